Background: an optimization exercise with open tools, aiming at small area. Do not read the settings as production practice. The RTL was checked by simulation tests, not by an equivalence proof against the original design. Order is by start time. A run may have started before the one above it ended, and the first run may already hold edits. The series may have gaps, and a smaller design here may also do less where the tests do not look.

==> design/flow/run.sh <==
#!/bin/bash
# synth_recipe.tcl (not shown) runs the flow's synth.tcl, then flattens the netlist and writes it again
# the make line also repeats each setting of config.mk as NAME=value (left out here)
make -C /OpenROAD-flow-scripts/flow DESIGN_CONFIG=/design/flow/config.mk WORK_HOME=/design/flow/orfs CLKGATE_MAP_FILE= SYNTH_SCRIPT=/design/flow/synth_recipe.tcl finish
==> design/flow/config.mk <==
export PLATFORM = sky130hd
export DESIGN_NAME = top_ip_i2c
export DESIGN_NICKNAME = top_ip_i2c
export VERILOG_FILES = /design/flow/design.v
export SDC_FILE = /design/flow/constraint.sdc
export NUM_CORES = 4
export LEC_CHECK = 0
export CAP_MARGIN = 20
export CORE_MARGIN = 2
export CORE_UTILIZATION = 40
export PLACE_DENSITY = 0.5
export SLEW_MARGIN = 20
==> design/flow/constraint.sdc <==
create_clock -name core_clock -period 10.0 [get_ports {PCLK}]
set_input_delay 2.0000 -clock core_clock [delete_from_list [all_inputs] [get_ports {PCLK}]]
set_output_delay 2.0000 -clock core_clock [all_outputs]
set_load 0.01 [all_outputs]
==> design/flow/design.v <==
module delay_signal
(
    input   wire          clk           ,   
    input   wire          rst           ,  
    input   wire          signal_in     ,
    output  wire          signal_out  
);
reg [7:0] reg_delay  ;
always_ff @(posedge clk or negedge rst)
begin
    if(~rst)
        begin
            reg_delay <= 8'b0 ;
        end
    else
        begin
            reg_delay  <= {reg_delay[6:0] ,signal_in} ;
        end
end
assign signal_out = reg_delay[7] ;
endmodule
module div_clk 
(   
    input   wire                clk, rst        ,
    input   wire    [10:0]      div_cnt         ,
    input   wire                stretch         ,
    output  reg                 sclk ,clk_en
);
reg [10:0] counter;
reg [10:0] counter_clk;
always_ff @( posedge clk or negedge rst)
    begin
        if(~rst)
            begin
            counter <= 16'b0      ;
            sclk    <= 1'b0  ;
            end
                else if (counter >= div_cnt)
                    begin
                    counter <= 16'b0  ;
                    sclk <= 1'b1 ;
                    end
                else if(~stretch)
                    begin
                    counter <= counter +1'b1;
                    sclk <= 1'b0;
                    end
    end
always_ff @(posedge clk or negedge rst)
    begin
        if(~rst)
            begin
                counter_clk <= 16'b0;
                clk_en <= 1'b0;
            end
        else if (counter_clk >= div_cnt/2)
            begin
                clk_en <= ~ clk_en;
                counter_clk <= 0;
            end
        else if(~stretch)
            begin
                clk_en <= 1'b0;
                counter_clk <= counter_clk +1;
            end
    end
endmodule
module i2c_master(
    input       wire            clk             ,
    input       wire            rst             ,
    input       wire            i2c_ready       ,
    input       wire    [6:0]   addr            ,
    input       wire    [1:0]   rw              ,
    input       wire    [7:0]   data_in         ,
    output      reg     [7:0]   data_out        ,
    input       wire    [7:0]   data_cnt        ,        
    input       wire            sda_i           ,
    input       wire            scl_i           ,
    output      reg             sda_o           ,
    output      wire            scl_o           ,
    output      wire    [7:0]   status          ,
    input       wire    [10:0]  div_cnt         ,        
    input       wire    [1 :0]  mode_i2c
);
reg   [3:0]     Q,Q_next                  ;
reg   [7:0]     counter, counter_byte     ;
reg   [7:0]     data_addr_rw              ;
reg             repeat_sta                ;
wire            sclk,clk_en               ;
reg             sta_sto                   ;
reg   [15:0]    cnt_clk                   ;
wire            scl_falling               ;
wire            scl_rising                ;
reg             reg_scl_i                 ;
wire            stretch                   ;
wire            tx_da_ack                 ;
wire            rx_da_ack                 ;
wire            i2c_done                  ;
localparam  [3:0]   
                    IDLE            = 4'd1 ,
                    START           = 4'd2 ,
                    ADDR            = 4'd3 ,      
                    ADDR_ACK        = 4'd4 ,      
                    WRITE_DATA      = 4'd5 ,      
                    READ_ACK_DATA   = 4'd6 ,      
                    READ_DATA       = 4'd7 ,      
                    WRITE_ACK_DATA  = 4'd8 ,      
                    SR              = 4'd9 ,      
                    STOP            = 4'd10;
div_clk  div_clk(
    .clk        (clk        ),
    .rst        (rst        ),
    .div_cnt    (div_cnt    ),
    .stretch    (stretch    ),
    .clk_en     (clk_en     ),
    .sclk       (sclk       )
);
always_ff @(posedge clk or negedge rst)
begin
    if(~rst)
        cnt_clk <= 16'b0;
    else 
    begin
        if(scl_falling || scl_rising || Q == IDLE || Q==START || Q==ADDR || Q==STOP || Q==SR)
            cnt_clk <= 16'b0 ;
        else if (i2c_ready)
            cnt_clk <= cnt_clk + 1 ;
    end
end
always_ff @(posedge clk or negedge rst)
begin
    if(~rst)
        reg_scl_i <= 1'b0 ;
    else
        reg_scl_i <= scl_i ;
end
always_ff @(posedge clk or negedge rst)
begin
        if(~rst)
            begin
                Q <= IDLE ;              
            end
        else if(sclk)
            begin
                Q <= Q_next ;               
            end
end
always_comb
begin
    Q_next = Q ;
    case(Q)
            IDLE:  
                    begin
                        if(i2c_ready && (mode_i2c == 2'b10))
                            begin 
                                Q_next = START ;
                            end
                        else
                            begin
                                Q_next = IDLE ;
                            end
                    end
            START:      
                    begin   
                        Q_next = ADDR ;
                    end
            ADDR :    
                    begin 
                        if(counter == 0)  
                            begin                            
                                Q_next = ADDR_ACK;
                            end
                    end
            ADDR_ACK:     
                    begin
                        if((data_addr_rw[0] == 1'b0) && (sda_i == 1'b0)) 
                            begin
                                Q_next = WRITE_DATA; 
                            end
                        else if ((data_addr_rw[0] == 1'b1) && (sda_i == 1'b0)) 
                            begin
                                Q_next = READ_DATA;
                            end
                        else 
                            begin
                                Q_next = STOP;
                            end
                    end            
            WRITE_DATA :        
                        begin 
                            if(counter == 8'd0)
                                begin
                                    Q_next = READ_ACK_DATA;
                                end                                
                        end
            READ_ACK_DATA :      
                        begin 
                            if((counter_byte > 0) && ( sda_i == 0 ))
                            begin
                                if (rw == 2'b10)
                                    begin
                                        Q_next = SR ;
                                    end
                                else
                                    begin    
                                        Q_next = WRITE_DATA;                                   
                                    end
                            end 
                            else
                                begin
                                    Q_next = STOP ;
                                end 
                        end   
            READ_DATA :       
                        begin 
                            if(counter == 0)
                                begin
                                    Q_next = WRITE_ACK_DATA;
                                end
                        end
            WRITE_ACK_DATA :      
                        begin 
                            if(counter_byte > 0) 
                                begin  
                                    Q_next = READ_DATA;  
                                end
                            else 
                                begin
                                    Q_next = STOP ;
                                end
                        end
            SR :
                        begin
                            Q_next = START ;
                        end
            STOP :       
                        begin 
                            Q_next = IDLE;
                        end
        endcase
end
always_ff @(posedge clk )
begin
    if(~rst)
    begin
        sda_o               <= 1'b1     ;
        counter             <= 8'b0     ;
        counter_byte        <= 8'b0     ;
        repeat_sta          <= 1'b0     ;
        data_addr_rw        <= 8'b0     ;
        data_out            <= 8'b0     ;
    end
    else
        case(Q)
                    IDLE: begin
                            sda_o           <= 1'b1     ;
                            counter_byte    <= 8'b0     ;
                            counter         <= 8'd7     ;
                          end
                    START :                     
                        begin 
                            counter         <= 8'd7     ;
                            counter_byte    <= data_cnt ;
                            sda_o           <= 1'b0     ;
                            if(repeat_sta)
                                data_addr_rw  <= {addr , rw[1]} ;
                            else
                                data_addr_rw  <= {addr , rw[0]} ;
                        end
                    ADDR : begin
                        if(sclk) 
                        begin 
                            counter <= counter - 1      ;                            
                        end                     
                        sda_o <= data_addr_rw[counter[2:0]]  ;
                        repeat_sta <= 1'b0 ;
                        end
                    ADDR_ACK:begin
                        if(sclk)
                        begin
                            counter      <= 8'd7        ;
                            counter_byte <= data_cnt    ;                            
                        end
                        sda_o <= 1'b1 ;
                        end 
                    WRITE_DATA :
                    begin
                       if(sclk)  
                        begin 
                            counter <= counter -1    ;
                        end
                        sda_o <= data_in[counter[2:0]];
                        end
                    READ_DATA:begin
                       if(sclk)  
                        begin 
                            counter <= counter - 1    ;
                        end
                        sda_o <= 1'b1;
                        data_out[counter[2:0]] <= sda_i    ;
                        end
                    WRITE_ACK_DATA :begin
                        if(sclk)  
                            begin 
                                counter <= 8'd7 ;
                                if((counter_byte > data_cnt) || (counter < 0)) begin
                                    counter_byte <= data_cnt         ;                                   
                                    end
                                else begin
                                    counter_byte <= counter_byte - 1 ;                                   
                                    end
                            end
                        if(counter_byte > 0)
                            sda_o  <= 1'b0 ;
                            else
                            sda_o  <= 1'b1 ;
                        end
                    READ_ACK_DATA :
                    begin
                        if(sclk)  
                        begin
                            counter <= 8'd7 ;
                            if((counter_byte > data_cnt) || (counter < 0))
                                counter_byte <= data_cnt        ;
                            else
                                counter_byte <= counter_byte -1 ;
                        end
                        sda_o <= 1'b1 ;
                        end
                    SR:
                    begin
                        sda_o       <= 1'b1 ;
                        repeat_sta  <= 1'b1 ;
                    end
                    STOP :  
                        begin
                            counter_byte    <= data_cnt     ;
                            sda_o           <= 1'b0         ;
                        end
        endcase                  
end                  
always_ff @(posedge clk or negedge rst)
begin
    if(~rst)
        begin
            sta_sto <= 1'b0 ;
        end
    else if( Q == IDLE)
        begin
            sta_sto <= 1'b0 ;
        end
    else if(clk_en)
        begin
            sta_sto <= ~ sta_sto ;
        end
end
    assign  scl_o           = (Q == IDLE ) ? 1'b1 : ( Q == START ? ~sta_sto : sta_sto )      ;
    assign  i2c_done        =  Q == STOP                                                                ;
    assign  rx_da_ack       = (Q == WRITE_ACK_DATA  )                                                   ;
    assign  tx_da_ack       = (Q == READ_ACK_DATA  || Q == ADDR_ACK) && Q_next != STOP                  ;
    assign  status          = { 4'b0  , rx_da_ack , tx_da_ack  , i2c_done ,1'b0}                        ;
    assign  scl_falling =  ~scl_i &&  reg_scl_i      ;     
    assign  scl_rising  =   scl_i && ~reg_scl_i      ;
    assign  stretch     = (cnt_clk > div_cnt/2 +1 )  ;     
endmodule            
module i2c_slave
(
    input       wire            scl_i          ,
    output      wire            scl_o          ,
    output      reg             sda_o          ,
    input       wire            sda_i          ,
    input       wire            clk            ,
    input       wire            rst            ,
    input       wire    [7:0]   data_in        ,    
    input       wire    [1:0]   mode_i2c       ,    
    input       wire    [6:0]   addr_device    ,   
    input       wire            tx_data_en     ,
    input       wire    [19:0]  time_out       ,
    output      wire    [7:0]   status         ,
    output      reg     [7:0]   data_out           
);
localparam [4:0] 
                IDLE        = 4'd0 ,
                READ_ADDR   = 4'd1 ,
                ACK_ADDR    = 4'd2 ,
                READ_DATA   = 4'd3 ,
                ACK_READ    = 4'd4 ,
                WRITE_DATA  = 4'd5 ,
                ACK_WRITE   = 4'd6 ;
reg     [4:0]   Q , Q_next          ;    
reg     [7:0]   sr                  ;    
reg     [3:0]   cnt_bit             ;    
wire            byte_done           ;    
wire            acc_addr            ;    
reg             reg_addr            ;    
reg             ready               ;    
wire            d_scl_i             ;    
wire            d_sda_falling       ;    
wire            d_sda_rising        ;    
reg             d_sta , d_sto       ;   
reg     [7:0]   cnt_st              ;
reg             reg_sda             ;
reg             reg_scl             ;
reg             scl_falling         ;  
reg             scl_rising          ; 
reg             sda_rising          ;
reg             sda_falling         ;
wire            tx_da_ack           ;     
wire            rx_da_ack           ;     
reg             sta , sto           ;     
reg             rw                  ;     
reg             reg_tx_da_ack       ;
wire            tx_da_ack_rising    ;
wire            stretch             ;    
reg             stc                 ;    
reg             reg_stretch         ;    
reg  [19:0]     cnt_stretch         ;
delay_signal   delay_sda_falling(
    .clk        (clk            ),
    .rst        (rst            ),
    .signal_in  (sda_falling    ),
    .signal_out (d_sda_falling  )
);
delay_signal   delay_sda_rising(
    .clk        (clk            ),
    .rst        (rst            ),
    .signal_in  (sda_rising     ),
    .signal_out (d_sda_rising   )
);
delay_signal   delay_scl(
    .clk        (clk            ),
    .rst        (rst            ),
    .signal_in  (scl_i          ),
    .signal_out (d_scl_i        )
); 
always_ff @(posedge clk or negedge rst)
begin
    if(~rst)
        begin
            reg_scl         <= 1'b1 ;
            reg_sda         <= 1'b1 ;
            reg_tx_da_ack   <= 1'b0 ;
            reg_stretch     <= 1'b0 ;
        end
    else
        begin
            reg_scl         <= scl_i     ;
            reg_sda         <= sda_i     ;
            reg_tx_da_ack   <= tx_da_ack ;
            reg_stretch     <= stretch   ;
        end
end
always_comb
begin
    scl_falling = 1'b0 ;
    scl_rising  = 1'b0 ;
    sda_falling = 1'b0 ;
    sda_rising  = 1'b0 ;
        if(reg_scl && ~scl_i)
            begin
                scl_falling = 1'b1 ;
            end
        else if (~reg_scl && scl_i)
            begin
                scl_rising = 1'b1 ;
            end
        else if (~reg_sda && sda_i)
            begin
                sda_rising = 1'b1 ;
            end
        else if(reg_sda && ~sda_i)
            begin
                sda_falling = 1'b1 ;
            end
        else 
            begin   
                scl_falling = 1'b0 ; 
                scl_rising  = 1'b0 ;
                sda_rising  = 1'b0 ;
                sda_falling = 1'b0 ;
            end
end
always_ff @(posedge clk or negedge rst)
begin
    if(~rst)
        cnt_st <= 8'b0 ;
    else if((sda_falling && d_scl_i) || (sda_rising && d_scl_i))
        cnt_st <= 8'b0 ;
    else   
        cnt_st <= cnt_st + 8'b1 ;
end
always_ff @(posedge clk or negedge rst)
begin
    if(~rst)
        begin
            sta   <= 1'b0 ;
            sto   <= 1'b0 ; 
            d_sta <= 1'b0 ;
            d_sto <= 1'b0 ;         
        end
    else if ( sda_falling && d_scl_i )
        d_sta <= 1'b1 ;                
    else if (( d_sda_falling && scl_i ) && d_sta) 
        sta <= 1'b1 ;
    else if (sda_rising && d_scl_i)
        d_sto <= 1'b1 ;
    else if (( d_sda_rising && scl_i ) && d_sto)
        sto <= 1'b1 ;
    else if(cnt_st > 8'd10)   
        begin
            d_sto <= 1'b0 ;
            d_sta <= 1'b0 ;
        end    
    else
        begin
            sta <= 1'b0 ;
            sto <= 1'b0 ;
        end
end
always_ff @(posedge clk or negedge rst)
begin
    if(~rst)
        ready <= 1'b0;
    else if (sta)
        ready <= 1'b1 ;
    else if (sto)
        ready <= 1'b0 ;
end
always_ff @(posedge clk or negedge rst)
begin
    if(~rst)
        begin
            sr  <= 8'd0 ;           
        end
    else if(scl_rising)   
        begin
            sr <= {sr[6:0],sda_i} ;
        end
end
always_ff @(posedge clk or negedge rst)
    begin
        if(~rst)
            begin
                Q <= IDLE ;         
                reg_addr <= 1'b0 ;      
            end
        else if( scl_falling)
            begin
                Q <= Q_next ;
                reg_addr <= acc_addr ;
            end 
        else if( sto || sta ||(cnt_stretch >= time_out ))
                Q <= IDLE ;
    end
always_comb
begin
    Q_next = Q ;
    case(Q)
    IDLE :      
        begin
            if(ready && (mode_i2c == 2'b01))
                Q_next = READ_ADDR ;
        end
    READ_ADDR :if( scl_falling)     
        begin
            if(cnt_bit == 0 )
                Q_next = ACK_ADDR ;
        end
    ACK_ADDR :if( scl_falling)     
        begin
            if(reg_addr && rw)
                Q_next = WRITE_DATA ;
            else if(reg_addr && ~rw)
                Q_next = READ_DATA ;
            else 
                Q_next = IDLE ; 
        end
    READ_DATA :if( scl_falling)    
        begin
            if(cnt_bit == 0)
                Q_next = ACK_READ ;
        end
    ACK_READ :if( scl_falling)     
        begin
                Q_next = READ_DATA ;
        end
    WRITE_DATA :if( scl_falling)    
        begin
            if(cnt_bit == 0)
                Q_next = ACK_WRITE ;
        end
    ACK_WRITE :if( scl_falling)     
        begin
            if(sr[0] )         
                Q_next = IDLE ;
            else
                Q_next = WRITE_DATA ;
        end
    endcase
end
always_ff @(posedge clk or negedge rst)
begin
    if(~rst)
        begin
            sda_o    <= 1'b1 ;
            cnt_bit  <= 4'd7 ;
            data_out <= 8'b0 ;
            rw       <= 1'b0 ;
        end
    else 
    begin
            case(Q)
            IDLE :      
                begin
                    sda_o    <= 1'd1 ;
                    cnt_bit  <= 4'd8 ;
                end
            READ_ADDR :   
                begin
                    sda_o   <= 1'b1  ;
                    if(scl_rising  )
                        cnt_bit <= cnt_bit - 4'd1 ;          
                    else if ( cnt_bit == 0 )
                        rw      <= sr[0] ;             
                end
            ACK_ADDR :    
                begin 
                    if(rw)
                    cnt_bit <= 4'd7  ;         
                    else
                    cnt_bit <= 4'd8  ;           
                    if(reg_addr)
                        sda_o   <= 1'b0 ;
                    else 
                        sda_o   <= 1'b1 ;
                end
            READ_DATA :     
                begin
                    sda_o    <= 1'b1 ;
                    if(scl_rising  )
                        cnt_bit <= cnt_bit - 4'd1 ;
                    else if (cnt_bit == 0)
                        data_out <= sr   ;
                end
            ACK_READ :      
                begin
                    cnt_bit  <= 4'd8 ;
                    sda_o    <= 1'b0 ;                                      
                end
            WRITE_DATA :     
                begin
                    sda_o   <= data_in[cnt_bit[2:0]] ; 
                    if(scl_falling  )
                        cnt_bit <= cnt_bit - 4'd1 ;
                end
            ACK_WRITE :      
                begin
                    sda_o   <= 1'b1 ;
                    cnt_bit <= 4'd7 ;
                end
            endcase 
        end
end
always_ff @(posedge clk or negedge rst)
begin
    if(~rst)
        begin
            stc <= 1'b0  ;           
        end
     else
        begin
             if (tx_da_ack_rising) 
                begin
                    stc <= 1'b1 ;
                end
            else if ( tx_data_en || (cnt_stretch > time_out)) 
                begin
                    stc <= 1'b0 ;
                end
        end
end
always_ff @(posedge clk or negedge rst)
begin
    if(~rst)
        cnt_stretch <= 20'd0 ;
    else if (stretch)
        cnt_stretch <= cnt_stretch + 20'b1 ;
    else if((stretch && ~reg_stretch) || (~stretch && reg_stretch) || (Q ==  ACK_ADDR || Q == ACK_WRITE))
        cnt_stretch <= 20'd0 ;  
end
assign acc_addr             =   ( sr[7:1] == addr_device )                               ;
assign byte_done            =   ( cnt_bit == 4'd0 )                                      ;
assign stretch              =   (stc & ~tx_da_ack)                                       ;  
assign scl_o                =   (Q ==  WRITE_DATA && rw && stretch) ? 1'b0 : 1'b1        ;  
assign tx_da_ack_rising     =   tx_da_ack && ~reg_tx_da_ack                              ;
assign rx_da_ack            =   ( Q == ACK_READ)                                                        ; 
assign tx_da_ack            =   (((Q == ACK_ADDR || Q == ACK_WRITE ) && Q_next != IDLE ) && rw )        ;
assign status               =   {2'b0 ,rw, rx_da_ack , tx_da_ack  , sto , sta }                         ;   
endmodule
module core_i2c(
    input   wire                clk                 ,
    input   wire                rst                 ,
    input   wire                i2c_ready           ,
    output  reg     [7:0]       status              ,
    input   wire    [8:0]       tx_apb_addr         ,   
    input   wire    [7:0]       tx_apb_data_cnt     ,
    input   wire    [15:0]      tx_ctrl             ,   
    input   wire    [7:0]       tx_apb_data         , 
    input   wire                tx_data_en          ,
    input   wire    [19:0]      time_out            ,
    output  reg     [7:0]       rx_apb_data         ,   
    input   wire                scl_i               ,
    output  reg                 scl_o               ,
    output  reg                 sda_o               ,
    input   wire                sda_i          
    );
reg  [6:0]   addr_device     ;
reg  [7:0]   data_cnt        ;
reg  [8:0]   data_addr_rw    ;
wire [7:0]   data_out_si     ;
reg  [7:0]   data_in_si      ;
wire [7:0]   data_out_mi     ;
reg  [7:0]   data_in_mi      ;
wire [7:0]   m_status        ;
wire [7:0]   s_status        ;       
wire         sda_mo ,scl_mo  ; 
reg          sda_mi ,scl_mi  ;
wire         sda_so ,scl_so  ; 
reg          sda_si ,scl_si  ;
    i2c_master i2c_master
        (
            .clk            (clk                ),
            .rst            (rst                ),
            .i2c_ready      (i2c_ready          ),
            .addr           (data_addr_rw[8:2]  ),
            .rw             (data_addr_rw[1:0]  ),
            .data_in        (data_in_mi         ),
            .data_out       (data_out_mi        ),
            .data_cnt       (tx_apb_data_cnt    ),
            .div_cnt        (tx_ctrl[10:0]      ),           
            .mode_i2c       (tx_ctrl[13:12]     ),
            .status         (m_status           ),
            .sda_o          (sda_mo             ),
            .sda_i          (sda_mi             ),
            .scl_o          (scl_mo             ),
            .scl_i          (scl_mi             )
        );
    i2c_slave i2c_slave
        (
            .clk            (clk                ),
            .rst            (rst                ),
            .sda_i          (sda_si             ),
            .sda_o          (sda_so             ),
            .scl_i          (scl_si             ), 
            .scl_o          (scl_so             ),
            .data_in        (data_in_si         ),
            .data_out       (data_out_si        ),
            .addr_device    (addr_device        ),
            .time_out       (time_out           ),
            .status         (s_status           ),       
            .mode_i2c       (tx_ctrl[13:12]     ),
            .tx_data_en     (tx_data_en         )
        );
    always_comb
    begin
    addr_device     =   7'd0    ;
    data_addr_rw    =   9'd0    ;
    data_cnt        =   8'd0    ;
    status          =   8'b0    ;
    data_in_mi      =   8'b0    ;
    data_in_si      =   8'b0    ;
    rx_apb_data     =   8'b0    ;
    sda_si          =   1'b1    ;
    scl_si          =   1'b1    ;
    sda_mi          =   1'b1    ;
    scl_mi          =   1'b1    ;
    sda_o           =   1'b1    ;
    scl_o           =   1'b1    ;            
        if(tx_ctrl[13:12] == 2'b01)  
            begin
                sda_o           =   sda_so              ;
                scl_o           =   scl_so              ;
                sda_si          =   sda_i               ;
                scl_si          =   scl_i               ;
                addr_device     =   tx_apb_addr[8:2]    ;
                rx_apb_data     =   data_out_si         ;
                data_in_si      =   tx_apb_data         ;
                status          =   s_status            ;
            end
        else if(tx_ctrl[13:12] == 2'b10)  
            begin
                sda_o           =   sda_mo              ;
                sda_mi          =   sda_i               ;
                scl_o           =   scl_mo              ;
                scl_mi          =   scl_i               ;
                data_addr_rw    =   tx_apb_addr         ;
                data_cnt        =   tx_apb_data_cnt     ;
                rx_apb_data     =   data_out_mi         ;
                data_in_mi      =   tx_apb_data         ;
                status          =   m_status            ;
            end
        else
            begin 
                status          =   8'b0    ;                            
                addr_device     =   7'd0    ;
                data_addr_rw    =   9'd0    ;
                data_cnt        =   8'd0    ;
                data_in_mi      =   8'b0    ;
                data_in_si      =   8'b0    ;
                sda_si          =   1'b1    ;
                scl_si          =   1'b1    ;
                scl_mi          =   1'b1    ;
                sda_mi          =   1'b1    ;
                sda_o           =   1'b1    ;
                scl_o           =   1'b1    ;
            end
    end
endmodule
module apb_interface
(   
    input       wire                PCLK,PRESETn        ,
    input       wire                PSEL,PENABLE        ,
    input       wire                PWRITE              ,    
    input       wire    [31:0]      PADDR               ,
    input       wire    [31:0]      PWDATA              ,
    output      reg     [31:0]      PRDATA              ,
    output      wire                PREADY              ,
    output      wire                PSLVERR             ,
    output      reg                 PINT                , 
    input       wire    [7:0]       rx_apb_data         ,    
    output      reg     [7:0]       tx_apb_data         ,    
    output      reg     [8:0]       tx_apb_addr         ,    
    output      reg     [7:0]       tx_apb_data_cnt     ,    
    output      reg     [15:0]      tx_ctrl             ,    
    output      reg                 tx_data_en          ,
    output      reg     [19:0]      time_out            ,
    input       wire    [7:0]       status              ,    
    output      reg                 i2c_ready 
);
wire        cmd                 ;
reg         irpt_en             ;
wire        cmd_rising          ;
reg         reg_cmd             ;
always_ff @(posedge PCLK or negedge PRESETn)
begin
    if(~PRESETn)
         begin
            i2c_ready    <= 1'b0 ;
        end
    else if( status[1] )  
        begin
            i2c_ready    <= 1'b0 ;
        end   
    else if ( tx_ctrl[11])  
        begin
            i2c_ready <= 1'b1 ;
        end  
end
always_ff @(posedge PCLK or negedge PRESETn)
begin
    if(~PRESETn)
    begin
        tx_apb_data <= 8'b0     ;
        tx_apb_addr <= 9'b0     ;
        tx_ctrl     <= 16'b0    ;
        irpt_en     <= 1'b0     ;
        tx_data_en  <= 1'b0     ;
        time_out    <= 20'b0    ;
        PRDATA      <= 0        ;
        tx_apb_data_cnt <= 8'b0 ;
    end
    else if(PWRITE & PSEL & ~PENABLE)  
    begin
        case(PADDR[8:2])
            7'd0:
                begin
                    tx_apb_addr <= PWDATA[8:0] ;
                end
            7'd2:
                begin
                    tx_apb_data <= PWDATA[7:0] ;   
                    tx_data_en  <= 1'b1        ;       
                end
            7'd4:
                begin
                    tx_apb_data_cnt <= PWDATA[7:0] ;
                end
            7'd6: 
                begin
                    tx_ctrl <= PWDATA[15:0] ; 
                end
            7'd8:
                begin
                    irpt_en <= PWDATA[0] ;  
                end
             7'd10:
                begin
                    time_out <= PWDATA[19:0] ; 
                end
        endcase
    end
     else if(~PWRITE & PSEL & ~PENABLE)  
        begin
            case(PADDR[8:2])
            7'd1: 
                begin
                    PRDATA <= {24'd0 , status}  ;
                end
            7'd3: 
                begin
                    PRDATA <= {24'd0 , rx_apb_data} ;   
                end
            endcase
        end
      else
        begin
            tx_data_en <= 1'b0 ;
            irpt_en    <= 1'b0 ;
        end
end
always_ff @(posedge PCLK or negedge PRESETn)
begin
    if(~PRESETn)
        begin
            reg_cmd       <= 1'b0 ;
        end
    else 
        begin
            reg_cmd       <= cmd        ;
        end
end 
always_ff @(posedge PCLK or negedge PRESETn)
begin
    if(~PRESETn)
        PINT <= 1'b0 ;
    else if(cmd_rising)
        PINT <= 1'b1 ;
    else if(irpt_en)
        PINT <= 1'b0 ;
end
    assign PREADY     = 1'b1 ;
    assign PSLVERR    = 1'b0 ;
    assign cmd_rising = (cmd && ~reg_cmd)                       ;
    assign cmd = status[3] | status[2] | status[1] |status[0]   ;  
endmodule
module top_ip_i2c
(
    input       wire                PCLK,PRESETn  ,
    input       wire                PSEL,PENABLE  ,
    input       wire                PWRITE        ,      
    input       wire    [31:0]      PADDR         ,
    input       wire    [31:0]      PWDATA        ,
    output      wire    [31:0]      PRDATA        ,
    output      wire                PREADY        , 
    output      wire                PSLVERR       ,
    output      wire                PINT          , 
    input       wire                sda_i         ,
    output      wire                sda_o         ,
    output      wire                scl_o         ,
    input       wire                scl_i         
);
    wire    [7:0]   rx_apb_data     ;
    wire    [7:0]   tx_apb_data     ;
    wire            tx_data_en      ;
    wire    [8:0]   tx_apb_addr     ; 
    wire    [7:0]   tx_apb_data_cnt ;
    wire    [15:0]  tx_ctrl         ;
    wire    [19:0]  time_out        ;
    wire            i2c_ready       ;   
    wire    [7:0]   status          ;
    wire    [6:0]   addr_device     ;
    wire    [1:0]   mode_i2c        ;    
        apb_interface apb_interface
            (
                .PCLK               (PCLK               ),
                .PSEL               (PSEL               ),
                .PRESETn            (PRESETn            ),
                .PENABLE            (PENABLE            ),
                .PWDATA             (PWDATA             ),
                .PWRITE             (PWRITE             ),
                .PRDATA             (PRDATA             ),  
                .PREADY             (PREADY             ),
                .PADDR              (PADDR              ),
                .PSLVERR            (PSLVERR            ),
                .rx_apb_data        (rx_apb_data        ),
                .tx_apb_data        (tx_apb_data        ),
                .tx_data_en         (tx_data_en         ),
                .tx_apb_addr        (tx_apb_addr        ),
                .tx_apb_data_cnt    (tx_apb_data_cnt    ),
                .tx_ctrl            (tx_ctrl            ),
                .i2c_ready          (i2c_ready          ),
                .status             (status             ),
                .time_out           (time_out           ),
                .PINT               (PINT               )
            );
        core_i2c    core_i2c
            (
                .clk                (PCLK               ),
                .rst                (PRESETn            ),
                .tx_apb_addr        (tx_apb_addr        ),
                .tx_apb_data_cnt    (tx_apb_data_cnt    ),                
                .i2c_ready          (i2c_ready          ),
                .tx_apb_data        (tx_apb_data        ),
                .tx_data_en         (tx_data_en         ),
                .rx_apb_data        (rx_apb_data        ),                
                .tx_ctrl            (tx_ctrl            ),
                .time_out           (time_out           ),
                .status             (status             ),
                .scl_i              (scl_i              ),
                .scl_o              (scl_o              ),
                .sda_i              (sda_i              ),
                .sda_o              (sda_o              )
            );
endmodule
==> flow_metrics.env, run 1 <==
export IMPL_start_util_pct=40.3
export IMPL_htreeDepth=1
export IMPL_setup_viol=0
export IMPL_yosys_warnings=6
export IMPL_dp_cells=1807
export IMPL_grt_pass1_wl_microns=53700
export IMPL_reg2reg_slack_ps=6370
export IMPL_totalWireLength_microns=32700
export IMPL_post_cts_buffers=0
export IMPL_antenna_found_initial=0
export IMPL_clockBufferDepth=3
export IMPL_drive_gt1_share_pct=11.3
export IMPL_worstSetupEndpointType="output pin"
export IMPL_drt_iter0_markers=646
export IMPL_core_rowCount=67
export IMPL_pin_count=108
export IMPL_die_w_microns=187
export IMPL_max_freq_ghz=0.135
export IMPL_tritoncts="yes"
export IMPL_r2r_worst_path_cells=14
export IMPL_clk_pin_slew_worst_paths_ps=60
export IMPL_maxCapViolCount=0
export IMPL_worst_setup_path_start_kind="primary input"
export IMPL_relSlewSlack_pct=28.5
export IMPL_cts_made_buffers=29
export IMPL_cts_root_buf="clkbuf_16"
export IMPL_antenna_left=0
export IMPL_path_max_fanout=28
export IMPL_post_route_drc_count=0
export IMPL_via_count=10000
export IMPL_track_usage_pct=18.9
export IMPL_fin_crit_sh_pct=74.3
export IMPL_stdcell_count=1861
export IMPL_hold_path_endpoint="core_i2c.i2c_slave.delay_sda_rising.reg_delay[1]"
export IMPL_grt_pass1_vias=9698
export IMPL_vias_per_cell=5.38
export IMPL_hold_start="core_i2c.i2c_slave.delay_sda_rising.reg_delay[0]"
export IMPL_async_flop_share_pct=86.0
export IMPL_min_path_cells=0
export IMPL_cts_num_sinks=242
export IMPL_status="timing/DRC/antenna clean"
export IMPL_worstSkewPairLatency_ps=550
export IMPL_overflow=0
export IMPL_hold_path_class="flip-flop to flip-flop"
export IMPL_dieArea_sq_mm=0.0350
export IMPL_arrival_ps=5430
export IMPL_ys_seq_area_share_pct=43.9
export IMPL_syn2layout_area_growth_pct=13.3
export IMPL_path_class="primary input to output pin"
export IMPL_finClkSkew_ps=17.0
export IMPL_rsz0062_at_grt="false"
export IMPL_synth_seq_cells=242
export IMPL_fin_crit_ps=7430
export IMPL_first_pass_iters=5
export IMPL_tns_ps=0
export IMPL_dieHeight_microns=187
export IMPL_hold_viol_final=0
export IMPL_synth_top_flop_cell="dfrtp_1"
export IMPL_synth_cell_area_sq_mm=0.0134
export IMPL_r2r_end="core_i2c.i2c_master.div_clk.counter[10]"
export IMPL_syn_inst=1361
export IMPL_ys_types=87
export IMPL_rr_startpoint="apb_interface.tx_ctrl[3]"
export IMPL_drv_slew=0
export IMPL_tightest_slew_ps=1070
export IMPL_gp_congestion=0.834
export IMPL_diodes=0
export IMPL_dpl_hpwl_microns=22800
export IMPL_syn_area_per_cell_sq_um=9.86
export IMPL_cts_hold_buf=0
export IMPL_synth_edf_count=0
export IMPL_core_sq_mm=0.0333
export IMPL_post_cts_resized=0
export IMPL_grt_max_degree=109
export IMPL_port_buffers=44
export IMPL_crit_required_ps=8000
export IMPL_nNetsFinal=1535
export IMPL_fill_cells=3200
export IMPL_wl_per_cell_microns=17.5
## routing by layer
layer / GRT usage (%) / vias up / routed length (microns)
li1: - / 4921 / -
met4: 4.06 / 0 / 548
met2: 30.1 / 171 / 14900
met5: 0 / - / 0
met3: 2.55 / 38 / 1290
met1: 27.4 / 4875 / 15900
## logic make-up (layout without fill, tap and decap cells)
group / count (synthesis) / after routing / synth area share (%)
DFF: 242 / 242 / 43.9
xor gates and xnor gates: 57 / 57 / 3.72
and+or+nand+nor: 456 / 456 / 17.7
adders and majority gates: 73 / 73 / 6.81
other: 2 / 26 / 0.0560
AOI/OAI and AO/OA: 282 / 282 / 14.4
buffers and inverters: 158 / 186 / 5.41
muxes: 91 / 91 / 8.00
## Yosys cell counts (all sizes together), types with 7 or more instances
cell	count	area [sq um]
xor2	20	175
nand2b	15	93.8
inv	78	293
nor3b	13	97.6
nor3	35	175
dfrtp	201	5030
a22o	7	61.3
o21a	12	90.1
mux2i	15	150
dfstp	7	184
xnor2	37	324
a31oi	10	77.6
ha	73	913
dfxtp	34	681
nor4	19	140
nor2	83	312
o22ai	8	50.1
o21ai	61	305
nand2	111	417
a21o	25	188
clkbuf	32	120
and3	22	138
o2bb2ai	8	70.1
or3	13	81.3
nor2b	20	125
a21oi	62	310
a211oi	9	77.6
nand4	19	119
and2	9	56.3
buf	47	309
mux2	70	788
a21boi	12	90.1
nand3	65	325
## worst max-delay path by stage
stage,from,end,slack [ps],cells after the start
after floorplan,scl_i,scl_o,4180,9
after global placement,scl_i,scl_o,2540,8
after detailed placement,scl_i,scl_o,2520,8
after CTS,scl_i,scl_o,2510,8
after global routing,scl_i,scl_o,2330,8
final,scl_i,scl_o,2570,8
## cell usage in the layout, fill, tap and decap left out, types with 13 or more instances in the layout
| master | n |
|---|---|
| mux2i_1 | 15 |
| o21ai_0 | 60 |
| conb_1 | 26 |
| nand4_1 | 19 |
| mux2_2 | 70 |
| a21oi_1 | 62 |
| clkbuf_16 | 29 |
| nor2b_1 | 20 |
| xor2_1 | 20 |
| xnor2_1 | 37 |
| nor3b_1 | 13 |
| clkdlybuf4s50_1 | 43 |
| nor4_1 | 17 |
| nand2_1 | 111 |
| nor2_1 | 83 |
| ha_1 | 73 |
| nor3_1 | 35 |
| or3_1 | 13 |
| dfrtp_1 | 201 |
| nand2b_1 | 15 |
| inv_1 | 77 |
| nand3_1 | 65 |
| a21o_1 | 25 |
| and3_1 | 22 |
| dfxtp_1 | 34 |
## critical path, cell delays in order
cell and delay, ps:
clkdlybuf4s50_1 570, nand4bb_1 590, or3_1 470, a31oi_1 200, nor4b_2 110, a31oi_4 620
o32a_1 310, clkdlybuf4s50_1 540
## state kept, by name, indices dropped and copies added, names as in the netlist, 5 cells and up
| register | flops |
|---|---|
| core_i2c.i2c_master.data_addr_rw | 8 |
| core_i2c.i2c_master.div_clk.counter | 11 |
| core_i2c.i2c_slave.cnt_st | 8 |
| apb_interface.tx_apb_data_cnt | 8 |
| apb_interface.tx_apb_data | 8 |
| apb_interface.tx_apb_addr | 9 |
| core_i2c.i2c_slave.delay_sda_falling.reg_delay | 8 |
| core_i2c.i2c_master.counter_byte | 8 |
| core_i2c.i2c_slave.sr | 8 |
| core_i2c.i2c_master.counter | 8 |
| core_i2c.i2c_master.data_out | 8 |
| core_i2c.i2c_slave.delay_sda_rising.reg_delay | 8 |
| apb_interface.PRDATA | 8 |
| core_i2c.i2c_master.cnt_clk | 16 |
| apb_interface.time_out | 20 |
| core_i2c.i2c_slave.cnt_stretch | 20 |
| core_i2c.i2c_master.div_clk.counter_clk | 11 |
| core_i2c.i2c_slave.delay_scl.reg_delay | 8 |
| core_i2c.i2c_slave.data_out | 8 |
| apb_interface.tx_ctrl | 14 |
| core_i2c.i2c_slave.Q | 5 |
## metrics by stage
step | hold WS [ps] | util, % | area, sq um | worst slack (ps)
2_1_floorplan | 331 | - | 13500 | 4180
3_3_place_gp | 332 | 42.5 | 14100 | 2540
3_5_place_dp | 335 | 42.5 | 14200 | 2520
4_1_cts | 344 | 45.6 | 15200 | 2510
5_1_grt | 354 | 45.7 | 15200 | 2330
6_report | 345 | 45.7 | 15200 | 2570
## area by class of cell
type | count | area (sq um) | area share, %
Timing Repair Buffer | 54 | 544 | 3.58
Inverter | 79 | 297 | 1.95
Clock inverter | 15 | 233 | 1.53
Clock buffer | 38 | 790 | 5.19
Sequential cell | 242 | 5890 | 38.8
Tap cell | 448 | 561 | 3.69
Multi-Input combinational cell | 985 | 6890 | 45.3
Power of run 1 is not shown: the default activity estimate is doubtful for this run.
==> run 2: changes to the inputs <==
--- a/design/flow/config.mk
+++ b/design/flow/config.mk
@@ -6,4 +6,5 @@
 export NUM_CORES = 4
 export LEC_CHECK = 0
+export ABC_AREA = 1
 export CAP_MARGIN = 20
 export CORE_MARGIN = 2
==> flow_metrics.env, run 2 <==
export IMPL_tightest_slew_ps=1060
export IMPL_hold_path_endpoint="core_i2c.i2c_slave.delay_sda_rising.reg_delay[7]"
export IMPL_wl_per_cell_microns=15.5
export IMPL_dpl_hpwl_microns=25400
export IMPL_synth_edf_count=0
export IMPL_cts_root_buf="clkbuf_16"
export IMPL_largestRegisters="apb_interface.time_out (20), core_i2c.i2c_slave.cnt_stretch (20), core_i2c.i2c_master.cnt_clk (16)"
export IMPL_crit_path_frequent_cell="nand2_2"
export IMPL_hold_viol_final=0
export IMPL_worstSetupEndpointType="output pin"
export IMPL_syn_area_per_cell_sq_um=7.86
export IMPL_min_path_cells=0
export IMPL_synthSimpleGateAreaFrac_pct=23.4
export IMPL_post_route_drc_count=0
export IMPL_syn2layout_area_growth_pct=13.5
export IMPL_path_class="primary input to output pin"
export IMPL_dieArea_sq_mm=0.0350
export IMPL_drv_slew=0
export IMPL_antenna_left=0
export IMPL_synthAdderAreaFrac_pct=6.82
export IMPL_post_place_ws_ps=2850
export IMPL_crit_required_ps=8000
export IMPL_mostFrequentLayoutCell="nand2_1"
export IMPL_tns_ps=0
export IMPL_worst_setup_path_start_kind="primary input"
export IMPL_cp_slowest_cell="clkdlybuf4s50_1"
export IMPL_synth_common_cells="nand2_1 (347), inv_1 (209), dfrtp_1 (201)"
export IMPL_max_freq_ghz=0.142
export IMPL_fin_crit_ps=7060
export IMPL_via_count=11200
export IMPL_yosys_area_top_type="dfrtp_1"
export IMPL_path_max_fanout=41
export IMPL_setup_viol=0
export IMPL_status="timing/DRC/antenna clean"
export IMPL_dieHeight_microns=187
export IMPL_reg2reg_slack_ps=6930
export IMPL_synth_top_family_by_area="simple AND/OR/NAND/NOR gates"
export IMPL_syn_inst=1704
export IMPL_yosys_warnings=6
export IMPL_antenna_found_initial=3
export IMPL_synthMuxAreaShare_pct=0
export IMPL_port_buffers=44
export IMPL_post_cts_buffers=0
export IMPL_synth_compound_area_share_pct=13.9
export IMPL_synth_seq_cells=242
export IMPL_nNetsFinal=1895
export IMPL_grt_pass1_vias=11100
export IMPL_r2r_worst_path_cells=16
export IMPL_cp_startpoint="scl_i"
export IMPL_maxCapViolCount=0
export IMPL_synth_cell_area_sq_mm=0.0134
export IMPL_fin_crit_sh_pct=70.6
export IMPL_hold_path_class="flip-flop to flip-flop"
export IMPL_layout_common_cells="nand2_1 (346), inv_1 (209), dfrtp_1 (201)"
export IMPL_htreeDepth=1
export IMPL_rr_startpoint="apb_interface.tx_ctrl[1]"
export IMPL_tritoncts="yes"
export IMPL_synth_xor_area_share_pct=3.14
export IMPL_synth_top_area_share_pct=37.6
export IMPL_grt_max_degree=82
export IMPL_pin_count=108
export IMPL_ys_types=54
export IMPL_ys_seq_area_share_pct=44.0
export IMPL_cp_cell_sequence="clkdlybuf4s50_1 > nor2_4 > nand2_2 > inv_2 > nand3_1 > nand2_1 > nand3_1 > nor2_1 > nand2_1 > nand2_2 > nand2_2 > o21ai_1 > inv_1 > clkdlybuf4s50_1"
export IMPL_fill_cells=3417
export IMPL_slowest_delay_ps=500
export IMPL_cts_made_buffers=30
export IMPL_setup_ws_ps=2940
export IMPL_synth_area_leaders="dfrtp_1 (38%), nand2_1 (9.7%), ha_1 (6.8%)"
export IMPL_arrival_ps=5060
export IMPL_drive_gt1_share_pct=4.68
export IMPL_die_w_microns=187
export IMPL_relSlewSlack_pct=29.1
export IMPL_hold_start="core_i2c.i2c_slave.delay_sda_rising.reg_delay[6]"
export IMPL_grt_pass1_wl_microns=57400
export IMPL_diodes=0
export IMPL_r2r_end="core_i2c.i2c_master.div_clk.counter[10]"
export IMPL_start_util_pct=40.2
export IMPL_async_flop_share_pct=86.0
export IMPL_finClkSkew_ps=6.93
export IMPL_yosysMostFrequentCell="nand2_1"
export IMPL_synth_top_flop_cell="dfrtp_1"
export IMPL_cts_hold_buf=0
export IMPL_clockBufferDepth=3
export IMPL_track_usage_pct=20.0
export IMPL_worstSkewPairLatency_ps=560
export IMPL_totalWireLength_microns=34500
export IMPL_rsz0062_at_grt="false"
export IMPL_gp_congestion=0.863
export IMPL_core_sq_mm=0.0333
export IMPL_vias_per_cell=5.05
export IMPL_drt_iter0_markers=661
export IMPL_first_pass_iters=8
export IMPL_cts_num_sinks=242
export IMPL_core_rowCount=67
export IMPL_overflow=0
export IMPL_post_cts_resized=0
export IMPL_clk_pin_slew_worst_paths_ps=50
## run 2: cell types whose count changed after synthesis, sizes merged, moves of 20 or more
cell / previous run / this run
mux2: 70 / 0
nor2: 83 / 154
a21o: 25 / 0
xnor2: 37 / 13
nand3: 65 / 114
inv: 78 / 213
nor2b: 20 / 0
nand2: 111 / 351
a21oi: 62 / 108
o21ai: 61 / 169
## run 2: kinds of logic after synthesis
logic type,Yosys count
adders and majority gates,73
DFF,242
AOI/OAI and AO/OA,336
xor gates and xnor gates,48
buffers and inverters,275
and+or+nand+nor,728
other,2
## run 2: how the worst max path moves through the flow
stage | to | slack, ps
after CTS | scl_o | 2830
final | scl_o | 2940
after detailed placement | scl_o | 2850
after floorplan | scl_o | 4760
after global routing | scl_o | 2630
after global placement | scl_o | 2820
## run 2: cell type report
type / count / area [sq um] / share of cell area, %
flip-flops and latches: 242 / 5890 / 38.8
clock inverters: 12 / 146 / 0.963
well taps: 448 / 561 / 3.69
multi-input cells: 1211 / 6430 / 42.3
clock buffers: 43 / 860 / 5.66
repair buffers: 52 / 505 / 3.33
inverters: 214 / 803 / 5.29
## run 2: per-stage QoR
| stage | cells | hold WS (ps) | cell area (sq um) | utilization [%] |
|---|---|---|---|---|
| 2_1_floorplan | 1728 | 331 | 13500 | - |
| 3_3_place_gp | 2167 | 334 | 14200 | 42.6 |
| 3_5_place_dp | 2167 | 336 | 14200 | 42.6 |
| 4_1_cts | 2222 | 348 | 15200 | 45.7 |
| 5_1_grt | 2222 | 355 | 15200 | 45.7 |
| 6_report | 2222 | 345 | 15200 | 45.7 |
## run 2: metal layers
| metal | share of wire, % | GRT usage [%] |
|---|---|---|
| met4 | 2.7 | 5.89 |
| met2 | 47 | 33.7 |
| met1 | 47 | 27.2 |
| met3 | 3.4 | 2.44 |
| met5 | 0 | 0 |
## run 2: worst max-delay path: cells and delay by family
kind,cells,cell delay (ps)
AO/OA/AOI/OAI,1,410
buffers and inverters,4,1240
AND/OR/NAND/NOR,9,1400
Power of run 2 is not shown: the default activity estimate is doubtful for this run.
==> run 3: changes to the inputs <==
==> design/flow/design.v (replaced) <==
module top_ip_i2c
(
    input       wire                PCLK,PRESETn  ,
    input       wire                PSEL,PENABLE  ,
    input       wire                PWRITE        ,
    input       wire    [31:0]      PADDR         ,
    input       wire    [31:0]      PWDATA        ,
    output      wire    [31:0]      PRDATA        ,
    output      wire                PREADY        ,
    output      wire                PSLVERR       ,
    output      wire                PINT          ,
    input       wire                sda_i         ,
    output      wire                sda_o         ,
    output      wire                scl_o         ,
    input       wire                scl_i
);
    function automatic [19:0] inc20(input [19:0] q);
        reg c; integer i;
        begin c = 1'b1; for (i = 0; i < 20; i = i + 1) begin inc20[i] = q[i] ^ c; c = c & q[i]; end end
    endfunction
    function automatic ge20(input [19:0] a, input [19:0] b);    
        reg g; integer i;
        begin g = 1'b1; for (i = 0; i < 20; i = i + 1) g = (a[i] & ~b[i]) | (~(a[i] ^ b[i]) & g); ge20 = g; end
    endfunction
    wire        setup   = PSEL & ~PENABLE;
    wire        wr      = setup &  PWRITE;
    wire        rd      = setup & ~PWRITE;
    wire [6:0]  idx     = PADDR[8:2];
    reg  [8:0]  tx_apb_addr;
    reg  [7:0]  tx_apb_data;
    reg  [7:0]  tx_apb_data_cnt;
    reg  [13:0] tx_ctrl;
    reg  [19:0] time_out;
    reg         irpt_en, tx_data_en;
    reg  [7:0]  prdata;
    reg         i2c_ready, reg_cmd, pint;
    wire [7:0]  status;
    wire [7:0]  rx_apb_data;
    wire        ms = tx_ctrl[13] & ~tx_ctrl[12];    
    wire        ss = ~tx_ctrl[13] & tx_ctrl[12];    
    always_ff @(posedge PCLK or negedge PRESETn)
    begin
        if (~PRESETn) begin
            tx_apb_addr     <= 9'd0;
            tx_apb_data     <= 8'd0;
            tx_apb_data_cnt <= 8'd0;
            tx_ctrl         <= 14'd0;
            time_out        <= 20'd0;
            irpt_en         <= 1'b0;
            tx_data_en      <= 1'b0;
            prdata          <= 8'd0;
        end else begin
            if (wr && idx == 7'd0)  tx_apb_addr     <= PWDATA[8:0];
            if (wr && idx == 7'd2)  tx_apb_data     <= PWDATA[7:0];
            if (wr && idx == 7'd4)  tx_apb_data_cnt <= PWDATA[7:0];
            if (wr && idx == 7'd6)  tx_ctrl         <= PWDATA[13:0];
            if (wr && idx == 7'd10) time_out        <= PWDATA[19:0];
            if (wr && idx == 7'd2)  tx_data_en      <= 1'b1;
            else if (~setup)        tx_data_en      <= 1'b0;
            if (wr && idx == 7'd8)  irpt_en         <= PWDATA[0];
            else if (~setup)        irpt_en         <= 1'b0;
            if (rd && idx == 7'd1)  prdata          <= status;
            else if (rd && idx == 7'd3) prdata      <= rx_apb_data;
        end
    end
    wire cmd = |status[3:0];
    always_ff @(posedge PCLK or negedge PRESETn)
    begin
        if (~PRESETn) begin
            i2c_ready <= 1'b0;
            pint      <= 1'b0;
        end else begin
            if (status[1])          i2c_ready <= 1'b0;
            else if (tx_ctrl[11])   i2c_ready <= 1'b1;
            if (cmd & ~reg_cmd)     pint <= 1'b1;
            else if (irpt_en)       pint <= 1'b0;
        end
    end
    always_ff @(posedge PCLK)
        reg_cmd <= cmd;
    assign PRDATA  = {24'd0, prdata};
    assign PREADY  = 1'b1;
    assign PSLVERR = 1'b0;
    assign PINT    = pint;
    localparam [3:0] M_IDLE  = 4'd1, M_START = 4'd2, M_ADDR  = 4'd3, M_AACK  = 4'd4,
                     M_WR    = 4'd5, M_RACK  = 4'd6, M_RD    = 4'd7, M_WACK  = 4'd8,
                     M_SR    = 4'd9, M_STOP  = 4'd10;
    wire        m_sda_i = ms ? sda_i : 1'b1;
    wire        m_scl_i = ms ? scl_i : 1'b1;
    wire [1:0]  m_rw    = ms ? tx_apb_addr[1:0] : 2'b00;
    wire [6:0]  m_addr  = ms ? tx_apb_addr[8:2] : 7'd0;
    wire [7:0]  m_din   = ms ? tx_apb_data : 8'd0;
    wire [10:0] div_cnt = tx_ctrl[10:0];
    reg  [3:0]  mq, mq_next;
    reg  [2:0]  m_cnt;           
    reg  [7:0]  m_cb;            
    reg  [7:0]  m_dar;           
    reg         m_rep;           
    reg         m_sda;
    reg  [7:0]  m_dout;
    reg  [15:0] m_cnt_clk;
    reg         m_reg_scl;
    reg         m_sta_sto;
    reg  [10:0] d_cnt, d_cnt2;
    reg         sclk, clk_en;
    wire        m_cnt_z  = (m_cnt == 3'd0);
    wire        m_cb_nz  = |m_cb;
    wire        m_stretch = (m_cnt_clk >= {6'd0, div_cnt[10:1]}) & ~&m_cnt_clk[15:1];
    always_ff @(posedge PCLK)
    begin
        if (d_cnt >= div_cnt) begin
            d_cnt <= 11'd0;
            sclk  <= 1'b1;
        end else if (~m_stretch) begin
            d_cnt <= inc20({9'd0, d_cnt});
            sclk  <= 1'b0;
        end
    end
    wire d2_wrap = d_cnt2 >= {1'b0, div_cnt[10:1]};
    always_ff @(posedge PCLK)
    begin
        if (d2_wrap)
            d_cnt2 <= 11'd0;
        else if (~m_stretch)
            d_cnt2 <= inc20({9'd0, d_cnt2});
    end
    always_ff @(posedge PCLK or negedge PRESETn)
    begin
        if (~PRESETn)
            clk_en <= 1'b0;
        else if (d2_wrap)
            clk_en <= ~clk_en;
        else if (~m_stretch)
            clk_en <= 1'b0;
    end
    wire m_clr_clk = (m_scl_i ^ m_reg_scl) | mq == M_IDLE | mq == M_START | mq == M_ADDR |
                     mq == M_STOP | mq == M_SR;
    always_ff @(posedge PCLK)
    begin
        if (m_clr_clk)
            m_cnt_clk <= 16'hfffe;
        else if (i2c_ready)
            m_cnt_clk <= inc20({4'd0, m_cnt_clk});
    end
    always_ff @(posedge PCLK)
        m_reg_scl <= m_scl_i;
    always_comb
    begin
        mq_next = mq;
        case (mq)
            M_IDLE:  if (i2c_ready && ms) mq_next = M_START;
            M_START: mq_next = M_ADDR;
            M_ADDR:  if (m_cnt_z) mq_next = M_AACK;
            M_AACK:  mq_next = m_sda_i ? M_STOP : (m_dar[0] ? M_RD : M_WR);
            M_WR:    if (m_cnt_z) mq_next = M_RACK;
            M_RACK:  mq_next = (m_cb_nz && !m_sda_i) ? ((m_rw == 2'b10) ? M_SR : M_WR) : M_STOP;
            M_RD:    if (m_cnt_z) mq_next = M_WACK;
            M_WACK:  mq_next = m_cb_nz ? M_RD : M_STOP;
            M_SR:    mq_next = M_START;
            M_STOP:  mq_next = M_IDLE;
            default: mq_next = mq;
        endcase
    end
    always_ff @(posedge PCLK or negedge PRESETn)
    begin
        if (~PRESETn)
            mq <= M_IDLE;
        else if (sclk)
            mq <= mq_next;
    end
    always_ff @(posedge PCLK)
    begin
        if (~PRESETn) begin
            m_rep  <= 1'b0;
            m_dout <= 8'd0;
        end else begin
            if (mq == M_SR)        m_rep <= 1'b1;
            else if (mq == M_ADDR) m_rep <= 1'b0;
            if (mq == M_RD)        m_dout[m_cnt] <= m_sda_i;
        end
    end
    always_ff @(posedge PCLK)
    begin
        if (sclk)
            m_cnt <= (mq == M_ADDR || mq == M_WR || mq == M_RD) ? m_cnt - 3'd1 : 3'd7;
        if (sclk && (mq == M_AACK || mq == M_RACK || mq == M_WACK))
            m_cb <= (mq == M_AACK || m_cb > tx_apb_data_cnt) ? tx_apb_data_cnt : m_cb - 8'd1;
        if (mq == M_START)
            m_dar <= {m_addr, m_rep ? m_rw[1] : m_rw[0]};
        case (mq)
            M_START, M_STOP: m_sda <= 1'b0;
            M_ADDR:          m_sda <= m_dar[m_cnt];
            M_WR:            m_sda <= m_din[m_cnt];
            M_WACK:          m_sda <= ~m_cb_nz;
            default:         m_sda <= 1'b1;
        endcase
    end
    always_ff @(posedge PCLK)
    begin
        if (mq == M_IDLE)
            m_sta_sto <= 1'b0;
        else if (clk_en)
            m_sta_sto <= ~m_sta_sto;
    end
    wire m_scl_o = (mq == M_IDLE) | (m_sta_sto ^ (mq == M_START));
    wire m_tx    = ~m_sda_i & ((mq == M_AACK) | (mq == M_RACK & m_cb_nz));
    wire [7:0] m_status = {4'b0, mq == M_WACK, m_tx, mq == M_STOP, 1'b0};
    localparam [2:0] S_IDLE = 3'd0, S_RADDR = 3'd1, S_AADDR = 3'd2, S_RD = 3'd3,
                     S_ARD  = 3'd4, S_WR    = 3'd5, S_AWR   = 3'd6;
    wire        s_sda_i = ss ? sda_i : 1'b1;
    wire        s_scl_i = ss ? scl_i : 1'b1;
    wire [6:0]  s_addr  = ss ? tx_apb_addr[8:2] : 7'd0;
    wire [7:0]  s_din   = ss ? tx_apb_data : 8'd0;
    reg         s_reg_scl, s_reg_sda;
    reg  [7:0]  s_dscl, s_dsf, s_dsr;
    reg  [7:0]  s_cnt_st;
    reg         s_sta, s_sto, s_dsta, s_dsto;
    reg         s_ready;
    reg  [7:0]  s_sr;
    reg  [2:0]  sq, sq_next;
    reg         s_reg_addr;
    reg         s_sda;
    reg  [3:0]  s_cnt_bit;
    reg  [7:0]  s_dout;
    reg         s_rw;
    reg         s_reg_tx, s_reg_stretch;
    reg         s_stc;
    reg  [19:0] s_cnt_stretch;
    wire s_scl_ev   = s_reg_scl ^ s_scl_i;
    wire s_scl_fall = s_reg_scl & ~s_scl_i;
    wire s_scl_rise = ~s_reg_scl & s_scl_i;
    wire s_sda_rise = ~s_scl_ev & ~s_reg_sda & s_sda_i;
    wire s_sda_fall = ~s_scl_ev & s_reg_sda & ~s_sda_i;
    wire s_d_scl    = s_dscl[7];
    wire s_d_sf     = s_dsf[7];
    wire s_d_sr     = s_dsr[7];
    wire s_to_ge    = s_cnt_stretch >= time_out;
    wire s_to_gt    = s_cnt_stretch >  time_out;
    always_ff @(posedge PCLK)
    begin
        s_reg_scl <= s_scl_i;
        s_reg_sda <= s_sda_i;
    end
    always_ff @(posedge PCLK or negedge PRESETn)
    begin
        if (~PRESETn) begin
            s_dscl <= 8'd0;
            s_dsf  <= 8'd0;
            s_dsr  <= 8'd0;
        end else begin
            s_dscl <= {s_dscl[6:0], s_scl_i};
            s_dsf  <= {s_dsf[6:0], s_sda_fall};
            s_dsr  <= {s_dsr[6:0], s_sda_rise};
        end
    end
    always_ff @(posedge PCLK or negedge PRESETn)
    begin
        if (~PRESETn)
            s_cnt_st <= 8'd0;
        else if ((s_sda_fall | s_sda_rise) & s_d_scl)
            s_cnt_st <= 8'd0;
        else
            s_cnt_st <= inc20({12'd0, s_cnt_st});
    end
    always_ff @(posedge PCLK or negedge PRESETn)
    begin
        if (~PRESETn) begin
            s_sta  <= 1'b0;
            s_sto  <= 1'b0;
            s_dsta <= 1'b0;
            s_dsto <= 1'b0;
        end else if (s_sda_fall & s_d_scl)
            s_dsta <= 1'b1;
        else if (s_d_sf & s_scl_i & s_dsta)
            s_sta <= 1'b1;
        else if (s_sda_rise & s_d_scl)
            s_dsto <= 1'b1;
        else if (s_d_sr & s_scl_i & s_dsto)
            s_sto <= 1'b1;
        else if (s_cnt_st > 8'd10) begin
            s_dsto <= 1'b0;
            s_dsta <= 1'b0;
        end else begin
            s_sta <= 1'b0;
            s_sto <= 1'b0;
        end
    end
    always_ff @(posedge PCLK or negedge PRESETn)
    begin
        if (~PRESETn)
            s_ready <= 1'b0;
        else if (s_sta)
            s_ready <= 1'b1;
        else if (s_sto)
            s_ready <= 1'b0;
    end
    always_ff @(posedge PCLK)
        if (s_scl_rise)
            s_sr <= {s_sr[6:0], s_sda_i};
    wire s_cnt_z = (s_cnt_bit == 4'd0);
    always_comb
    begin
        sq_next = sq;
        case (sq)
            S_IDLE:  if (s_ready && ss) sq_next = S_RADDR;
            S_RADDR: if (s_cnt_z) sq_next = S_AADDR;
            S_AADDR: sq_next = s_reg_addr ? (s_rw ? S_WR : S_RD) : S_IDLE;
            S_RD:    if (s_cnt_z) sq_next = S_ARD;
            S_ARD:   sq_next = S_RD;
            S_WR:    if (s_cnt_z) sq_next = S_AWR;
            S_AWR:   sq_next = s_sr[0] ? S_IDLE : S_WR;
            default: sq_next = sq;
        endcase
    end
    always_ff @(posedge PCLK or negedge PRESETn)
    begin
        if (~PRESETn)
            sq <= S_IDLE;
        else if (s_scl_fall)
            sq <= sq_next;
        else if (s_sto | s_sta | s_to_ge)
            sq <= S_IDLE;
    end
    always_ff @(posedge PCLK)
        if (s_scl_fall)
            s_reg_addr <= (s_sr[7:1] == s_addr);
    always_ff @(posedge PCLK or negedge PRESETn)
    begin
        if (~PRESETn) begin
            s_dout <= 8'd0;
            s_rw   <= 1'b0;
        end else begin
            if (sq == S_RADDR && !s_scl_rise && s_cnt_z) s_rw   <= s_sr[0];
            if (sq == S_RD    && !s_scl_rise && s_cnt_z) s_dout <= s_sr;
        end
    end
    always_ff @(posedge PCLK)
    begin
        case (sq)
            S_IDLE:  begin s_sda <= 1'b1; s_cnt_bit <= 4'd8; end
            S_RADDR: begin s_sda <= 1'b1; if (s_scl_rise) s_cnt_bit <= s_cnt_bit - 4'd1; end
            S_AADDR: begin s_sda <= ~s_reg_addr; s_cnt_bit <= s_rw ? 4'd7 : 4'd8; end
            S_RD:    begin s_sda <= 1'b1; if (s_scl_rise) s_cnt_bit <= s_cnt_bit - 4'd1; end
            S_ARD:   begin s_sda <= 1'b0; s_cnt_bit <= 4'd8; end
            S_WR:    begin s_sda <= s_din[s_cnt_bit[2:0]]; if (s_scl_fall) s_cnt_bit <= s_cnt_bit - 4'd1; end
            S_AWR:   begin s_sda <= 1'b1; s_cnt_bit <= 4'd7; end
            default: begin s_sda <= 1'b1; s_cnt_bit <= 4'd8; end
        endcase
    end
    wire s_tx = s_rw & (((sq == S_AADDR) & ~(s_scl_fall & ~s_reg_addr)) |
                        ((sq == S_AWR)   & ~(s_scl_fall & s_sr[0])));
    wire s_stretch = s_stc & ~s_tx;
    always_ff @(posedge PCLK)
    begin
        s_reg_tx      <= s_tx;
        s_reg_stretch <= s_stretch;
    end
    always_ff @(posedge PCLK or negedge PRESETn)
    begin
        if (~PRESETn)
            s_stc <= 1'b0;
        else if (s_tx & ~s_reg_tx)
            s_stc <= 1'b1;
        else if (tx_data_en | s_to_gt)
            s_stc <= 1'b0;
    end
    always_ff @(posedge PCLK or negedge PRESETn)
    begin
        if (~PRESETn)
            s_cnt_stretch <= 20'd0;
        else if (s_stretch)
            s_cnt_stretch <= inc20(s_cnt_stretch);
        else if (s_reg_stretch | sq == S_AADDR | sq == S_AWR)
            s_cnt_stretch <= 20'd0;
    end
    wire s_scl_o = ~(sq == S_WR & s_rw & s_stretch);
    wire [7:0] s_status = {2'b0, s_rw, sq == S_ARD, s_tx, s_sto, s_sta};
    assign status      = ss ? s_status : ms ? m_status : 8'd0;
    assign rx_apb_data = ss ? s_dout   : ms ? m_dout   : 8'd0;
    assign sda_o       = ss ? s_sda    : ms ? m_sda    : 1'b1;
    assign scl_o       = ss ? s_scl_o  : ms ? m_scl_o  : 1'b1;
endmodule
--- a/design/flow/config.mk
+++ b/design/flow/config.mk
@@ -6,5 +6,4 @@
 export NUM_CORES = 4
 export LEC_CHECK = 0
-export ABC_AREA = 1
 export CAP_MARGIN = 20
 export CORE_MARGIN = 2
==> flow_metrics.env, run 3 <==
export IMPL_status="timing/DRC/antenna clean"
export IMPL_tns_ps=0
export IMPL_die_w_microns=179
export IMPL_synth_top_area_share_pct=29.6
export IMPL_synthMuxAreaShare_pct=11.2
export IMPL_max_freq_ghz=0.217
export IMPL_antenna_found_initial=0
export IMPL_post_cts_buffers=0
export IMPL_mostFrequentLayoutCell="dfrtp_1"
export IMPL_path_class="flip-flop to output pin"
export IMPL_dieArea_sq_mm=0.0321
export IMPL_synth_top_family_by_area="adder cells"
export IMPL_drive_gt1_share_pct=11.5
export IMPL_yosys_warnings=1
export IMPL_cp_num_buf_inv=1
export IMPL_async_flop_share_pct=62.1
export IMPL_tritoncts="yes"
export IMPL_path_delay_family="flip-flops"
export IMPL_worstSetupEndpointType="output pin"
export IMPL_yosysMostFrequentCell="dfrtp_1"
export IMPL_totalWireLength_microns=27100
export IMPL_slowest_delay_ps=660
export IMPL_layout_common_cells="dfrtp_1 (145), ha_1 (124), nand2_1 (96)"
export IMPL_drt_iter0_markers=328
export IMPL_dpl_hpwl_microns=19300
export IMPL_clockBufferDepth=3
export IMPL_synthAdderAreaFrac_pct=12.7
export IMPL_core_rowCount=64
export IMPL_cp_slowest_cell="dfrtp_1"
export IMPL_track_usage_pct=17.4
export IMPL_cp_cell_sequence="nand2b_1 > nor2_1 > a21oi_1 > o22ai_1 > a21oi_1 > clkdlybuf4s50_1"
export IMPL_path_max_fanout=17
export IMPL_diodes=0
export IMPL_dieHeight_microns=179
export IMPL_synth_edf_count=32
export IMPL_via_count=7995
export IMPL_crit_path_frequent_cell="a21oi_1"
export IMPL_cts_num_sinks=235
export IMPL_gp_congestion=0.783
export IMPL_pin_count=108
export IMPL_tightest_slew_ps=1040
export IMPL_fin_crit_ps=4600
export IMPL_clk_pin_slew_worst_paths_ps=60
export IMPL_synth_common_cells="dfrtp_1 (145), ha_1 (124), nand2_1 (96)"
export IMPL_drv_slew=0
export IMPL_synth_xor_area_share_pct=1.50
export IMPL_synth_seq_cells=235
export IMPL_syn_area_per_cell_sq_um=11.0
export IMPL_relSlewSlack_pct=30.6
export IMPL_worst_setup_path_start_kind="flip-flop"
export IMPL_synthSimpleGateAreaFrac_pct=12.6
export IMPL_crit_required_ps=8000
export IMPL_hold_viol_final=0
export IMPL_hold_path_class="flip-flop to flip-flop"
export IMPL_synth_top_flop_cell="dfrtp_1"
export IMPL_post_cts_resized=0
export IMPL_finClkSkew_ps=10.4
export IMPL_wl_per_cell_microns=17.2
export IMPL_cts_made_buffers=29
export IMPL_largestRegisters="s_cnt_stretch (20), time_out (20), m_cnt_clk (16)"
export IMPL_setup_viol=0
export IMPL_ys_types=71
export IMPL_synth_cell_area_sq_mm=0.0123
export IMPL_vias_per_cell=5.06
export IMPL_grt_max_degree=95
export IMPL_fill_cells=2869
export IMPL_port_buffers=44
export IMPL_post_route_drc_count=0
export IMPL_maxCapViolCount=0
export IMPL_antenna_left=0
export IMPL_ys_seq_area_share_pct=47.0
export IMPL_first_pass_iters=4
export IMPL_htreeDepth=1
export IMPL_yosys_area_top_type="dfrtp_1"
export IMPL_syn2layout_area_growth_pct=14.0
export IMPL_synth_compound_area_share_pct=10.0
export IMPL_core_sq_mm=0.0303
export IMPL_nNetsFinal=1355
export IMPL_fin_crit_sh_pct=46.0
export IMPL_start_util_pct=40.4
export IMPL_grt_pass1_vias=7927
export IMPL_cts_root_buf="clkbuf_16"
export IMPL_overflow=0
export IMPL_worstSkewPairLatency_ps=540
export IMPL_rsz0062_at_grt="false"
export IMPL_syn_inst=1113
export IMPL_synth_area_leaders="dfrtp_1 (30%), ha_1 (13%), dfxtp_1 (9.3%)"
export IMPL_grt_pass1_wl_microns=43700
export IMPL_arrival_ps=2600
export IMPL_cts_hold_buf=0
-- run 3: cell count changes after synthesis, sizes merged, moves of 56 or more --
cell / delta
nand2: -255
inv: -150
o21ai: -121
nand3: -93
a21oi: -81
nor2: -77
mux2: +62
dfrtp: -56
-- run 3: final cells by class --
| cell class | count | area (sq um) | share of cell area [%] |
|---|---|---|---|
| Clock buffer | 49 | 923 | 6.61 |
| Multi-Input combinational cell | 778 | 5990 | 42.9 |
| Timing Repair Buffer | 53 | 509 | 3.64 |
| Tap cell | 396 | 495 | 3.54 |
| Inverter | 63 | 236 | 1.69 |
| Clock inverter | 5 | 61.3 | 0.439 |
| Sequential cell | 235 | 5760 | 41.2 |
-- run 3: cells by family after synthesis --
logic type	Yosys count
compound gates	179
xor+xnor	21
fa+ha+maj	124
buf+inv	124
flops	235
mux	114
other cells	2
simple gates	314
-- run 3: worst paths after layout --
check,start,end,slack [ps],cells after the start
worst max register to register,s_cnt_stretch[0],s_cnt_stretch[19],5830,21
worst max-delay path,mq[3],scl_o,5400,6
worst min-delay path,s_dsf[4],s_dsf[5],340,0
min in group asynchronous,PRESETn,s_cnt_stretch[9],1540,1
worst min register to register,s_dsf[4],s_dsf[5],340,0
max in group asynchronous,PRESETn,prdata[0],7170,2
-- run 3: through the flow --
step | cells | setup slack, ps | hold slack (ps) | util [%] | cell area [sq um]
after floorplan | 1137 | 6100 | 331 | - | 12300
after global placement | 1525 | 5270 | 333 | 42.8 | 13000
after detailed placement | 1525 | 5260 | 335 | 42.8 | 13000
after CTS | 1579 | 5420 | 348 | 46.0 | 14000
after global routing | 1579 | 5230 | 352 | 46.1 | 14000
final | 1579 | 5400 | 343 | 46.1 | 14000
-- run 3: metal layers --
layer / global-route usage [%] / part of all wire (%) / vias up
met4: 3.83 / 1.5 / 0
met5: 0 / 0 / -
met3: 2.40 / 3.7 / 31
met2: 27.1 / 44 / 101
met1: 25.7 / 51 / 3833
li1: - / - / 4030
Power of run 3 is not shown: the default activity estimate is doubtful for this run.
==> run 4: changes to the inputs <==
--- a/design/flow/config.mk
+++ b/design/flow/config.mk
@@ -9,4 +9,7 @@
 export CORE_MARGIN = 2
 export CORE_UTILIZATION = 40
+export CTS_BUF_LIST = sky130_fd_sc_hd__clkbuf_4 sky130_fd_sc_hd__clkbuf_8
+export CTS_CLUSTER_DIAMETER = 60
+export CTS_CLUSTER_SIZE = 20
 export PLACE_DENSITY = 0.5
 export SLEW_MARGIN = 20
==> flow_metrics.env, run 4 <==
export IMPL_tightest_slew_ps=1020
export IMPL_arrival_ps=2660
export IMPL_setup_viol=0
export IMPL_vias_per_cell=5.08
export IMPL_cts_made_buffers=27
export IMPL_track_usage_pct=17.4
export IMPL_drt_iter0_markers=369
export IMPL_path_max_fanout=17
export IMPL_dieArea_sq_mm=0.0321
export IMPL_synth_top_area_share_pct=29.6
export IMPL_r2r_worst_path_cells=21
export IMPL_largestRegisters="s_cnt_stretch (20), time_out (20), m_cnt_clk (16)"
export IMPL_wl_per_cell_microns=17.2
export IMPL_hold_viol_final=0
export IMPL_gp_congestion=0.783
export IMPL_syn_area_per_cell_sq_um=11.0
export IMPL_cts_hold_buf=0
export IMPL_htreeDepth=1
export IMPL_hold_start="s_dsf[4]"
export IMPL_worst_setup_path_start_kind="flip-flop"
export IMPL_totalWireLength_microns=27100
export IMPL_min_path_cells=0
export IMPL_synth_area_leaders="dfrtp_1 (30%), ha_1 (13%), dfxtp_1 (9.3%)"
export IMPL_fin_crit_sh_pct=46.6
export IMPL_yosys_warnings=1
export IMPL_worstSkewPairLatency_ps=600
export IMPL_core_sq_mm=0.0303
export IMPL_synth_seq_cells=235
export IMPL_grt_max_degree=95
export IMPL_drv_slew=0
export IMPL_layout_common_cells="dfrtp_1 (145), ha_1 (124), nand2_1 (96)"
export IMPL_post_cts_resized=0
export IMPL_antenna_found_initial=0
export IMPL_port_buffers=44
export IMPL_mostFrequentLayoutCell="dfrtp_1"
export IMPL_rr_startpoint="s_cnt_stretch[0]"
export IMPL_r2r_end="s_cnt_stretch[19]"
export IMPL_die_w_microns=179
export IMPL_ys_seq_area_share_pct=47.0
export IMPL_antenna_left=0
export IMPL_overflow=0
export IMPL_cts_root_buf="clkbuf_8"
export IMPL_drive_gt1_share_pct=12.0
export IMPL_nNetsFinal=1353
export IMPL_synth_cell_area_sq_mm=0.0123
export IMPL_via_count=8003
export IMPL_hold_path_class="flip-flop to flip-flop"
export IMPL_grt_pass1_vias=7879
export IMPL_post_cts_buffers=0
export IMPL_core_rowCount=64
export IMPL_tritoncts="yes"
export IMPL_hold_slack_ps=356
export IMPL_synth_edf_count=32
export IMPL_yosys_area_top_type="dfrtp_1"
export IMPL_dieHeight_microns=179
export IMPL_synth_common_cells="dfrtp_1 (145), ha_1 (124), nand2_1 (96)"
export IMPL_finClkSkew_ps=30.5
export IMPL_rsz0062_at_grt="false"
export IMPL_postLayoutCoreUtil_pct=44.9
export IMPL_max_freq_ghz=0.214
export IMPL_relSlewSlack_pct=31.8
export IMPL_synth_top_flop_cell="dfrtp_1"
export IMPL_clk_pin_slew_worst_paths_ps=100
export IMPL_fin_crit_ps=4660
export IMPL_ys_types=71
export IMPL_path_class="flip-flop to output pin"
export IMPL_async_flop_share_pct=62.1
export IMPL_dpl_hpwl_microns=19300
export IMPL_yosysMostFrequentCell="dfrtp_1"
export IMPL_pin_count=108
export IMPL_crit_required_ps=8000
export IMPL_clockBufferDepth=3
export IMPL_tns_ps=0
export IMPL_start_util_pct=40.4
export IMPL_syn_inst=1113
export IMPL_diodes=0
export IMPL_cts_num_sinks=235
export IMPL_syn2layout_area_growth_pct=11.1
export IMPL_reg2reg_slack_ps=5850
export IMPL_first_pass_iters=5
export IMPL_hold_path_endpoint="s_dsf[5]"
export IMPL_worstSetupEndpointType="output pin"
export IMPL_status="timing/DRC/antenna clean"
export IMPL_grt_pass1_wl_microns=43600
export IMPL_post_route_drc_count=0
export IMPL_maxCapViolCount=0
-- run 4: cell count changes in the layout (fill, tap and decap cells not counted) --
cell        before  now
clkbuf_1        10    0
clkbuf_16       31    0
clkbuf_4         0    1
clkbuf_8         8   28
clkinv_2         1    2
clkinv_8         0    6
clkinvlp_4       0    1
inv_4            0    2
inv_6            1    3
inv_8            0    3
-- run 4: area by class of cell --
type	instances	area (sq um)
Timing Repair Buffer	53	509
Multi-Input combinational cell	778	5990
Clock buffer	29	393
Clock inverter	20	235
Inverter	63	236
Fill cell	2909	16700
Tap cell	396	495
Sequential cell	235	5760
-- run 4: how the worst max path moves through the flow --
| stage | startpoint | to | slack [ps] | cells after the start |
|---|---|---|---|---|
| floorplan | s_cnt_stretch[0] | s_cnt_stretch[18] | 6100 | 19 |
| global placement | scl_i | s_cnt_stretch[4] | 5270 | 10 |
| detailed placement | scl_i | s_cnt_stretch[6] | 5260 | 10 |
| CTS | mq[3] | scl_o | 5340 | 6 |
| global route | mq[3] | scl_o | 5150 | 6 |
| finish | mq[3] | scl_o | 5340 | 6 |
-- run 4: critical path, cell delays in order (launching register included) --
cell and delay, ps:
dfrtp_1 660, nand2b_1 190, nor2_1 70, a21oi_1 170
o22ai_1 100, a21oi_1 280, clkdlybuf4s50_1 600
-- run 4: metrics by stage --
stage,cells,worst slack (ps),instance area [sq um]
after floorplan,1137,6100,12300
after global placement,1525,5270,13000
after detailed placement,1525,5260,13000
after CTS,1574,5340,13600
after global routing,1574,5150,13600
final,1574,5340,13600
-- run 4: logic make-up after synthesis --
| family | count (synthesis) | synth area share, % |
|---|---|---|
| adders and majority gates | 124 | 12.7 |
| muxes | 114 | 11.2 |
| buffers and inverters | 124 | 4.99 |
| xor gates and xnor gates | 21 | 1.50 |
| other | 2 | 0.0613 |
| DFF | 235 | 47.0 |
| and+or+nand+nor | 314 | 12.6 |
| AOI/OAI and AO/OA | 179 | 10.0 |
-- run 4: layer usage --
metal	GRT usage, %	up-vias	part of all wire (%)
met1	25.6	3846	51
met5	0	-	0
li1	-	4020	-
met3	2.46	34	3.3
met2	27.0	103	44
met4	4.30	0	1.9
Power of run 4 is not shown: the default activity estimate is doubtful for this run.

==> afterwards: timing with drivers on the ports <==
The flow's constraints put no driver on any port. The routed layouts listed below were extracted and timed again, unchanged, in two steps.
Step 1: set_driving_cell puts a clkbuf_16 on PCLK and a buf_2 on each other input, an assumption about the parent block.
Step 2 times the ports against the registers' clock, not the clock port: input delays grow and output delays shrink by t, the midpoint of the rising clock arrivals with the driver on.
a / b / c = no drivers / after step 1 / after step 2; a / b = the first two.
run | shift t [ns] | setup slack, ns | worst setup path after step 2 | worst register clock-pin slew, ns
run 1 | 0.595 | 2.570 / 2.527 / 2.527 | input to output | 0.06 / 0.06
run 2 | 0.607 | 2.937 / 2.914 / 2.914 | input to output | 0.06 / 0.06
run 3 | 0.590 | 5.395 / 5.342 / 5.365 | input to register | 0.06 / 0.06
run 4 | 0.632 | 5.335 / 5.289 / 5.334 | input to register | 0.11 / 0.11
After both steps every run listed still meets setup and hold. The setup slack of run 1, which loses most, moves by -0.043 ns with the drivers and by -0.043 ns with both steps.
